From an optimization exercise on the open Yosys and OpenROAD flow, aimed at small area; shortcuts taken in it are not production practice.
Where RTL was checked, it was by simulation tests only, not by an equivalence proof against the original.
Order is by start time. A run may have started before the one above it ended, and the first run may already hold edits.
Not every run is shown, and edits may drop behaviour that the tests do not exercise.
For run 2, only the layout was checked, not whether the RTL still works.
Power and IR drop assume default switching activity.

<file path="design/flow/config.mk">
export PLATFORM = sky130hd
export DESIGN_NAME = SortingNetwork
export DESIGN_NICKNAME = SortingNetwork
export VERILOG_FILES = /design/flow/design.v
export SDC_FILE = /design/flow/constraint.sdc
export NUM_CORES = 4
export LEC_CHECK = 0
export CAP_MARGIN = 20
export CORE_MARGIN = 10
export CORE_UTILIZATION = 40
export SLEW_MARGIN = 20
</file>
<file path="design/flow/constraint.sdc">
create_clock -name core_clock -period 6.0 [get_ports {clk}]
set_input_delay 1.2000 -clock core_clock [delete_from_list [all_inputs] [get_ports {clk}]]
set_output_delay 1.2000 -clock core_clock [all_outputs]
set_load 0.01 [all_outputs]
</file>
<file path="design/flow/design.v">
module SwitchComparator (
    input wire [31:0] a_in,
    input wire [31:0] b_in,
    output wire [31:0] a_out,
    output wire [31:0] b_out
    );
    assign a_out = (a_in < b_in) ? b_in : a_in;
    assign b_out = (a_in < b_in) ? a_in : b_in;
endmodule
module SortingNetwork (
    input wire [511:0] data_in,      
    input wire clk,                  
    input wire ena,                  
    input wire rst,                  
    output reg [511:0] data_out,    
    output wire valid                
    );
    reg [3:0] cnt;
    assign valid = (cnt >= 4'd11);
    wire [31:0] data_in_1 [0:15];
    wire [31:0] data_out_1 [0:15];
    wire [31:0] data_in_2 [0:15];
    wire [31:0] data_out_2 [0:15];
    wire [31:0] data_in_3 [0:15];
    wire [31:0] data_out_3 [0:15];
    wire [31:0] data_in_4 [0:15];
    wire [31:0] data_out_4 [0:15];
    wire [31:0] data_in_5 [0:15];
    wire [31:0] data_out_5 [0:15];
    wire [31:0] data_in_6 [0:15];
    wire [31:0] data_out_6 [0:15];
    wire [31:0] data_in_7 [0:15];
    wire [31:0] data_out_7 [0:15];
    wire [31:0] data_in_8 [0:15];
    wire [31:0] data_out_8 [0:15];
    wire [31:0] data_in_9 [0:15];
    wire [31:0] data_out_9 [0:15];
    wire [31:0] data_in_10 [0:15];
    wire [31:0] data_out_10 [0:15];
    reg [511:0] reg1, reg2, reg3, reg4, reg5, reg6, reg7, reg8, reg9, reg10;
    assign {data_in_1[0], data_in_1[1], data_in_1[2], data_in_1[3], 
            data_in_1[4], data_in_1[5], data_in_1[6], data_in_1[7], 
            data_in_1[8], data_in_1[9], data_in_1[10], data_in_1[11], 
            data_in_1[12], data_in_1[13], data_in_1[14], data_in_1[15]} = reg1;
    assign {data_in_2[0], data_in_2[1], data_in_2[2], data_in_2[3], 
            data_in_2[4], data_in_2[5], data_in_2[6], data_in_2[7], 
            data_in_2[8], data_in_2[9], data_in_2[10], data_in_2[11], 
            data_in_2[12], data_in_2[13], data_in_2[14], data_in_2[15]} = reg2;
    assign {data_in_3[0], data_in_3[1], data_in_3[2], data_in_3[3], 
            data_in_3[4], data_in_3[5], data_in_3[6], data_in_3[7], 
            data_in_3[8], data_in_3[9], data_in_3[10], data_in_3[11], 
            data_in_3[12], data_in_3[13], data_in_3[14], data_in_3[15]} = reg3;
    assign {data_in_4[0], data_in_4[1], data_in_4[2], data_in_4[3], 
            data_in_4[4], data_in_4[5], data_in_4[6], data_in_4[7], 
            data_in_4[8], data_in_4[9], data_in_4[10], data_in_4[11], 
            data_in_4[12], data_in_4[13], data_in_4[14], data_in_4[15]} = reg4;
    assign {data_in_5[0], data_in_5[1], data_in_5[2], data_in_5[3], 
            data_in_5[4], data_in_5[5], data_in_5[6], data_in_5[7], 
            data_in_5[8], data_in_5[9], data_in_5[10], data_in_5[11], 
            data_in_5[12], data_in_5[13], data_in_5[14], data_in_5[15]} = reg5;
    assign {data_in_6[0], data_in_6[1], data_in_6[2], data_in_6[3], 
            data_in_6[4], data_in_6[5], data_in_6[6], data_in_6[7], 
            data_in_6[8], data_in_6[9], data_in_6[10], data_in_6[11], 
            data_in_6[12], data_in_6[13], data_in_6[14], data_in_6[15]} = reg6;
    assign {data_in_7[0], data_in_7[1], data_in_7[2], data_in_7[3], 
            data_in_7[4], data_in_7[5], data_in_7[6], data_in_7[7], 
            data_in_7[8], data_in_7[9], data_in_7[10], data_in_7[11], 
            data_in_7[12], data_in_7[13], data_in_7[14], data_in_7[15]} = reg7;
    assign {data_in_8[0], data_in_8[1], data_in_8[2], data_in_8[3], 
            data_in_8[4], data_in_8[5], data_in_8[6], data_in_8[7], 
            data_in_8[8], data_in_8[9], data_in_8[10], data_in_8[11], 
            data_in_8[12], data_in_8[13], data_in_8[14], data_in_8[15]} = reg8;
    assign {data_in_9[0], data_in_9[1], data_in_9[2], data_in_9[3], 
            data_in_9[4], data_in_9[5], data_in_9[6], data_in_9[7], 
            data_in_9[8], data_in_9[9], data_in_9[10], data_in_9[11], 
            data_in_9[12], data_in_9[13], data_in_9[14], data_in_9[15]} = reg9;
    assign {data_in_10[0], data_in_10[1], data_in_10[2], data_in_10[3], 
            data_in_10[4], data_in_10[5], data_in_10[6], data_in_10[7], 
            data_in_10[8], data_in_10[9], data_in_10[10], data_in_10[11], 
            data_in_10[12], data_in_10[13], data_in_10[14], data_in_10[15]} = reg10;
    always @(posedge clk or posedge rst) begin
        if(rst) begin
            cnt <= 0;
        end else if (ena) begin
            reg1 <= data_in;
            reg2 <= {data_out_1[0], data_out_1[1], data_out_1[2], data_out_1[3], 
                    data_out_1[4], data_out_1[5], data_out_1[6], data_out_1[7], 
                    data_out_1[8], data_out_1[9], data_out_1[10], data_out_1[11], 
                    data_out_1[12], data_out_1[13], data_out_1[14], data_out_1[15]};
            reg3 <= {data_out_2[0], data_out_2[1], data_out_2[2], data_out_2[3], 
                    data_out_2[4], data_out_2[5], data_out_2[6], data_out_2[7], 
                    data_out_2[8], data_out_2[9], data_out_2[10], data_out_2[11], 
                    data_out_2[12], data_out_2[13], data_out_2[14], data_out_2[15]};
            reg4 <= {data_out_3[0], data_out_3[1], data_out_3[2], data_out_3[3], 
                    data_out_3[4], data_out_3[5], data_out_3[6], data_out_3[7], 
                    data_out_3[8], data_out_3[9], data_out_3[10], data_out_3[11], 
                    data_out_3[12], data_out_3[13], data_out_3[14], data_out_3[15]};
            reg5 <= {data_out_4[0], data_out_4[1], data_out_4[2], data_out_4[3], 
                    data_out_4[4], data_out_4[5], data_out_4[6], data_out_4[7], 
                    data_out_4[8], data_out_4[9], data_out_4[10], data_out_4[11], 
                    data_out_4[12], data_out_4[13], data_out_4[14], data_out_4[15]};
            reg6 <= {data_out_5[0], data_out_5[1], data_out_5[2], data_out_5[3], 
                    data_out_5[4], data_out_5[5], data_out_5[6], data_out_5[7], 
                    data_out_5[8], data_out_5[9], data_out_5[10], data_out_5[11], 
                    data_out_5[12], data_out_5[13], data_out_5[14], data_out_5[15]};
            reg7 <= {data_out_6[0], data_out_6[1], data_out_6[2], data_out_6[3], 
                    data_out_6[4], data_out_6[5], data_out_6[6], data_out_6[7], 
                    data_out_6[8], data_out_6[9], data_out_6[10], data_out_6[11], 
                    data_out_6[12], data_out_6[13], data_out_6[14], data_out_6[15]};
            reg8 <= {data_out_7[0], data_out_7[1], data_out_7[2], data_out_7[3], 
                    data_out_7[4], data_out_7[5], data_out_7[6], data_out_7[7], 
                    data_out_7[8], data_out_7[9], data_out_7[10], data_out_7[11], 
                    data_out_7[12], data_out_7[13], data_out_7[14], data_out_7[15]};
            reg9 <= {data_out_8[0], data_out_8[1], data_out_8[2], data_out_8[3], 
                    data_out_8[4], data_out_8[5], data_out_8[6], data_out_8[7], 
                    data_out_8[8], data_out_8[9], data_out_8[10], data_out_8[11], 
                    data_out_8[12], data_out_8[13], data_out_8[14], data_out_8[15]};
            reg10 <= {data_out_9[0], data_out_9[1], data_out_9[2], data_out_9[3], 
                    data_out_9[4], data_out_9[5], data_out_9[6], data_out_9[7], 
                    data_out_9[8], data_out_9[9], data_out_9[10], data_out_9[11], 
                    data_out_9[12], data_out_9[13], data_out_9[14], data_out_9[15]};
            data_out <= {data_out_10[0], data_out_10[1], data_out_10[2], data_out_10[3], 
                    data_out_10[4], data_out_10[5], data_out_10[6], data_out_10[7], 
                    data_out_10[8], data_out_10[9], data_out_10[10], data_out_10[11], 
                    data_out_10[12], data_out_10[13], data_out_10[14], data_out_10[15]};
            if (cnt >= 4'd15) begin
                cnt <= 4'd12;
            end else begin
                cnt <= cnt + 1;
            end
        end
    end
    SwitchComparator cmp1_1(data_in_1[0], data_in_1[1], data_out_1[0], data_out_1[1]);
    SwitchComparator cmp1_2(data_in_1[2], data_in_1[3], data_out_1[2], data_out_1[3]);
    SwitchComparator cmp1_3(data_in_1[4], data_in_1[5], data_out_1[4], data_out_1[5]);
    SwitchComparator cmp1_4(data_in_1[6], data_in_1[7], data_out_1[6], data_out_1[7]);
    SwitchComparator cmp1_5(data_in_1[8], data_in_1[9], data_out_1[8], data_out_1[9]);
    SwitchComparator cmp1_6(data_in_1[10], data_in_1[11], data_out_1[10], data_out_1[11]);
    SwitchComparator cmp1_7(data_in_1[12], data_in_1[13], data_out_1[12], data_out_1[13]);
    SwitchComparator cmp1_8(data_in_1[14], data_in_1[15], data_out_1[14], data_out_1[15]);
    SwitchComparator cmp2_1(data_in_2[0], data_in_2[2], data_out_2[0], data_out_2[2]);
    SwitchComparator cmp2_2(data_in_2[1], data_in_2[3], data_out_2[1], data_out_2[3]);
    SwitchComparator cmp2_3(data_in_2[4], data_in_2[6], data_out_2[4], data_out_2[6]);
    SwitchComparator cmp2_4(data_in_2[5], data_in_2[7], data_out_2[5], data_out_2[7]);
    SwitchComparator cmp2_5(data_in_2[8], data_in_2[10], data_out_2[8], data_out_2[10]);
    SwitchComparator cmp2_6(data_in_2[9], data_in_2[11], data_out_2[9], data_out_2[11]);
    SwitchComparator cmp2_7(data_in_2[12], data_in_2[14], data_out_2[12], data_out_2[14]);
    SwitchComparator cmp2_8(data_in_2[13], data_in_2[15], data_out_2[13], data_out_2[15]);
    SwitchComparator cmp3_1(data_in_3[1], data_in_3[2], data_out_3[1], data_out_3[2]);
    SwitchComparator cmp3_2(data_in_3[5], data_in_3[6], data_out_3[5], data_out_3[6]);
    SwitchComparator cmp3_3(data_in_3[9], data_in_3[10], data_out_3[9], data_out_3[10]);
    SwitchComparator cmp3_4(data_in_3[13], data_in_3[14], data_out_3[13], data_out_3[14]);
    assign data_out_3[0] = data_in_3[0];
    assign data_out_3[3] = data_in_3[3];
    assign data_out_3[4] = data_in_3[4];
    assign data_out_3[7] = data_in_3[7];
    assign data_out_3[8] = data_in_3[8];
    assign data_out_3[11] = data_in_3[11];
    assign data_out_3[12] = data_in_3[12];
    assign data_out_3[15] = data_in_3[15];
    SwitchComparator cmp4_1(data_in_4[0], data_in_4[4], data_out_4[0], data_out_4[4]);
    SwitchComparator cmp4_2(data_in_4[1], data_in_4[5], data_out_4[1], data_out_4[5]);
    SwitchComparator cmp4_3(data_in_4[2], data_in_4[6], data_out_4[2], data_out_4[6]);
    SwitchComparator cmp4_4(data_in_4[3], data_in_4[7], data_out_4[3], data_out_4[7]);
    SwitchComparator cmp4_5(data_in_4[8], data_in_4[12], data_out_4[8], data_out_4[12]);
    SwitchComparator cmp4_6(data_in_4[9], data_in_4[13], data_out_4[9], data_out_4[13]);
    SwitchComparator cmp4_7(data_in_4[10], data_in_4[14], data_out_4[10], data_out_4[14]);
    SwitchComparator cmp4_8(data_in_4[11], data_in_4[15], data_out_4[11], data_out_4[15]);
    SwitchComparator cmp5_1(data_in_5[2], data_in_5[4], data_out_5[2], data_out_5[4]);
    SwitchComparator cmp5_2(data_in_5[3], data_in_5[5], data_out_5[3], data_out_5[5]);
    SwitchComparator cmp5_3(data_in_5[10], data_in_5[12], data_out_5[10], data_out_5[12]);
    SwitchComparator cmp5_4(data_in_5[11], data_in_5[13], data_out_5[11], data_out_5[13]);
    assign data_out_5[0] = data_in_5[0];
    assign data_out_5[1] = data_in_5[1];
    assign data_out_5[6] = data_in_5[6];
    assign data_out_5[7] = data_in_5[7];
    assign data_out_5[8] = data_in_5[8];
    assign data_out_5[9] = data_in_5[9];
    assign data_out_5[14] = data_in_5[14];
    assign data_out_5[15] = data_in_5[15];
    SwitchComparator cmp6_1(data_in_6[1], data_in_6[2], data_out_6[1], data_out_6[2]);
    SwitchComparator cmp6_2(data_in_6[3], data_in_6[4], data_out_6[3], data_out_6[4]);
    SwitchComparator cmp6_3(data_in_6[5], data_in_6[6], data_out_6[5], data_out_6[6]);
    SwitchComparator cmp6_4(data_in_6[9], data_in_6[10], data_out_6[9], data_out_6[10]);
    SwitchComparator cmp6_5(data_in_6[11], data_in_6[12], data_out_6[11], data_out_6[12]);
    SwitchComparator cmp6_6(data_in_6[13], data_in_6[14], data_out_6[13], data_out_6[14]);
    assign data_out_6[0] = data_in_6[0];
    assign data_out_6[7] = data_in_6[7];
    assign data_out_6[8] = data_in_6[8];
    assign data_out_6[15] = data_in_6[15];
    SwitchComparator cmp7_1(data_in_7[0], data_in_7[8], data_out_7[0], data_out_7[8]);
    SwitchComparator cmp7_2(data_in_7[1], data_in_7[9], data_out_7[1], data_out_7[9]);
    SwitchComparator cmp7_3(data_in_7[2], data_in_7[10], data_out_7[2], data_out_7[10]);
    SwitchComparator cmp7_4(data_in_7[3], data_in_7[11], data_out_7[3], data_out_7[11]);
    SwitchComparator cmp7_5(data_in_7[4], data_in_7[12], data_out_7[4], data_out_7[12]);
    SwitchComparator cmp7_6(data_in_7[5], data_in_7[13], data_out_7[5], data_out_7[13]);
    SwitchComparator cmp7_7(data_in_7[6], data_in_7[14], data_out_7[6], data_out_7[14]);
    SwitchComparator cmp7_8(data_in_7[7], data_in_7[15], data_out_7[7], data_out_7[15]);
    SwitchComparator cmp8_1(data_in_8[4], data_in_8[8], data_out_8[4], data_out_8[8]);
    SwitchComparator cmp8_2(data_in_8[5], data_in_8[9], data_out_8[5], data_out_8[9]);
    SwitchComparator cmp8_3(data_in_8[6], data_in_8[10], data_out_8[6], data_out_8[10]);
    SwitchComparator cmp8_4(data_in_8[7], data_in_8[11], data_out_8[7], data_out_8[11]);
    assign data_out_8[0] = data_in_8[0];
    assign data_out_8[1] = data_in_8[1];
    assign data_out_8[2] = data_in_8[2];
    assign data_out_8[3] = data_in_8[3];
    assign data_out_8[12] = data_in_8[12];
    assign data_out_8[13] = data_in_8[13];
    assign data_out_8[14] = data_in_8[14];
    assign data_out_8[15] = data_in_8[15];
    SwitchComparator cmp9_1(data_in_9[2], data_in_9[4], data_out_9[2], data_out_9[4]);
    SwitchComparator cmp9_2(data_in_9[3], data_in_9[5], data_out_9[3], data_out_9[5]);
    SwitchComparator cmp9_3(data_in_9[6], data_in_9[8], data_out_9[6], data_out_9[8]);
    SwitchComparator cmp9_4(data_in_9[7], data_in_9[9], data_out_9[7], data_out_9[9]);
    SwitchComparator cmp9_5(data_in_9[10], data_in_9[12], data_out_9[10], data_out_9[12]);
    SwitchComparator cmp9_6(data_in_9[11], data_in_9[13], data_out_9[11], data_out_9[13]);
    assign data_out_9[0] = data_in_9[0];
    assign data_out_9[1] = data_in_9[1];
    assign data_out_9[14] = data_in_9[14];
    assign data_out_9[15] = data_in_9[15];
    SwitchComparator cmp10_1(data_in_10[1], data_in_10[2], data_out_10[1], data_out_10[2]);
    SwitchComparator cmp10_2(data_in_10[3], data_in_10[4], data_out_10[3], data_out_10[4]);
    SwitchComparator cmp10_3(data_in_10[5], data_in_10[6], data_out_10[5], data_out_10[6]);
    SwitchComparator cmp10_4(data_in_10[7], data_in_10[8], data_out_10[7], data_out_10[8]);
    SwitchComparator cmp10_5(data_in_10[9], data_in_10[10], data_out_10[9], data_out_10[10]);
    SwitchComparator cmp10_6(data_in_10[11], data_in_10[12], data_out_10[11], data_out_10[12]);
    SwitchComparator cmp10_7(data_in_10[13], data_in_10[14], data_out_10[13], data_out_10[14]);
    assign data_out_10[0] = data_in_10[0];
    assign data_out_10[15] = data_in_10[15];
endmodule
</file>
<file path="design/flow/run.sh">
#!/bin/bash
# synth_recipe.tcl (not shown) runs the flow's synth.tcl, then flattens the netlist and writes it again
# the make line also repeats each setting of config.mk as NAME=value (left out here)
make -C /OpenROAD-flow-scripts/flow DESIGN_CONFIG=/design/flow/config.mk WORK_HOME=/design/flow/orfs CLKGATE_MAP_FILE= SYNTH_SCRIPT=/design/flow/synth_recipe.tcl finish
</file>
==> results of run 1 <==
==> power by group through the flow <==
stage,registers [mW],clock network (mW),logic (mW)
after floorplan,52.3,0,6.84
after global placement,49.5,0,10.8
after detailed placement,49.5,0,11.0
after CTS,48.7,38.9,11.1
after global routing,48.8,40.5,12.0
final,48.7,38.1,11.1
==> layout make-up <==
class                   count  share of cell area [%]
clock buffers             719                    5.12
clock inverters           382                    1.47
diodes                     18                  0.0146
well taps                8879                    3.61
inverters                1961                    2.39
flip-flops and latches   5636                    55.0
repair buffers           1264                    4.21
multi-input cells        8829                    28.2
==> how the worst min path moves through the flow <==
stage	slack, ns	end	cells after the start	from
2_1_floorplan	0.40	data_out[0]	0	reg10[0]
3_3_place_gp	0.40	reg9[451]	0	reg8[451]
3_5_place_dp	0.40	reg4[152]	0	reg3[152]
4_1_cts	0.31	cnt[0]	2	rst
5_1_grt	0.37	cnt[0]	2	rst
6_report	0.39	reg9[475]	0	reg8[475]
==> flip-flops by register name, summed over array words and instances, names as in the netlist <==
signal and cells:
data_out 512, reg10 512, reg1 512, reg2 512
reg3 512, reg4 512, reg5 512, reg6 512
reg7 512, reg8 512, reg9 512, cnt 4
==> cells in the mapped netlist, types with 105 or more instances <==
cell type / number / area [µm²]
a21oi_1: 561 / 2810
a221oi_1: 105 / 920
nand3_1: 256 / 1280
nor2_1: 160 / 601
and4_1: 118 / 1030
edfxtp_1: 5632 / 169000
buf_2: 402 / 2010
inv_1: 1961 / 7360
mux2_2: 3912 / 44100
a21o_1: 145 / 1090
nand4_1: 255 / 1600
nand2_1: 420 / 1580
nor3_1: 113 / 566
ha_1: 1954 / 24400
o21ai_0: 143 / 716
==> critical path, cell delays in order (launching register included) <==
cell	delay [ns]
edfxtp_1	0.38
inv_1	0.06
ha_1	0.32
a211o_1	0.31
a31oi_1	0.18
nor3_1	0.08
nor3_1	0.49
o31a_1	0.39
o311a_2	0.62
buf_4	0.56
mux2_2	0.41
==> cell families (layout without fill, tap and decap cells) <==
logic type / Yosys count / count (layout)
DFF: 5636 / 5636
adders and majority gates: 1954 / 1954
and+or+nand+nor: 1498 / 1498
buffers and inverters: 2383 / 4326
other: 0 / 18
muxes: 4034 / 4034
AOI/OAI and AO/OA: 1343 / 1343
==> through the flow <==
stage                     cell area [µm²]  utilization (%)  total power, mW  worst slack (ns)  instances
after floorplan                    266000                -             59.1            -79.56      16800
after global placement             287000             43.4             60.3              1.27      26600
after detailed placement           288000             43.4             60.5              1.70      26600
after CTS                          308000             46.5             98.6              1.83      27700
after global routing               308000             46.5              101              1.66      27700
final                              308000             46.5             97.9              1.88      27700
==> routing by layer <==
| metal | vias up | global-route usage [%] | wire (µm) |
|---|---|---|---|
| met4 | 70 | 8.49 | 36400 |
| met5 | - | 0 | 475 |
| met3 | 1193 | 3.53 | 56400 |
| li1 | 67100 | - | - |
| met1 | 74900 | 33.2 | 370000 |
| met2 | 5668 | 35.6 | 369000 |
==> cells in the final DEF (no fill, tap or decap), types with 255 or more instances in the layout <==
cell,netlist,layout
a21oi_1,561,561
clkbuf_16,0,614
clkdlybuf4s50_1,0,1027
edfxtp_1,5632,5632
ha_1,1954,1954
inv_1,1961,1961
mux2_2,3912,3912
nand2_1,420,420
nand3_1,256,256
nand4_1,255,255
==> flow_metrics.py, run 1 <==
metrics = {
    "floorplan": {
        "placeableCoreArea_um2": 663000,
        "number_of_top_level_design_ports": 1028,
        "initial_core_util_pct": 40.1,
        "core.rowCount": 299,
        "fp.dieArea_um2": 697000,
        "chipWidth_um": 835,
        "chipHeight_um": 835,
    },
    "synthesis": {
        "post_synth_num_cell_types": 46,
        "dominant_combinational_cell_family_by_area_after_synthesis": "multiplexers",
        "synth_simple_gate_area_share_pct": 2.92,
        "ys_async_sr_fraction_pct": 0.0710,
        "yosysWarnings": 1,
        "ys_seq_elements": 5636,
        "edff_count_synth": 5632,
        "syn_nets": 19300,
        "post_synthesis_xor_xnor_area_fraction_pct": 0,
        "synth_compound_gate_area_share_pct": 3.37,
        "synth.area.mux_share_pct": 17.2,
        "post_synth.cell_area_avg_um2": 15.8,
        "post_synth_inst_count": 16800,
        "ys_dominant_reg_cell": "edfxtp_1",
        "synth_adder_area_share_pct": 9.20,
        "mappedNetlistArea_um2": 266000,
        "ys_seq_area_share_pct": 63.7,
    },
    "timing": {
        "timing.final.max_slew_violations": 0,
        "clock.fmax_mhz": 243,
        "fin_crit_ns": 4.12,
        "final.hold.worst_slack_ns": 0.387,
        "hold_viol": 0,
        "timing.clock.skew_ns": 0.0798,
        "post-route-period-util_pct": 68.7,
        "grt_setup_unrepaired": "no",
        "timing_worst_slew_pin_value_ns": 1.11,
        "maxSlewHeadroom_pct": 25.8,
        "setup_viol": 0,
        "timing.setup.tns_ns": 0,
    },
    "place": {
        "placement.io_buffers": 1027,
        "gpl.final_weighted_congestion": 0.974,
        "estimated_wirelength_of_the_detail_placed_design_um": 671000,
    },
    "cells_and_area": {
        "layout-drive-gt1-share_pct": 27.6,
        "nNetsFinal": 20800,
        "seq_area_um2": 169000,
        "filler_cell_count": 56800,
        "multi_input_comb_area_um2": 86900,
        "syn2layout_area_growth_pct": 15.9,
    },
    "route": {
        "drt_wl_total_um": 833000,
        "drt.antenna.violating_nets": 0,
        "drt_pass1_iterations": 8,
        "vias_per_cell": 5.38,
        "number_of_drc_markers_in_iteration_0": 16900,
        "drcViolationCount": 0,
        "num_vias": 149000,
        "detail_route.wl_per_cell_um": 30.1,
    },
    "critical_path": {
        "worst_ep_arrival_time_ns": 5.00,
        "startpoint_of_the_worst_slack_reg_to_reg_timing_path": "reg1[450]",
        "worstSetupEndpoint": "reg2[456]",
        "timing_worst_setup_path_type": "reg -> reg",
        "timing.critical_path.to_type": "register",
        "worst-path-max-fanout": 42,
        "critical_path.startpoint": "reg1[450]",
        "r2r_depth": 10,
        "timing.critical_path.from_type": "register",
        "critPathRequiredTime_ns": 6.88,
        "r2r_slack_ns": 1.88,
        "worst_r2r_endpoint": "reg2[456]",
    },
    "power_and_ir_drop": {
        "power.clock.fraction_pct": 38.9,
        "p_sw_mw": 24.5,
        "comb_power_share_pct": 11.3,
        "power_per_cell_area_nw_per_um2": 318,
        "cellLeakagePower_nw": 116,
        "p_int_mw": 73.4,
        "pwr-share-seq_pct": 49.8,
        "power_switching_share_pct": 25.0,
        "power.ir.vdd_worst_mv": 0.370,
    },
    "global_route": {
        "groute.usage.overall_pct": 23.1,
        "grt_remaining_overflow": 0,
        "number_of_global_route_vias_before_repair": 143000,
        "grt_first_pass_wirelength_um": 1140000,
        "grt_max_degree": 108,
        "initial_antenna_violation_count": 114,
    },
    "clock_network": {
        "cts_root_buf": "clkbuf_16",
        "cts_max_level": 6,
        "max-clock-path-buffers": 4,
        "cts_tree": "done",
        "clk_transition_reported_paths_ns": 0.06,
        "holdBufCountCts": 0,
        "clock_insertion_delay_worst_skew_ns": 1.14,
        "cts_setup_buffers": 0,
        "number_of_resized_instances_in_the_post_cts_repair_step": 0,
        "cts_inserted_buffers": 610,
        "clkSinkCount": 5636,
    },
    "hold_path": {
        "type_of_the_tightest_min_delay_check": "reg -> reg",
    },
    "run_status": {
        "status": "no timing/DRC/antenna violations",
    },
    "job": {
        "drv.max_cap_violation_count": 0,
    },
}
==> run 2, diff against run 1 <==
==> design/flow/design.v (replaced) <==
module INV   (input a, output y); assign y = ~a; endmodule
module O22AI (input a1, input a2, input b1, input b2, output y); assign y = ~((a1 | a2) & (b1 | b2)); endmodule
module CAS_SAME (input [31:0] x, input [31:0] y, output [31:0] lo_n, output [31:0] hi_n);
    wire s, sn;
    CMP32 cmp(.x(x), .y(y), .s(s), .sn(sn));
    genvar i;
    generate for (i = 0; i < 32; i = i + 1) begin : m
        O22AI ml(.a1(y[i]), .a2(sn), .b1(x[i]), .b2(s), .y(lo_n[i]));   
        O22AI mh(.a1(x[i]), .a2(sn), .b1(y[i]), .b2(s), .y(hi_n[i]));   
    end endgenerate
endmodule
module INV32 (input [31:0] a, output [31:0] y);
    genvar i;
    generate for (i = 0; i < 32; i = i + 1) begin : n
        INV n(.a(a[i]), .y(y[i]));
    end endgenerate
endmodule
module C4 (input [3:0] x, input [3:0] y, output G, output P);
    wire [3:0] g0 = x & ~y;
    wire [3:0] p0 = x | ~y;
    wire g10 = g0[1] | (p0[1] & g0[0]);
    wire g32 = g0[3] | (p0[3] & g0[2]);
    assign G = g32 | (p0[3] & p0[2] & g10);
    assign P = p0[3] & p0[2] & p0[1] & p0[0];
endmodule
module NODE_T (input gh, input gl, input ph, input pl, output gn, output pn);
    assign gn = ~(gh | (ph & gl));
    assign pn = ~(ph & pl);
endmodule
module NODE_I (input gnh, input gnl, input pnh, input pnl, output g, output p);
    assign g = ~(gnh & (pnh | gnl));
    assign p = ~(pnh | pnl);
endmodule
module ROOT_T (input gh, input gl, input ph, output s, output sn);
    assign sn = ~(gh | (ph & gl));
    assign s = ~sn;
endmodule
module CMP32 (input [31:0] x, input [31:0] y, output s, output sn);
    wire [7:0] G, P;
    wire [3:0] g1n, p1n;
    wire [1:0] g2, p2;
    genvar i;
    generate for (i = 0; i < 8; i = i + 1) begin : b
        C4 c(.x(x[4*i+3:4*i]), .y(y[4*i+3:4*i]), .G(G[i]), .P(P[i]));
    end endgenerate
    generate for (i = 0; i < 4; i = i + 1) begin : n1
        NODE_T n(.gh(G[2*i+1]), .gl(G[2*i]), .ph(P[2*i+1]), .pl(P[2*i]), .gn(g1n[i]), .pn(p1n[i]));
    end endgenerate
    generate for (i = 0; i < 2; i = i + 1) begin : n2
        NODE_I n(.gnh(g1n[2*i+1]), .gnl(g1n[2*i]), .pnh(p1n[2*i+1]), .pnl(p1n[2*i]), .g(g2[i]), .p(p2[i]));
    end endgenerate
    ROOT_T r(.gh(g2[1]), .gl(g2[0]), .ph(p2[1]), .s(s), .sn(sn));
endmodule
module SortingNetwork (
    input  wire [511:0] data_in,
    input  wire         clk,
    input  wire         ena,
    input  wire         rst,
    output wire [511:0] data_out,
    output wire         valid
    );
    reg [1:0] vld;
    always @(posedge clk or posedge rst) begin
        if (rst) vld <= 2'd0;
        else if (ena) vld <= {vld[0:0], 1'b1};
    end
    assign valid = vld[1];
    wire [31:0] w0_0, w0_13;
    CAS_SAME c0_0_13(.x(data_in[31:0]), .y(data_in[447:416]), .lo_n(w0_0), .hi_n(w0_13));
    wire [31:0] w0_1, w0_12;
    CAS_SAME c0_1_12(.x(data_in[63:32]), .y(data_in[415:384]), .lo_n(w0_1), .hi_n(w0_12));
    wire [31:0] w0_2, w0_15;
    CAS_SAME c0_2_15(.x(data_in[95:64]), .y(data_in[511:480]), .lo_n(w0_2), .hi_n(w0_15));
    wire [31:0] w0_3, w0_14;
    CAS_SAME c0_3_14(.x(data_in[127:96]), .y(data_in[479:448]), .lo_n(w0_3), .hi_n(w0_14));
    wire [31:0] w0_4, w0_8;
    CAS_SAME c0_4_8(.x(data_in[159:128]), .y(data_in[287:256]), .lo_n(w0_4), .hi_n(w0_8));
    wire [31:0] w0_5, w0_6;
    CAS_SAME c0_5_6(.x(data_in[191:160]), .y(data_in[223:192]), .lo_n(w0_5), .hi_n(w0_6));
    wire [31:0] w0_7, w0_11;
    CAS_SAME c0_7_11(.x(data_in[255:224]), .y(data_in[383:352]), .lo_n(w0_7), .hi_n(w0_11));
    wire [31:0] w0_9, w0_10;
    CAS_SAME c0_9_10(.x(data_in[319:288]), .y(data_in[351:320]), .lo_n(w0_9), .hi_n(w0_10));
    wire [31:0] w1_0, w1_5;
    CAS_SAME c1_0_5(.x(w0_0), .y(w0_5), .lo_n(w1_5), .hi_n(w1_0));
    wire [31:0] w1_1, w1_7;
    CAS_SAME c1_1_7(.x(w0_1), .y(w0_7), .lo_n(w1_7), .hi_n(w1_1));
    wire [31:0] w1_2, w1_9;
    CAS_SAME c1_2_9(.x(w0_2), .y(w0_9), .lo_n(w1_9), .hi_n(w1_2));
    wire [31:0] w1_3, w1_4;
    CAS_SAME c1_3_4(.x(w0_3), .y(w0_4), .lo_n(w1_4), .hi_n(w1_3));
    wire [31:0] w1_6, w1_13;
    CAS_SAME c1_6_13(.x(w0_6), .y(w0_13), .lo_n(w1_13), .hi_n(w1_6));
    wire [31:0] w1_8, w1_14;
    CAS_SAME c1_8_14(.x(w0_8), .y(w0_14), .lo_n(w1_14), .hi_n(w1_8));
    wire [31:0] w1_10, w1_15;
    CAS_SAME c1_10_15(.x(w0_10), .y(w0_15), .lo_n(w1_15), .hi_n(w1_10));
    wire [31:0] w1_11, w1_12;
    CAS_SAME c1_11_12(.x(w0_11), .y(w0_12), .lo_n(w1_12), .hi_n(w1_11));
    wire [31:0] w2_0, w2_1;
    CAS_SAME c2_0_1(.x(w1_0), .y(w1_1), .lo_n(w2_0), .hi_n(w2_1));
    wire [31:0] w2_2, w2_3;
    CAS_SAME c2_2_3(.x(w1_2), .y(w1_3), .lo_n(w2_2), .hi_n(w2_3));
    wire [31:0] w2_4, w2_5;
    CAS_SAME c2_4_5(.x(w1_4), .y(w1_5), .lo_n(w2_4), .hi_n(w2_5));
    wire [31:0] w2_6, w2_8;
    CAS_SAME c2_6_8(.x(w1_6), .y(w1_8), .lo_n(w2_6), .hi_n(w2_8));
    wire [31:0] w2_7, w2_9;
    CAS_SAME c2_7_9(.x(w1_7), .y(w1_9), .lo_n(w2_7), .hi_n(w2_9));
    wire [31:0] w2_10, w2_11;
    CAS_SAME c2_10_11(.x(w1_10), .y(w1_11), .lo_n(w2_10), .hi_n(w2_11));
    wire [31:0] w2_12, w2_13;
    CAS_SAME c2_12_13(.x(w1_12), .y(w1_13), .lo_n(w2_12), .hi_n(w2_13));
    wire [31:0] w2_14, w2_15;
    CAS_SAME c2_14_15(.x(w1_14), .y(w1_15), .lo_n(w2_14), .hi_n(w2_15));
    wire [31:0] w3_0, w3_2;
    CAS_SAME c3_0_2(.x(w2_0), .y(w2_2), .lo_n(w3_2), .hi_n(w3_0));
    wire [31:0] w3_1, w3_3;
    CAS_SAME c3_1_3(.x(w2_1), .y(w2_3), .lo_n(w3_3), .hi_n(w3_1));
    wire [31:0] w3_4, w3_10;
    CAS_SAME c3_4_10(.x(w2_4), .y(w2_10), .lo_n(w3_10), .hi_n(w3_4));
    wire [31:0] w3_5, w3_11;
    CAS_SAME c3_5_11(.x(w2_5), .y(w2_11), .lo_n(w3_11), .hi_n(w3_5));
    wire [31:0] w3_6, w3_7;
    CAS_SAME c3_6_7(.x(w2_6), .y(w2_7), .lo_n(w3_7), .hi_n(w3_6));
    wire [31:0] w3_8, w3_9;
    CAS_SAME c3_8_9(.x(w2_8), .y(w2_9), .lo_n(w3_9), .hi_n(w3_8));
    wire [31:0] w3_12, w3_14;
    CAS_SAME c3_12_14(.x(w2_12), .y(w2_14), .lo_n(w3_14), .hi_n(w3_12));
    wire [31:0] w3_13, w3_15;
    CAS_SAME c3_13_15(.x(w2_13), .y(w2_15), .lo_n(w3_15), .hi_n(w3_13));
    reg [511:0] r0;   
    always @(posedge clk) if (ena) r0 <= {w3_15, w3_14, w3_13, w3_12, w3_11, w3_10, w3_9, w3_8, w3_7, w3_6, w3_5, w3_4, w3_3, w3_2, w3_1, w3_0};
    wire [31:0] w4_1, w4_2;
    CAS_SAME c4_1_2(.x(r0[63:32]), .y(r0[95:64]), .lo_n(w4_1), .hi_n(w4_2));
    wire [31:0] w4_3, w4_12;
    CAS_SAME c4_3_12(.x(r0[127:96]), .y(r0[415:384]), .lo_n(w4_3), .hi_n(w4_12));
    wire [31:0] w4_4, w4_6;
    CAS_SAME c4_4_6(.x(r0[159:128]), .y(r0[223:192]), .lo_n(w4_4), .hi_n(w4_6));
    wire [31:0] w4_5, w4_7;
    CAS_SAME c4_5_7(.x(r0[191:160]), .y(r0[255:224]), .lo_n(w4_5), .hi_n(w4_7));
    wire [31:0] w4_8, w4_10;
    CAS_SAME c4_8_10(.x(r0[287:256]), .y(r0[351:320]), .lo_n(w4_8), .hi_n(w4_10));
    wire [31:0] w4_9, w4_11;
    CAS_SAME c4_9_11(.x(r0[319:288]), .y(r0[383:352]), .lo_n(w4_9), .hi_n(w4_11));
    wire [31:0] w4_13, w4_14;
    CAS_SAME c4_13_14(.x(r0[447:416]), .y(r0[479:448]), .lo_n(w4_13), .hi_n(w4_14));
    wire [31:0] w5_1, w5_4;
    CAS_SAME c5_1_4(.x(w4_1), .y(w4_4), .lo_n(w5_4), .hi_n(w5_1));
    wire [31:0] w5_2, w5_6;
    CAS_SAME c5_2_6(.x(w4_2), .y(w4_6), .lo_n(w5_6), .hi_n(w5_2));
    wire [31:0] w5_5, w5_8;
    CAS_SAME c5_5_8(.x(w4_5), .y(w4_8), .lo_n(w5_8), .hi_n(w5_5));
    wire [31:0] w5_7, w5_10;
    CAS_SAME c5_7_10(.x(w4_7), .y(w4_10), .lo_n(w5_10), .hi_n(w5_7));
    wire [31:0] w5_9, w5_13;
    CAS_SAME c5_9_13(.x(w4_9), .y(w4_13), .lo_n(w5_13), .hi_n(w5_9));
    wire [31:0] w5_11, w5_14;
    CAS_SAME c5_11_14(.x(w4_11), .y(w4_14), .lo_n(w5_14), .hi_n(w5_11));
    wire [31:0] w6_2, w6_4;
    CAS_SAME c6_2_4(.x(w5_2), .y(w5_4), .lo_n(w6_2), .hi_n(w6_4));
    wire [31:0] w6_3, w6_6;
    wire [31:0] t6_3;
    INV32 ti6_3(.a(w4_3), .y(t6_3));
    CAS_SAME c6_3_6(.x(t6_3), .y(w5_6), .lo_n(w6_3), .hi_n(w6_6));
    wire [31:0] w6_9, w6_12;
    wire [31:0] t6_12;
    INV32 ti6_12(.a(w4_12), .y(t6_12));
    CAS_SAME c6_9_12(.x(w5_9), .y(t6_12), .lo_n(w6_9), .hi_n(w6_12));
    wire [31:0] w6_11, w6_13;
    CAS_SAME c6_11_13(.x(w5_11), .y(w5_13), .lo_n(w6_11), .hi_n(w6_13));
    wire [31:0] w7_3, w7_5;
    wire [31:0] t7_3;
    INV32 ti7_3(.a(w6_3), .y(t7_3));
    CAS_SAME c7_3_5(.x(t7_3), .y(w5_5), .lo_n(w7_3), .hi_n(w7_5));
    wire [31:0] w7_6, w7_8;
    wire [31:0] t7_6;
    INV32 ti7_6(.a(w6_6), .y(t7_6));
    CAS_SAME c7_6_8(.x(t7_6), .y(w5_8), .lo_n(w7_6), .hi_n(w7_8));
    wire [31:0] w7_7, w7_9;
    wire [31:0] t7_9;
    INV32 ti7_9(.a(w6_9), .y(t7_9));
    CAS_SAME c7_7_9(.x(w5_7), .y(t7_9), .lo_n(w7_7), .hi_n(w7_9));
    wire [31:0] w7_10, w7_12;
    wire [31:0] t7_12;
    INV32 ti7_12(.a(w6_12), .y(t7_12));
    CAS_SAME c7_10_12(.x(w5_10), .y(t7_12), .lo_n(w7_10), .hi_n(w7_12));
    reg [511:0] r1;   
    always @(posedge clk) if (ena) r1 <= {r0[511:480], w5_14, w6_13, w7_12, w6_11, w7_10, w7_9, w7_8, w7_7, w7_6, w7_5, w6_4, w7_3, w6_2, w5_1, r0[31:0]};
    wire [31:0] w8_3, w8_4;
    CAS_SAME c8_3_4(.x(r1[127:96]), .y(r1[159:128]), .lo_n(w8_4), .hi_n(w8_3));
    wire [31:0] w8_5, w8_6;
    CAS_SAME c8_5_6(.x(r1[191:160]), .y(r1[223:192]), .lo_n(w8_6), .hi_n(w8_5));
    wire [31:0] w8_7, w8_8;
    CAS_SAME c8_7_8(.x(r1[255:224]), .y(r1[287:256]), .lo_n(w8_8), .hi_n(w8_7));
    wire [31:0] w8_9, w8_10;
    CAS_SAME c8_9_10(.x(r1[319:288]), .y(r1[351:320]), .lo_n(w8_10), .hi_n(w8_9));
    wire [31:0] w8_11, w8_12;
    CAS_SAME c8_11_12(.x(r1[383:352]), .y(r1[415:384]), .lo_n(w8_12), .hi_n(w8_11));
    wire [31:0] w9_6, w9_7;
    CAS_SAME c9_6_7(.x(w8_6), .y(w8_7), .lo_n(w9_6), .hi_n(w9_7));
    wire [31:0] w9_8, w9_9;
    CAS_SAME c9_8_9(.x(w8_8), .y(w8_9), .lo_n(w9_8), .hi_n(w9_9));
    wire [31:0] o2;
    INV32 oi2(.a(r1[95:64]), .y(o2));
    wire [31:0] o6;
    INV32 oi6(.a(w9_6), .y(o6));
    wire [31:0] o7;
    INV32 oi7(.a(w9_7), .y(o7));
    wire [31:0] o8;
    INV32 oi8(.a(w9_8), .y(o8));
    wire [31:0] o9;
    INV32 oi9(.a(w9_9), .y(o9));
    wire [31:0] o13;
    INV32 oi13(.a(r1[447:416]), .y(o13));
    assign data_out = {r1[511:480], r1[479:448], o13, w8_12, w8_11, w8_10, o9, o8, o7, o6, w8_5, w8_4, w8_3, o2, r1[63:32], r1[31:0]};
endmodule
==> design/flow/flow/run.sh (new file) <==
#!/bin/bash
# The standard layout (standard.sh, unchanged synthesis and steps), with the
# port buffers made of the smallest buffer cell instead of the one ORFS picks by default.
export BUFFER_PORTS_ARGS="-buffer_cell sky130_fd_sc_hd__buf_1"
bash standard.sh > standard.log 2>&1
==> design/flow/standard.sh (new file) <==
#!/bin/bash
# synth_recipe.tcl (not shown) runs the flow's synth.tcl, then flattens the netlist and writes it again
# the make line also repeats each setting of config.mk as NAME=value (left out here)
make -C /OpenROAD-flow-scripts/flow DESIGN_CONFIG=/design/flow/config.mk WORK_HOME=/design/flow/orfs CLKGATE_MAP_FILE= SYNTH_SCRIPT=/design/flow/synth_recipe.tcl "${@:-finish}"
--- a/design/flow/config.mk
+++ b/design/flow/config.mk
@@ -8,4 +8,5 @@
 export CAP_MARGIN = 20
-export CORE_MARGIN = 10
-export CORE_UTILIZATION = 40
+export CORE_MARGIN = 2
+export CORE_UTILIZATION = 55
 export SLEW_MARGIN = 20
+export SYNTH_HIERARCHICAL = 1
removed: design/flow/run.sh
==> run 2 against run 1 <==
Compared with the run above:
- the flow now stops in global routing (5_1_grt)
- area after synthesis fell by 65%
- synthesized cell count fell by 36%
==> flow_metrics.py, run 2 <==
metrics = {
    "run_status": {
        "status": "did not finish",
        "outcome.stop_stage": "global routing (5_1_grt)",
        "error_message": "[ERROR GRT-0116] Global routing finished with congestion. Check the congestion regions in the DRC Viewer.",
    },
    "floorplan": {
        "initial_core_util_pct": 55.4,
        "chipWidth_um": 417,
        "number_of_top_level_design_ports": 1028,
        "core.rowCount": 151,
        "chipHeight_um": 417,
    },
    "clock_network": {
        "cts_inserted_buffers": 105,
        "max-clock-path-buffers": 3,
        "cts_max_level": 3,
        "clkSinkCount": 1026,
        "cts_root_buf": "clkbuf_16",
    },
    "global_route": {
        "groute.usage.overall_pct": 70.3,
        "grt_remaining_overflow": 7,
        "grt_max_degree": 173,
        "number_of_global_route_vias_before_repair": 137000,
        "grt_first_pass_wirelength_um": 911000,
    },
    "synthesis": {
        "post_synth.cell_area_avg_um2": 8.67,
        "post_synth_inst_count": 10800,
        "syn_nets": 11400,
        "mappedNetlistArea_um2": 94000,
        "yosysWarnings": 7,
    },
    "place": {
        "estimated_wirelength_of_the_detail_placed_design_um": 455000,
        "placement.setup.worst_slack_ns": -2.89,
        "placement.io_buffers": 1027,
        "place.detailed.instances": 18300,
        "gpl.final_weighted_congestion": 1.40,
    },
}
==> run 2: worst max-delay path by stage <==
stage | end | slack [ns]
detailed placement | r0[506] | -2.89
CTS | r0[372] | -1.29
floorplan | r0[0] | -2.27
global placement | r0[499] | -2.64
==> run 2: repair_timing <==
item,CTS
endpoints found under the hold margin,0
pin swaps,59
gates resized for setup,504
hold buffers,0
setup buffers,43
endpoints found under the setup margin,899
gates cloned,26
==> run 2: stage by stage <==
stage	setup TNS, ns	hold WS (ns)	area [µm²]
2_1_floorplan	-2217.54	0.400	94700
3_3_place_gp	-1525.23	0.403	135000
3_5_place_dp	-1706.95	0.412	135000
4_1_cts	-931.50	0.206	142000
==> run 2: metal layers <==
| metal | GRT overflow | track usage (%) |
|---|---|---|
| met1 | 0 | 71.3 |
| met2 | 4 | 89.7 |
| met3 | 1 | 49.9 |
| met4 | 2 | 69.5 |
| met5 | 0 | 23.9 |
==> run 3, diff against run 2 <==
==> design/flow/design.v (replaced) <==
module INV (input a, output y);
    assign y = ~a;
endmodule
module O22AI (input a1, input a2, input b1, input b2, output y);
    assign y = ~((a1 | a2) & (b1 | b2));
endmodule
module C4 (input [3:0] x, input [3:0] y, output G, output P);
    wire [3:0] g0 = x & ~y;
    wire [3:0] p0 = x | ~y;
    wire g10 = g0[1] | (p0[1] & g0[0]);
    wire g32 = g0[3] | (p0[3] & g0[2]);
    assign G = g32 | (p0[3] & p0[2] & g10);
    assign P = p0[3] & p0[2] & p0[1] & p0[0];
endmodule
module NODE_T (input gh, input gl, input ph, input pl, output gn, output pn);
    assign gn = ~(gh | (ph & gl));
    assign pn = ~(ph & pl);
endmodule
module NODE_I (input gnh, input gnl, input pnh, input pnl, output g, output p);
    assign g = ~(gnh & (pnh | gnl));
    assign p = ~(pnh | pnl);
endmodule
module ROOT_T (input gh, input gl, input ph, output s);
    assign s = gh | (ph & gl);
endmodule
module CMP32 (input [31:0] x, input [31:0] y, output s);
    wire [7:0] G, P;
    wire [3:0] g1n, p1n;
    wire [1:0] g2, p2;
    genvar i;
    generate for (i = 0; i < 8; i = i + 1) begin : b
        C4 c(.x(x[4*i+3:4*i]), .y(y[4*i+3:4*i]), .G(G[i]), .P(P[i]));
    end endgenerate
    generate for (i = 0; i < 4; i = i + 1) begin : n1
        NODE_T n(.gh(G[2*i+1]), .gl(G[2*i]), .ph(P[2*i+1]), .pl(P[2*i]), .gn(g1n[i]), .pn(p1n[i]));
    end endgenerate
    generate for (i = 0; i < 2; i = i + 1) begin : n2
        NODE_I n(.gnh(g1n[2*i+1]), .gnl(g1n[2*i]), .pnh(p1n[2*i+1]), .pnl(p1n[2*i]), .g(g2[i]), .p(p2[i]));
    end endgenerate
    ROOT_T r(.gh(g2[1]), .gl(g2[0]), .ph(p2[1]), .s(s));
endmodule
module MUX64 (input [31:0] x, input [31:0] y, input s, output [31:0] lo_n, output [31:0] hi_n);
    wire sn;
    INV is(.a(s), .y(sn));
    genvar i;
    generate for (i = 0; i < 32; i = i + 1) begin : m
        O22AI ml(.a1(y[i]), .a2(sn), .b1(x[i]), .b2(s), .y(lo_n[i]));
        O22AI mh(.a1(x[i]), .a2(sn), .b1(y[i]), .b2(s), .y(hi_n[i]));
    end endgenerate
endmodule
module CAS_SAME (input [31:0] x, input [31:0] y, output [31:0] lo_n, output [31:0] hi_n);
    wire s;
    CMP32 cmp(.x(x), .y(y), .s(s));
    MUX64 mux(.x(x), .y(y), .s(s), .lo_n(lo_n), .hi_n(hi_n));
endmodule
module INV32 (input [31:0] a, output [31:0] y);
    genvar i;
    generate for (i = 0; i < 32; i = i + 1) begin : n
        INV n(.a(a[i]), .y(y[i]));
    end endgenerate
endmodule
module SortingNetwork (
    input  wire [511:0] data_in,
    input  wire         clk,
    input  wire         ena,
    input  wire         rst,
    output wire [511:0] data_out,
    output wire         valid
    );
    reg [2:0] vld;
    always @(posedge clk or posedge rst) begin
        if (rst) vld <= 3'd0;
        else if (ena) vld <= {vld[1:0], 1'b1};
    end
    assign valid = vld[2];
    wire [31:0] w0_0, w0_13;
    CAS_SAME c0_0_13(.x(data_in[31:0]), .y(data_in[447:416]), .lo_n(w0_0), .hi_n(w0_13));
    wire [31:0] w0_1, w0_12;
    CAS_SAME c0_1_12(.x(data_in[63:32]), .y(data_in[415:384]), .lo_n(w0_1), .hi_n(w0_12));
    wire [31:0] w0_2, w0_15;
    CAS_SAME c0_2_15(.x(data_in[95:64]), .y(data_in[511:480]), .lo_n(w0_2), .hi_n(w0_15));
    wire [31:0] w0_3, w0_14;
    CAS_SAME c0_3_14(.x(data_in[127:96]), .y(data_in[479:448]), .lo_n(w0_3), .hi_n(w0_14));
    wire [31:0] w0_4, w0_8;
    CAS_SAME c0_4_8(.x(data_in[159:128]), .y(data_in[287:256]), .lo_n(w0_4), .hi_n(w0_8));
    wire [31:0] w0_5, w0_6;
    CAS_SAME c0_5_6(.x(data_in[191:160]), .y(data_in[223:192]), .lo_n(w0_5), .hi_n(w0_6));
    wire [31:0] w0_7, w0_11;
    CAS_SAME c0_7_11(.x(data_in[255:224]), .y(data_in[383:352]), .lo_n(w0_7), .hi_n(w0_11));
    wire [31:0] w0_9, w0_10;
    CAS_SAME c0_9_10(.x(data_in[319:288]), .y(data_in[351:320]), .lo_n(w0_9), .hi_n(w0_10));
    wire [31:0] w1_0, w1_5;
    CAS_SAME c1_0_5(.x(w0_0), .y(w0_5), .lo_n(w1_5), .hi_n(w1_0));
    wire [31:0] w1_1, w1_7;
    CAS_SAME c1_1_7(.x(w0_1), .y(w0_7), .lo_n(w1_7), .hi_n(w1_1));
    wire [31:0] w1_2, w1_9;
    CAS_SAME c1_2_9(.x(w0_2), .y(w0_9), .lo_n(w1_9), .hi_n(w1_2));
    wire [31:0] w1_3, w1_4;
    CAS_SAME c1_3_4(.x(w0_3), .y(w0_4), .lo_n(w1_4), .hi_n(w1_3));
    wire [31:0] w1_6, w1_13;
    CAS_SAME c1_6_13(.x(w0_6), .y(w0_13), .lo_n(w1_13), .hi_n(w1_6));
    wire [31:0] w1_8, w1_14;
    CAS_SAME c1_8_14(.x(w0_8), .y(w0_14), .lo_n(w1_14), .hi_n(w1_8));
    wire [31:0] w1_10, w1_15;
    CAS_SAME c1_10_15(.x(w0_10), .y(w0_15), .lo_n(w1_15), .hi_n(w1_10));
    wire [31:0] w1_11, w1_12;
    CAS_SAME c1_11_12(.x(w0_11), .y(w0_12), .lo_n(w1_12), .hi_n(w1_11));
    wire [31:0] w2_0, w2_1;
    CAS_SAME c2_0_1(.x(w1_0), .y(w1_1), .lo_n(w2_0), .hi_n(w2_1));
    wire [31:0] w2_2, w2_3;
    CAS_SAME c2_2_3(.x(w1_2), .y(w1_3), .lo_n(w2_2), .hi_n(w2_3));
    wire [31:0] w2_4, w2_5;
    CAS_SAME c2_4_5(.x(w1_4), .y(w1_5), .lo_n(w2_4), .hi_n(w2_5));
    wire [31:0] w2_6, w2_8;
    CAS_SAME c2_6_8(.x(w1_6), .y(w1_8), .lo_n(w2_6), .hi_n(w2_8));
    wire [31:0] w2_7, w2_9;
    CAS_SAME c2_7_9(.x(w1_7), .y(w1_9), .lo_n(w2_7), .hi_n(w2_9));
    wire [31:0] w2_10, w2_11;
    CAS_SAME c2_10_11(.x(w1_10), .y(w1_11), .lo_n(w2_10), .hi_n(w2_11));
    wire [31:0] w2_12, w2_13;
    CAS_SAME c2_12_13(.x(w1_12), .y(w1_13), .lo_n(w2_12), .hi_n(w2_13));
    wire [31:0] w2_14, w2_15;
    CAS_SAME c2_14_15(.x(w1_14), .y(w1_15), .lo_n(w2_14), .hi_n(w2_15));
    reg [511:0] r0;   
    always @(posedge clk) if (ena) r0 <= {w2_15, w2_14, w2_13, w2_12, w2_11, w2_10, w2_9, w2_8, w2_7, w2_6, w2_5, w2_4, w2_3, w2_2, w2_1, w2_0};
    wire [31:0] w3_0, w3_2;
    CAS_SAME c3_0_2(.x(r0[31:0]), .y(r0[95:64]), .lo_n(w3_2), .hi_n(w3_0));
    wire [31:0] w3_1, w3_3;
    CAS_SAME c3_1_3(.x(r0[63:32]), .y(r0[127:96]), .lo_n(w3_3), .hi_n(w3_1));
    wire [31:0] w3_4, w3_10;
    CAS_SAME c3_4_10(.x(r0[159:128]), .y(r0[351:320]), .lo_n(w3_10), .hi_n(w3_4));
    wire [31:0] w3_5, w3_11;
    CAS_SAME c3_5_11(.x(r0[191:160]), .y(r0[383:352]), .lo_n(w3_11), .hi_n(w3_5));
    wire [31:0] w3_6, w3_7;
    CAS_SAME c3_6_7(.x(r0[223:192]), .y(r0[255:224]), .lo_n(w3_7), .hi_n(w3_6));
    wire [31:0] w3_8, w3_9;
    CAS_SAME c3_8_9(.x(r0[287:256]), .y(r0[319:288]), .lo_n(w3_9), .hi_n(w3_8));
    wire [31:0] w3_12, w3_14;
    CAS_SAME c3_12_14(.x(r0[415:384]), .y(r0[479:448]), .lo_n(w3_14), .hi_n(w3_12));
    wire [31:0] w3_13, w3_15;
    CAS_SAME c3_13_15(.x(r0[447:416]), .y(r0[511:480]), .lo_n(w3_15), .hi_n(w3_13));
    wire [31:0] w4_1, w4_2;
    CAS_SAME c4_1_2(.x(w3_1), .y(w3_2), .lo_n(w4_1), .hi_n(w4_2));
    wire [31:0] w4_3, w4_12;
    CAS_SAME c4_3_12(.x(w3_3), .y(w3_12), .lo_n(w4_3), .hi_n(w4_12));
    wire [31:0] w4_4, w4_6;
    CAS_SAME c4_4_6(.x(w3_4), .y(w3_6), .lo_n(w4_4), .hi_n(w4_6));
    wire [31:0] w4_5, w4_7;
    CAS_SAME c4_5_7(.x(w3_5), .y(w3_7), .lo_n(w4_5), .hi_n(w4_7));
    wire [31:0] w4_8, w4_10;
    CAS_SAME c4_8_10(.x(w3_8), .y(w3_10), .lo_n(w4_8), .hi_n(w4_10));
    wire [31:0] w4_9, w4_11;
    CAS_SAME c4_9_11(.x(w3_9), .y(w3_11), .lo_n(w4_9), .hi_n(w4_11));
    wire [31:0] w4_13, w4_14;
    CAS_SAME c4_13_14(.x(w3_13), .y(w3_14), .lo_n(w4_13), .hi_n(w4_14));
    wire s5_1_4;
    CMP32 k5_1_4(.x(w4_1), .y(w4_4), .s(s5_1_4));
    wire s5_2_6;
    CMP32 k5_2_6(.x(w4_2), .y(w4_6), .s(s5_2_6));
    wire s5_5_8;
    CMP32 k5_5_8(.x(w4_5), .y(w4_8), .s(s5_5_8));
    wire s5_7_10;
    CMP32 k5_7_10(.x(w4_7), .y(w4_10), .s(s5_7_10));
    wire s5_9_13;
    CMP32 k5_9_13(.x(w4_9), .y(w4_13), .s(s5_9_13));
    wire s5_11_14;
    CMP32 k5_11_14(.x(w4_11), .y(w4_14), .s(s5_11_14));
    reg [511:0] r1;   
    always @(posedge clk) if (ena) r1 <= {w3_15, w4_14, w4_13, w4_12, w4_11, w4_10, w4_9, w4_8, w4_7, w4_6, w4_5, w4_4, w4_3, w4_2, w4_1, w3_0};
    reg [5:0] rs1;   
    always @(posedge clk) if (ena) rs1 <= {s5_11_14, s5_9_13, s5_7_10, s5_5_8, s5_2_6, s5_1_4};
    wire [31:0] w5_1, w5_4;
    MUX64 m5_1_4(.x(r1[63:32]), .y(r1[159:128]), .s(rs1[0]), .lo_n(w5_4), .hi_n(w5_1));
    wire [31:0] w5_2, w5_6;
    MUX64 m5_2_6(.x(r1[95:64]), .y(r1[223:192]), .s(rs1[1]), .lo_n(w5_6), .hi_n(w5_2));
    wire [31:0] w5_5, w5_8;
    MUX64 m5_5_8(.x(r1[191:160]), .y(r1[287:256]), .s(rs1[2]), .lo_n(w5_8), .hi_n(w5_5));
    wire [31:0] w5_7, w5_10;
    MUX64 m5_7_10(.x(r1[255:224]), .y(r1[351:320]), .s(rs1[3]), .lo_n(w5_10), .hi_n(w5_7));
    wire [31:0] w5_9, w5_13;
    MUX64 m5_9_13(.x(r1[319:288]), .y(r1[447:416]), .s(rs1[4]), .lo_n(w5_13), .hi_n(w5_9));
    wire [31:0] w5_11, w5_14;
    MUX64 m5_11_14(.x(r1[383:352]), .y(r1[479:448]), .s(rs1[5]), .lo_n(w5_14), .hi_n(w5_11));
    wire [31:0] t6_3;
    INV32 it6_3(.a(r1[127:96]), .y(t6_3));
    wire [31:0] t6_12;
    INV32 it6_12(.a(r1[415:384]), .y(t6_12));
    wire [31:0] w6_2, w6_4;
    CAS_SAME c6_2_4(.x(w5_2), .y(w5_4), .lo_n(w6_2), .hi_n(w6_4));
    wire [31:0] w6_3, w6_6;
    CAS_SAME c6_3_6(.x(t6_3), .y(w5_6), .lo_n(w6_3), .hi_n(w6_6));
    wire [31:0] w6_9, w6_12;
    CAS_SAME c6_9_12(.x(w5_9), .y(t6_12), .lo_n(w6_9), .hi_n(w6_12));
    wire [31:0] w6_11, w6_13;
    CAS_SAME c6_11_13(.x(w5_11), .y(w5_13), .lo_n(w6_11), .hi_n(w6_13));
    wire [31:0] t7_3;
    INV32 it7_3(.a(w6_3), .y(t7_3));
    wire [31:0] t7_6;
    INV32 it7_6(.a(w6_6), .y(t7_6));
    wire [31:0] t7_9;
    INV32 it7_9(.a(w6_9), .y(t7_9));
    wire [31:0] t7_12;
    INV32 it7_12(.a(w6_12), .y(t7_12));
    wire [31:0] w7_3, w7_5;
    CAS_SAME c7_3_5(.x(t7_3), .y(w5_5), .lo_n(w7_3), .hi_n(w7_5));
    wire [31:0] w7_6, w7_8;
    CAS_SAME c7_6_8(.x(t7_6), .y(w5_8), .lo_n(w7_6), .hi_n(w7_8));
    wire [31:0] w7_7, w7_9;
    CAS_SAME c7_7_9(.x(w5_7), .y(t7_9), .lo_n(w7_7), .hi_n(w7_9));
    wire [31:0] w7_10, w7_12;
    CAS_SAME c7_10_12(.x(w5_10), .y(t7_12), .lo_n(w7_10), .hi_n(w7_12));
    wire s8_3_4;
    CMP32 k8_3_4(.x(w7_3), .y(w6_4), .s(s8_3_4));
    wire s8_5_6;
    CMP32 k8_5_6(.x(w7_5), .y(w7_6), .s(s8_5_6));
    wire s8_7_8;
    CMP32 k8_7_8(.x(w7_7), .y(w7_8), .s(s8_7_8));
    wire s8_9_10;
    CMP32 k8_9_10(.x(w7_9), .y(w7_10), .s(s8_9_10));
    wire s8_11_12;
    CMP32 k8_11_12(.x(w6_11), .y(w7_12), .s(s8_11_12));
    reg [511:0] r2;   
    always @(posedge clk) if (ena) r2 <= {r1[511:480], w5_14, w6_13, w7_12, w6_11, w7_10, w7_9, w7_8, w7_7, w7_6, w7_5, w6_4, w7_3, w6_2, w5_1, r1[31:0]};
    reg [4:0] rs2;   
    always @(posedge clk) if (ena) rs2 <= {s8_11_12, s8_9_10, s8_7_8, s8_5_6, s8_3_4};
    wire [31:0] w8_3, w8_4;
    MUX64 m8_3_4(.x(r2[127:96]), .y(r2[159:128]), .s(rs2[0]), .lo_n(w8_4), .hi_n(w8_3));
    wire [31:0] w8_5, w8_6;
    MUX64 m8_5_6(.x(r2[191:160]), .y(r2[223:192]), .s(rs2[1]), .lo_n(w8_6), .hi_n(w8_5));
    wire [31:0] w8_7, w8_8;
    MUX64 m8_7_8(.x(r2[255:224]), .y(r2[287:256]), .s(rs2[2]), .lo_n(w8_8), .hi_n(w8_7));
    wire [31:0] w8_9, w8_10;
    MUX64 m8_9_10(.x(r2[319:288]), .y(r2[351:320]), .s(rs2[3]), .lo_n(w8_10), .hi_n(w8_9));
    wire [31:0] w8_11, w8_12;
    MUX64 m8_11_12(.x(r2[383:352]), .y(r2[415:384]), .s(rs2[4]), .lo_n(w8_12), .hi_n(w8_11));
    wire [31:0] w9_6, w9_7;
    CAS_SAME c9_6_7(.x(w8_6), .y(w8_7), .lo_n(w9_6), .hi_n(w9_7));
    wire [31:0] w9_8, w9_9;
    CAS_SAME c9_8_9(.x(w8_8), .y(w8_9), .lo_n(w9_8), .hi_n(w9_9));
    wire [31:0] o2;
    INV32 oi2(.a(r2[95:64]), .y(o2));
    wire [31:0] o6;
    INV32 oi6(.a(w9_6), .y(o6));
    wire [31:0] o7;
    INV32 oi7(.a(w9_7), .y(o7));
    wire [31:0] o8;
    INV32 oi8(.a(w9_8), .y(o8));
    wire [31:0] o9;
    INV32 oi9(.a(w9_9), .y(o9));
    wire [31:0] o13;
    INV32 oi13(.a(r2[447:416]), .y(o13));
    assign data_out = {r2[511:480], r2[479:448], o13, w8_12, w8_11, w8_10, o9, o8, o7, o6, w8_5, w8_4, w8_3, o2, r2[63:32], r2[31:0]};
endmodule
==> design/flow/flow/run.sh (replaced) <==
#!/bin/bash
# The standard layout (standard.sh, unchanged synthesis and steps), with the
# port buffers made of the smallest buffer cell instead of the one ORFS picks by default,
# and ORFS's power recovery (downsizing gates off the critical paths) after global routing.
export BUFFER_PORTS_ARGS="-buffer_cell sky130_fd_sc_hd__buf_1"
export RECOVER_POWER=100
bash standard.sh > standard.log 2>&1
--- a/design/flow/config.mk
+++ b/design/flow/config.mk
@@ -7,6 +7,7 @@
 export LEC_CHECK = 0
-export CAP_MARGIN = 20
+export CAP_MARGIN = 0
 export CORE_MARGIN = 2
-export CORE_UTILIZATION = 55
-export SLEW_MARGIN = 20
+export CORE_UTILIZATION = 70
+export PLACE_DENSITY = 0.8
+export SLEW_MARGIN = 0
 export SYNTH_HIERARCHICAL = 1
==> run 3 against run 2 <==
Compared with the run above:
- synthesized cell count increased by 4.8%
- the flow again stops in global routing (5_1_grt)
- area after synthesis increased by 17%
==> flow_metrics.py, run 3 <==
metrics = {
    "run_status": {
        "outcome.stop_stage": "global routing (5_1_grt)",
        "status": "did not finish",
        "error_message": "[ERROR GRT-0116] Global routing finished with congestion. Check the congestion regions in the DRC Viewer.",
    },
    "clock_network": {
        "cts_root_buf": "clkbuf_16",
        "max-clock-path-buffers": 3,
        "cts_inserted_buffers": 154,
        "clkSinkCount": 1550,
        "cts_max_level": 4,
    },
    "place": {
        "placement.io_buffers": 1027,
        "estimated_wirelength_of_the_detail_placed_design_um": 448000,
        "place.detailed.instances": 16700,
        "dpl-instance-area_um2": 135000,
        "gpl.final_weighted_congestion": 1.47,
    },
    "floorplan": {
        "number_of_top_level_design_ports": 1028,
        "chipWidth_um": 400,
        "core.rowCount": 145,
        "initial_core_util_pct": 70.4,
        "chipHeight_um": 400,
    },
    "synthesis": {
        "post_synth_inst_count": 11400,
        "mappedNetlistArea_um2": 110000,
        "yosysWarnings": 7,
        "syn_nets": 11900,
        "post_synth.cell_area_avg_um2": 9.65,
    },
    "global_route": {
        "grt_remaining_overflow": 2168,
        "grt_first_pass_wirelength_um": 1070000,
        "grt_max_degree": 161,
        "groute.usage.overall_pct": 89.0,
        "number_of_global_route_vias_before_repair": 150000,
    },
}
## run 3: how the worst max path moves through the flow
stage                       from  endpoint  slack (ns)  cells after the start
global placement    data_in[386]   r0[317]       -1.24                     28
detailed placement  data_in[386]   r0[316]       -1.53                     27
CTS                       rs1[4]    rs2[4]       -0.03                     29
floorplan                 rs1[4]    rs2[4]       -2.58                     25
## run 3: layer usage
metal / overflow / GRT usage, %
met1: 114 / 85.9
met2: 1202 / 100
met3: 107 / 80.8
met4: 734 / 91.6
met5: 11 / 60.7
## run 3: stage by stage
step	TNS, ns	hold WS, ns	worst slack [ns]	utilization, %
2_1_floorplan	-2294.94	0.400	-2.58	-
3_3_place_gp	-324.01	0.402	-1.24	86.5
3_5_place_dp	-469.91	0.405	-1.53	86.5
4_1_cts	-0.0650	0.177	-0.0345	90.7
## run 3: timing repair
item,CTS
resized for setup,210
endpoints found under the setup margin,412
cloned,0
pin swaps,4
setup buffers,4
hold buffers,0
==> run 4, diff against run 3 <==
--- a/design/flow/design.v
+++ b/design/flow/design.v
@@ -22,6 +22,9 @@
 endmodule
-module ROOT_T (input gh, input gl, input ph, output s);
+module ROOT_P (input gh, input gl, input ph, output s);
     assign s = gh | (ph & gl);
 endmodule
-module CMP32 (input [31:0] x, input [31:0] y, output s);
+module ROOT_N (input gh, input gl, input ph, output sn);
+    assign sn = ~(gh | (ph & gl));
+endmodule
+module CMP32 (input [31:0] x, input [31:0] y, output s, output sn);
     wire [7:0] G, P;
@@ -39,7 +42,6 @@
     end endgenerate
-    ROOT_T r(.gh(g2[1]), .gl(g2[0]), .ph(p2[1]), .s(s));
-endmodule
-module MUX64 (input [31:0] x, input [31:0] y, input s, output [31:0] lo_n, output [31:0] hi_n);
-    wire sn;
-    INV is(.a(s), .y(sn));
+    ROOT_P rp(.gh(g2[1]), .gl(g2[0]), .ph(p2[1]), .s(s));
+    ROOT_N rn(.gh(g2[1]), .gl(g2[0]), .ph(p2[1]), .sn(sn));
+endmodule
+module MUX64 (input [31:0] x, input [31:0] y, input s, input sn, output [31:0] lo_n, output [31:0] hi_n);
     genvar i;
@@ -51,5 +53,5 @@
 module CAS_SAME (input [31:0] x, input [31:0] y, output [31:0] lo_n, output [31:0] hi_n);
-    wire s;
-    CMP32 cmp(.x(x), .y(y), .s(s));
-    MUX64 mux(.x(x), .y(y), .s(s), .lo_n(lo_n), .hi_n(hi_n));
+    wire s, sn;
+    CMP32 cmp(.x(x), .y(y), .s(s), .sn(sn));
+    MUX64 mux(.x(x), .y(y), .s(s), .sn(sn), .lo_n(lo_n), .hi_n(hi_n));
 endmodule
@@ -155,30 +157,30 @@
     CAS_SAME c4_13_14(.x(w3_13), .y(w3_14), .lo_n(w4_13), .hi_n(w4_14));
-    wire s5_1_4;
-    CMP32 k5_1_4(.x(w4_1), .y(w4_4), .s(s5_1_4));
-    wire s5_2_6;
-    CMP32 k5_2_6(.x(w4_2), .y(w4_6), .s(s5_2_6));
-    wire s5_5_8;
-    CMP32 k5_5_8(.x(w4_5), .y(w4_8), .s(s5_5_8));
-    wire s5_7_10;
-    CMP32 k5_7_10(.x(w4_7), .y(w4_10), .s(s5_7_10));
-    wire s5_9_13;
-    CMP32 k5_9_13(.x(w4_9), .y(w4_13), .s(s5_9_13));
-    wire s5_11_14;
-    CMP32 k5_11_14(.x(w4_11), .y(w4_14), .s(s5_11_14));
+    wire s5_1_4, s5_1_4n;
+    CMP32 k5_1_4(.x(w4_1), .y(w4_4), .s(s5_1_4), .sn(s5_1_4n));
+    wire s5_2_6, s5_2_6n;
+    CMP32 k5_2_6(.x(w4_2), .y(w4_6), .s(s5_2_6), .sn(s5_2_6n));
+    wire s5_5_8, s5_5_8n;
+    CMP32 k5_5_8(.x(w4_5), .y(w4_8), .s(s5_5_8), .sn(s5_5_8n));
+    wire s5_7_10, s5_7_10n;
+    CMP32 k5_7_10(.x(w4_7), .y(w4_10), .s(s5_7_10), .sn(s5_7_10n));
+    wire s5_9_13, s5_9_13n;
+    CMP32 k5_9_13(.x(w4_9), .y(w4_13), .s(s5_9_13), .sn(s5_9_13n));
+    wire s5_11_14, s5_11_14n;
+    CMP32 k5_11_14(.x(w4_11), .y(w4_14), .s(s5_11_14), .sn(s5_11_14n));
     reg [511:0] r1;   
     always @(posedge clk) if (ena) r1 <= {w3_15, w4_14, w4_13, w4_12, w4_11, w4_10, w4_9, w4_8, w4_7, w4_6, w4_5, w4_4, w4_3, w4_2, w4_1, w3_0};
-    reg [5:0] rs1;   
-    always @(posedge clk) if (ena) rs1 <= {s5_11_14, s5_9_13, s5_7_10, s5_5_8, s5_2_6, s5_1_4};
+    reg [11:0] rs1;   
+    always @(posedge clk) if (ena) rs1 <= {s5_11_14n, s5_11_14, s5_9_13n, s5_9_13, s5_7_10n, s5_7_10, s5_5_8n, s5_5_8, s5_2_6n, s5_2_6, s5_1_4n, s5_1_4};
     wire [31:0] w5_1, w5_4;
-    MUX64 m5_1_4(.x(r1[63:32]), .y(r1[159:128]), .s(rs1[0]), .lo_n(w5_4), .hi_n(w5_1));
+    MUX64 m5_1_4(.x(r1[63:32]), .y(r1[159:128]), .s(rs1[0]), .sn(rs1[1]), .lo_n(w5_4), .hi_n(w5_1));
     wire [31:0] w5_2, w5_6;
-    MUX64 m5_2_6(.x(r1[95:64]), .y(r1[223:192]), .s(rs1[1]), .lo_n(w5_6), .hi_n(w5_2));
+    MUX64 m5_2_6(.x(r1[95:64]), .y(r1[223:192]), .s(rs1[2]), .sn(rs1[3]), .lo_n(w5_6), .hi_n(w5_2));
     wire [31:0] w5_5, w5_8;
-    MUX64 m5_5_8(.x(r1[191:160]), .y(r1[287:256]), .s(rs1[2]), .lo_n(w5_8), .hi_n(w5_5));
+    MUX64 m5_5_8(.x(r1[191:160]), .y(r1[287:256]), .s(rs1[4]), .sn(rs1[5]), .lo_n(w5_8), .hi_n(w5_5));
     wire [31:0] w5_7, w5_10;
-    MUX64 m5_7_10(.x(r1[255:224]), .y(r1[351:320]), .s(rs1[3]), .lo_n(w5_10), .hi_n(w5_7));
+    MUX64 m5_7_10(.x(r1[255:224]), .y(r1[351:320]), .s(rs1[6]), .sn(rs1[7]), .lo_n(w5_10), .hi_n(w5_7));
     wire [31:0] w5_9, w5_13;
-    MUX64 m5_9_13(.x(r1[319:288]), .y(r1[447:416]), .s(rs1[4]), .lo_n(w5_13), .hi_n(w5_9));
+    MUX64 m5_9_13(.x(r1[319:288]), .y(r1[447:416]), .s(rs1[8]), .sn(rs1[9]), .lo_n(w5_13), .hi_n(w5_9));
     wire [31:0] w5_11, w5_14;
-    MUX64 m5_11_14(.x(r1[383:352]), .y(r1[479:448]), .s(rs1[5]), .lo_n(w5_14), .hi_n(w5_11));
+    MUX64 m5_11_14(.x(r1[383:352]), .y(r1[479:448]), .s(rs1[10]), .sn(rs1[11]), .lo_n(w5_14), .hi_n(w5_11));
     wire [31:0] t6_3;
@@ -211,26 +213,26 @@
     CAS_SAME c7_10_12(.x(w5_10), .y(t7_12), .lo_n(w7_10), .hi_n(w7_12));
-    wire s8_3_4;
-    CMP32 k8_3_4(.x(w7_3), .y(w6_4), .s(s8_3_4));
-    wire s8_5_6;
-    CMP32 k8_5_6(.x(w7_5), .y(w7_6), .s(s8_5_6));
-    wire s8_7_8;
-    CMP32 k8_7_8(.x(w7_7), .y(w7_8), .s(s8_7_8));
-    wire s8_9_10;
-    CMP32 k8_9_10(.x(w7_9), .y(w7_10), .s(s8_9_10));
-    wire s8_11_12;
-    CMP32 k8_11_12(.x(w6_11), .y(w7_12), .s(s8_11_12));
+    wire s8_3_4, s8_3_4n;
+    CMP32 k8_3_4(.x(w7_3), .y(w6_4), .s(s8_3_4), .sn(s8_3_4n));
+    wire s8_5_6, s8_5_6n;
+    CMP32 k8_5_6(.x(w7_5), .y(w7_6), .s(s8_5_6), .sn(s8_5_6n));
+    wire s8_7_8, s8_7_8n;
+    CMP32 k8_7_8(.x(w7_7), .y(w7_8), .s(s8_7_8), .sn(s8_7_8n));
+    wire s8_9_10, s8_9_10n;
+    CMP32 k8_9_10(.x(w7_9), .y(w7_10), .s(s8_9_10), .sn(s8_9_10n));
+    wire s8_11_12, s8_11_12n;
+    CMP32 k8_11_12(.x(w6_11), .y(w7_12), .s(s8_11_12), .sn(s8_11_12n));
     reg [511:0] r2;   
     always @(posedge clk) if (ena) r2 <= {r1[511:480], w5_14, w6_13, w7_12, w6_11, w7_10, w7_9, w7_8, w7_7, w7_6, w7_5, w6_4, w7_3, w6_2, w5_1, r1[31:0]};
-    reg [4:0] rs2;   
-    always @(posedge clk) if (ena) rs2 <= {s8_11_12, s8_9_10, s8_7_8, s8_5_6, s8_3_4};
+    reg [9:0] rs2;   
+    always @(posedge clk) if (ena) rs2 <= {s8_11_12n, s8_11_12, s8_9_10n, s8_9_10, s8_7_8n, s8_7_8, s8_5_6n, s8_5_6, s8_3_4n, s8_3_4};
     wire [31:0] w8_3, w8_4;
-    MUX64 m8_3_4(.x(r2[127:96]), .y(r2[159:128]), .s(rs2[0]), .lo_n(w8_4), .hi_n(w8_3));
+    MUX64 m8_3_4(.x(r2[127:96]), .y(r2[159:128]), .s(rs2[0]), .sn(rs2[1]), .lo_n(w8_4), .hi_n(w8_3));
     wire [31:0] w8_5, w8_6;
-    MUX64 m8_5_6(.x(r2[191:160]), .y(r2[223:192]), .s(rs2[1]), .lo_n(w8_6), .hi_n(w8_5));
+    MUX64 m8_5_6(.x(r2[191:160]), .y(r2[223:192]), .s(rs2[2]), .sn(rs2[3]), .lo_n(w8_6), .hi_n(w8_5));
     wire [31:0] w8_7, w8_8;
-    MUX64 m8_7_8(.x(r2[255:224]), .y(r2[287:256]), .s(rs2[2]), .lo_n(w8_8), .hi_n(w8_7));
+    MUX64 m8_7_8(.x(r2[255:224]), .y(r2[287:256]), .s(rs2[4]), .sn(rs2[5]), .lo_n(w8_8), .hi_n(w8_7));
     wire [31:0] w8_9, w8_10;
-    MUX64 m8_9_10(.x(r2[319:288]), .y(r2[351:320]), .s(rs2[3]), .lo_n(w8_10), .hi_n(w8_9));
+    MUX64 m8_9_10(.x(r2[319:288]), .y(r2[351:320]), .s(rs2[6]), .sn(rs2[7]), .lo_n(w8_10), .hi_n(w8_9));
     wire [31:0] w8_11, w8_12;
-    MUX64 m8_11_12(.x(r2[383:352]), .y(r2[415:384]), .s(rs2[4]), .lo_n(w8_12), .hi_n(w8_11));
+    MUX64 m8_11_12(.x(r2[383:352]), .y(r2[415:384]), .s(rs2[8]), .sn(rs2[9]), .lo_n(w8_12), .hi_n(w8_11));
     wire [31:0] w9_6, w9_7;
==> design/flow/flow/run.sh (replaced) <==
#!/bin/bash
# The standard layout (standard.sh, unchanged synthesis and steps), with the
# port buffers made of the smallest buffer cell instead of the one ORFS picks by default.
export BUFFER_PORTS_ARGS="-buffer_cell sky130_fd_sc_hd__buf_1"
bash standard.sh > standard.log 2>&1
--- a/design/flow/config.mk
+++ b/design/flow/config.mk
@@ -9,4 +9,4 @@
 export CORE_MARGIN = 2
-export CORE_UTILIZATION = 70
-export PLACE_DENSITY = 0.8
+export CORE_UTILIZATION = 60
+export CTS_BUF_LIST = sky130_fd_sc_hd__clkbuf_4 sky130_fd_sc_hd__clkbuf_8
 export SLEW_MARGIN = 0
==> run 4 against run 3 <==
Compared with the run above:
- the run again fails in global routing (5_1_grt)
- synthesized cell count barely moved
- area after synthesis rose by 0.57%
==> flow_metrics.py, run 4 <==
metrics = {
    "synthesis": {
        "post_synth_inst_count": 11400,
        "yosysWarnings": 7,
        "mappedNetlistArea_um2": 110000,
        "syn_nets": 11900,
        "post_synth.cell_area_avg_um2": 9.70,
    },
    "place": {
        "estimated_wirelength_of_the_detail_placed_design_um": 456000,
        "gpl.final_weighted_congestion": 1.41,
        "placement.io_buffers": 1027,
        "dpl-instance-area_um2": 139000,
    },
    "floorplan": {
        "chipHeight_um": 433,
        "chipWidth_um": 433,
        "initial_core_util_pct": 60.3,
        "core.rowCount": 157,
        "number_of_top_level_design_ports": 1028,
    },
    "run_status": {
        "error_message": "[ERROR GRT-0116] Global routing finished with congestion. Check the congestion regions in the DRC Viewer.",
        "outcome.stop_stage": "global routing (5_1_grt)",
        "status": "did not finish",
    },
    "global_route": {
        "groute.usage.overall_pct": 62.5,
        "grt_first_pass_wirelength_um": 846000,
        "grt_max_degree": 156,
        "number_of_global_route_vias_before_repair": 129000,
        "grt_remaining_overflow": 12,
    },
    "clock_network": {
        "cts_max_level": 5,
        "max-clock-path-buffers": 4,
        "clkSinkCount": 1561,
        "cts_root_buf": "clkbuf_8",
        "cts_inserted_buffers": 280,
    },
}
run 4: how the worst max path moves through the flow:
stage          slack [ns]  depth (start not counted)  endpoint          from
3_3_place_gp        -0.90                         25     r0[6]    data_in[3]
4_1_cts              0.05                         21   rs1[11]       r0[287]
2_1_floorplan       -0.53                         21     r0[0]  data_in[418]
3_5_place_dp        -1.07                         28   r0[277]    data_in[3]
run 4: repair_timing:
item | in CTS
endpoints found under the setup margin | 40
gates resized for setup | 2
buffers inserted | 3
hold buffers | 1
endpoints found under the hold margin | 3
run 4: stage by stage:
stage          hold WS (ns)  std cells  worst slack, ns  utilization (%)
4_1_cts               0.418      17900           0.0517             78.6
3_5_place_dp          0.405      17400            -1.07             75.7
2_1_floorplan         0.400      11400           -0.535                -
3_3_place_gp          0.402      17400           -0.895             75.7
run 4: metal layers:
layer	overflow	GRT usage [%]
met5	0	13.8
met4	7	61.7
met3	0	38.9
met2	5	83.5
met1	0	64.4
==> run 5, diff against run 4 <==
==> design/flow/design.v (replaced) <==
module INV (input a, output y);
    assign y = ~a;
endmodule
module O22AI (input a1, input a2, input b1, input b2, output y);
    assign y = ~((a1 | a2) & (b1 | b2));
endmodule
module C4 (input [3:0] x, input [3:0] y, output G, output P);
    wire [3:0] g0 = x & ~y;
    wire [3:0] p0 = x | ~y;
    wire g10 = g0[1] | (p0[1] & g0[0]);
    wire g32 = g0[3] | (p0[3] & g0[2]);
    assign G = g32 | (p0[3] & p0[2] & g10);
    assign P = p0[3] & p0[2] & p0[1] & p0[0];
endmodule
module NODE_T (input gh, input gl, input ph, input pl, output gn, output pn);
    assign gn = ~(gh | (ph & gl));
    assign pn = ~(ph & pl);
endmodule
module NODE_I (input gnh, input gnl, input pnh, input pnl, output g, output p);
    assign g = ~(gnh & (pnh | gnl));
    assign p = ~(pnh | pnl);
endmodule
module ROOT_P (input gh, input gl, input ph, output s);
    assign s = gh | (ph & gl);
endmodule
module ROOT_N (input gh, input gl, input ph, output sn);
    assign sn = ~(gh | (ph & gl));
endmodule
module CMP32 (input [31:0] x, input [31:0] y, output s, output sn);
    wire [7:0] G, P;
    wire [3:0] g1n, p1n;
    wire [1:0] g2, p2;
    genvar i;
    generate for (i = 0; i < 8; i = i + 1) begin : b
        C4 c(.x(x[4*i+3:4*i]), .y(y[4*i+3:4*i]), .G(G[i]), .P(P[i]));
    end endgenerate
    generate for (i = 0; i < 4; i = i + 1) begin : n1
        NODE_T n(.gh(G[2*i+1]), .gl(G[2*i]), .ph(P[2*i+1]), .pl(P[2*i]), .gn(g1n[i]), .pn(p1n[i]));
    end endgenerate
    generate for (i = 0; i < 2; i = i + 1) begin : n2
        NODE_I n(.gnh(g1n[2*i+1]), .gnl(g1n[2*i]), .pnh(p1n[2*i+1]), .pnl(p1n[2*i]), .g(g2[i]), .p(p2[i]));
    end endgenerate
    ROOT_P rp(.gh(g2[1]), .gl(g2[0]), .ph(p2[1]), .s(s));
    ROOT_N rn(.gh(g2[1]), .gl(g2[0]), .ph(p2[1]), .sn(sn));
endmodule
module CMP32S (input [31:0] x, input [31:0] y, output s);
    wire [7:0] G, P;
    wire [3:0] g1n, p1n;
    wire [1:0] g2, p2;
    genvar i;
    generate for (i = 0; i < 8; i = i + 1) begin : b
        C4 c(.x(x[4*i+3:4*i]), .y(y[4*i+3:4*i]), .G(G[i]), .P(P[i]));
    end endgenerate
    generate for (i = 0; i < 4; i = i + 1) begin : n1
        NODE_T n(.gh(G[2*i+1]), .gl(G[2*i]), .ph(P[2*i+1]), .pl(P[2*i]), .gn(g1n[i]), .pn(p1n[i]));
    end endgenerate
    generate for (i = 0; i < 2; i = i + 1) begin : n2
        NODE_I n(.gnh(g1n[2*i+1]), .gnl(g1n[2*i]), .pnh(p1n[2*i+1]), .pnl(p1n[2*i]), .g(g2[i]), .p(p2[i]));
    end endgenerate
    ROOT_P rp(.gh(g2[1]), .gl(g2[0]), .ph(p2[1]), .s(s));
endmodule
module MUX64 (input [31:0] x, input [31:0] y, input s, input sn, output [31:0] lo_n, output [31:0] hi_n);
    genvar i;
    generate for (i = 0; i < 32; i = i + 1) begin : m
        O22AI ml(.a1(y[i]), .a2(sn), .b1(x[i]), .b2(s), .y(lo_n[i]));
        O22AI mh(.a1(x[i]), .a2(sn), .b1(y[i]), .b2(s), .y(hi_n[i]));
    end endgenerate
endmodule
module CAS_SAME (input [31:0] x, input [31:0] y, output [31:0] lo_n, output [31:0] hi_n);
    wire s, sn;
    CMP32 cmp(.x(x), .y(y), .s(s), .sn(sn));
    MUX64 mux(.x(x), .y(y), .s(s), .sn(sn), .lo_n(lo_n), .hi_n(hi_n));
endmodule
module INV32 (input [31:0] a, output [31:0] y);
    genvar i;
    generate for (i = 0; i < 32; i = i + 1) begin : n
        INV n(.a(a[i]), .y(y[i]));
    end endgenerate
endmodule
module SortingNetwork (
    input  wire [511:0] data_in,
    input  wire         clk,
    input  wire         ena,
    input  wire         rst,
    output wire [511:0] data_out,
    output wire         valid
    );
    reg [2:0] vld;
    always @(posedge clk or posedge rst) begin
        if (rst) vld <= 3'd0;
        else if (ena) vld <= {vld[1:0], 1'b1};
    end
    assign valid = vld[2];
    wire s0_0_13, s0_0_13n;
    CMP32 k0_0_13(.x(data_in[31:0]), .y(data_in[447:416]), .s(s0_0_13), .sn(s0_0_13n));
    wire s0_1_12, s0_1_12n;
    CMP32 k0_1_12(.x(data_in[63:32]), .y(data_in[415:384]), .s(s0_1_12), .sn(s0_1_12n));
    wire s0_2_15, s0_2_15n;
    CMP32 k0_2_15(.x(data_in[95:64]), .y(data_in[511:480]), .s(s0_2_15), .sn(s0_2_15n));
    wire s0_3_14, s0_3_14n;
    CMP32 k0_3_14(.x(data_in[127:96]), .y(data_in[479:448]), .s(s0_3_14), .sn(s0_3_14n));
    wire s0_4_8, s0_4_8n;
    CMP32 k0_4_8(.x(data_in[159:128]), .y(data_in[287:256]), .s(s0_4_8), .sn(s0_4_8n));
    wire s0_5_6, s0_5_6n;
    CMP32 k0_5_6(.x(data_in[191:160]), .y(data_in[223:192]), .s(s0_5_6), .sn(s0_5_6n));
    wire s0_7_11, s0_7_11n;
    CMP32 k0_7_11(.x(data_in[255:224]), .y(data_in[383:352]), .s(s0_7_11), .sn(s0_7_11n));
    wire s0_9_10, s0_9_10n;
    CMP32 k0_9_10(.x(data_in[319:288]), .y(data_in[351:320]), .s(s0_9_10), .sn(s0_9_10n));
    wire [31:0] w0_0, w0_13;
    MUX64 m0_0_13(.x(data_in[31:0]), .y(data_in[447:416]), .s(s0_0_13), .sn(s0_0_13n), .lo_n(w0_0), .hi_n(w0_13));
    wire [31:0] w0_1, w0_12;
    MUX64 m0_1_12(.x(data_in[63:32]), .y(data_in[415:384]), .s(s0_1_12), .sn(s0_1_12n), .lo_n(w0_1), .hi_n(w0_12));
    wire [31:0] w0_2, w0_15;
    MUX64 m0_2_15(.x(data_in[95:64]), .y(data_in[511:480]), .s(s0_2_15), .sn(s0_2_15n), .lo_n(w0_2), .hi_n(w0_15));
    wire [31:0] w0_3, w0_14;
    MUX64 m0_3_14(.x(data_in[127:96]), .y(data_in[479:448]), .s(s0_3_14), .sn(s0_3_14n), .lo_n(w0_3), .hi_n(w0_14));
    wire [31:0] w0_4, w0_8;
    MUX64 m0_4_8(.x(data_in[159:128]), .y(data_in[287:256]), .s(s0_4_8), .sn(s0_4_8n), .lo_n(w0_4), .hi_n(w0_8));
    wire [31:0] w0_5, w0_6;
    MUX64 m0_5_6(.x(data_in[191:160]), .y(data_in[223:192]), .s(s0_5_6), .sn(s0_5_6n), .lo_n(w0_5), .hi_n(w0_6));
    wire [31:0] w0_7, w0_11;
    MUX64 m0_7_11(.x(data_in[255:224]), .y(data_in[383:352]), .s(s0_7_11), .sn(s0_7_11n), .lo_n(w0_7), .hi_n(w0_11));
    wire [31:0] w0_9, w0_10;
    MUX64 m0_9_10(.x(data_in[319:288]), .y(data_in[351:320]), .s(s0_9_10), .sn(s0_9_10n), .lo_n(w0_9), .hi_n(w0_10));
    wire s1_0_5, s1_0_5n;
    CMP32 k1_0_5(.x(w0_5), .y(w0_0), .s(s1_0_5), .sn(s1_0_5n));
    wire s1_1_7, s1_1_7n;
    CMP32 k1_1_7(.x(w0_7), .y(w0_1), .s(s1_1_7), .sn(s1_1_7n));
    wire s1_2_9, s1_2_9n;
    CMP32 k1_2_9(.x(w0_9), .y(w0_2), .s(s1_2_9), .sn(s1_2_9n));
    wire s1_3_4, s1_3_4n;
    CMP32 k1_3_4(.x(w0_4), .y(w0_3), .s(s1_3_4), .sn(s1_3_4n));
    wire s1_6_13, s1_6_13n;
    CMP32 k1_6_13(.x(w0_13), .y(w0_6), .s(s1_6_13), .sn(s1_6_13n));
    wire s1_8_14, s1_8_14n;
    CMP32 k1_8_14(.x(w0_14), .y(w0_8), .s(s1_8_14), .sn(s1_8_14n));
    wire s1_10_15, s1_10_15n;
    CMP32 k1_10_15(.x(w0_15), .y(w0_10), .s(s1_10_15), .sn(s1_10_15n));
    wire s1_11_12, s1_11_12n;
    CMP32 k1_11_12(.x(w0_12), .y(w0_11), .s(s1_11_12), .sn(s1_11_12n));
    wire [31:0] w1_0, w1_5;
    MUX64 m1_0_5(.x(w0_0), .y(w0_5), .s(s1_0_5), .sn(s1_0_5n), .lo_n(w1_0), .hi_n(w1_5));
    wire [31:0] w1_1, w1_7;
    MUX64 m1_1_7(.x(w0_1), .y(w0_7), .s(s1_1_7), .sn(s1_1_7n), .lo_n(w1_1), .hi_n(w1_7));
    wire [31:0] w1_2, w1_9;
    MUX64 m1_2_9(.x(w0_2), .y(w0_9), .s(s1_2_9), .sn(s1_2_9n), .lo_n(w1_2), .hi_n(w1_9));
    wire [31:0] w1_3, w1_4;
    MUX64 m1_3_4(.x(w0_3), .y(w0_4), .s(s1_3_4), .sn(s1_3_4n), .lo_n(w1_3), .hi_n(w1_4));
    wire [31:0] w1_6, w1_13;
    MUX64 m1_6_13(.x(w0_6), .y(w0_13), .s(s1_6_13), .sn(s1_6_13n), .lo_n(w1_6), .hi_n(w1_13));
    wire [31:0] w1_8, w1_14;
    MUX64 m1_8_14(.x(w0_8), .y(w0_14), .s(s1_8_14), .sn(s1_8_14n), .lo_n(w1_8), .hi_n(w1_14));
    wire [31:0] w1_10, w1_15;
    MUX64 m1_10_15(.x(w0_10), .y(w0_15), .s(s1_10_15), .sn(s1_10_15n), .lo_n(w1_10), .hi_n(w1_15));
    wire [31:0] w1_11, w1_12;
    MUX64 m1_11_12(.x(w0_11), .y(w0_12), .s(s1_11_12), .sn(s1_11_12n), .lo_n(w1_11), .hi_n(w1_12));
    wire s2_0_1, s2_0_1n;
    CMP32 k2_0_1(.x(w1_0), .y(w1_1), .s(s2_0_1), .sn(s2_0_1n));
    wire s2_2_3, s2_2_3n;
    CMP32 k2_2_3(.x(w1_2), .y(w1_3), .s(s2_2_3), .sn(s2_2_3n));
    wire s2_4_5, s2_4_5n;
    CMP32 k2_4_5(.x(w1_4), .y(w1_5), .s(s2_4_5), .sn(s2_4_5n));
    wire s2_6_8, s2_6_8n;
    CMP32 k2_6_8(.x(w1_6), .y(w1_8), .s(s2_6_8), .sn(s2_6_8n));
    wire s2_7_9, s2_7_9n;
    CMP32 k2_7_9(.x(w1_7), .y(w1_9), .s(s2_7_9), .sn(s2_7_9n));
    wire s2_10_11, s2_10_11n;
    CMP32 k2_10_11(.x(w1_10), .y(w1_11), .s(s2_10_11), .sn(s2_10_11n));
    wire s2_12_13, s2_12_13n;
    CMP32 k2_12_13(.x(w1_12), .y(w1_13), .s(s2_12_13), .sn(s2_12_13n));
    wire s2_14_15, s2_14_15n;
    CMP32 k2_14_15(.x(w1_14), .y(w1_15), .s(s2_14_15), .sn(s2_14_15n));
    reg [511:0] r0;   
    always @(posedge clk) if (ena) r0 <= {w1_15, w1_14, w1_13, w1_12, w1_11, w1_10, w1_9, w1_8, w1_7, w1_6, w1_5, w1_4, w1_3, w1_2, w1_1, w1_0};
    reg [15:0] rs0;   
    always @(posedge clk) if (ena) rs0 <= {s2_14_15n, s2_14_15, s2_12_13n, s2_12_13, s2_10_11n, s2_10_11, s2_7_9n, s2_7_9, s2_6_8n, s2_6_8, s2_4_5n, s2_4_5, s2_2_3n, s2_2_3, s2_0_1n, s2_0_1};
    wire [31:0] w2_0, w2_1;
    MUX64 m2_0_1(.x(r0[31:0]), .y(r0[63:32]), .s(rs0[0]), .sn(rs0[1]), .lo_n(w2_0), .hi_n(w2_1));
    wire [31:0] w2_2, w2_3;
    MUX64 m2_2_3(.x(r0[95:64]), .y(r0[127:96]), .s(rs0[2]), .sn(rs0[3]), .lo_n(w2_2), .hi_n(w2_3));
    wire [31:0] w2_4, w2_5;
    MUX64 m2_4_5(.x(r0[159:128]), .y(r0[191:160]), .s(rs0[4]), .sn(rs0[5]), .lo_n(w2_4), .hi_n(w2_5));
    wire [31:0] w2_6, w2_8;
    MUX64 m2_6_8(.x(r0[223:192]), .y(r0[287:256]), .s(rs0[6]), .sn(rs0[7]), .lo_n(w2_6), .hi_n(w2_8));
    wire [31:0] w2_7, w2_9;
    MUX64 m2_7_9(.x(r0[255:224]), .y(r0[319:288]), .s(rs0[8]), .sn(rs0[9]), .lo_n(w2_7), .hi_n(w2_9));
    wire [31:0] w2_10, w2_11;
    MUX64 m2_10_11(.x(r0[351:320]), .y(r0[383:352]), .s(rs0[10]), .sn(rs0[11]), .lo_n(w2_10), .hi_n(w2_11));
    wire [31:0] w2_12, w2_13;
    MUX64 m2_12_13(.x(r0[415:384]), .y(r0[447:416]), .s(rs0[12]), .sn(rs0[13]), .lo_n(w2_12), .hi_n(w2_13));
    wire [31:0] w2_14, w2_15;
    MUX64 m2_14_15(.x(r0[479:448]), .y(r0[511:480]), .s(rs0[14]), .sn(rs0[15]), .lo_n(w2_14), .hi_n(w2_15));
    wire s3_0_2, s3_0_2n;
    CMP32 k3_0_2(.x(w2_2), .y(w2_0), .s(s3_0_2), .sn(s3_0_2n));
    wire s3_1_3, s3_1_3n;
    CMP32 k3_1_3(.x(w2_3), .y(w2_1), .s(s3_1_3), .sn(s3_1_3n));
    wire s3_4_10, s3_4_10n;
    CMP32 k3_4_10(.x(w2_10), .y(w2_4), .s(s3_4_10), .sn(s3_4_10n));
    wire s3_5_11, s3_5_11n;
    CMP32 k3_5_11(.x(w2_11), .y(w2_5), .s(s3_5_11), .sn(s3_5_11n));
    wire s3_6_7, s3_6_7n;
    CMP32 k3_6_7(.x(w2_7), .y(w2_6), .s(s3_6_7), .sn(s3_6_7n));
    wire s3_8_9, s3_8_9n;
    CMP32 k3_8_9(.x(w2_9), .y(w2_8), .s(s3_8_9), .sn(s3_8_9n));
    wire s3_12_14, s3_12_14n;
    CMP32 k3_12_14(.x(w2_14), .y(w2_12), .s(s3_12_14), .sn(s3_12_14n));
    wire s3_13_15, s3_13_15n;
    CMP32 k3_13_15(.x(w2_15), .y(w2_13), .s(s3_13_15), .sn(s3_13_15n));
    wire [31:0] w3_0, w3_2;
    MUX64 m3_0_2(.x(w2_0), .y(w2_2), .s(s3_0_2), .sn(s3_0_2n), .lo_n(w3_0), .hi_n(w3_2));
    wire [31:0] w3_1, w3_3;
    MUX64 m3_1_3(.x(w2_1), .y(w2_3), .s(s3_1_3), .sn(s3_1_3n), .lo_n(w3_1), .hi_n(w3_3));
    wire [31:0] w3_4, w3_10;
    MUX64 m3_4_10(.x(w2_4), .y(w2_10), .s(s3_4_10), .sn(s3_4_10n), .lo_n(w3_4), .hi_n(w3_10));
    wire [31:0] w3_5, w3_11;
    MUX64 m3_5_11(.x(w2_5), .y(w2_11), .s(s3_5_11), .sn(s3_5_11n), .lo_n(w3_5), .hi_n(w3_11));
    wire [31:0] w3_6, w3_7;
    MUX64 m3_6_7(.x(w2_6), .y(w2_7), .s(s3_6_7), .sn(s3_6_7n), .lo_n(w3_6), .hi_n(w3_7));
    wire [31:0] w3_8, w3_9;
    MUX64 m3_8_9(.x(w2_8), .y(w2_9), .s(s3_8_9), .sn(s3_8_9n), .lo_n(w3_8), .hi_n(w3_9));
    wire [31:0] w3_12, w3_14;
    MUX64 m3_12_14(.x(w2_12), .y(w2_14), .s(s3_12_14), .sn(s3_12_14n), .lo_n(w3_12), .hi_n(w3_14));
    wire [31:0] w3_13, w3_15;
    MUX64 m3_13_15(.x(w2_13), .y(w2_15), .s(s3_13_15), .sn(s3_13_15n), .lo_n(w3_13), .hi_n(w3_15));
    wire s4_1_2, s4_1_2n;
    CMP32 k4_1_2(.x(w3_1), .y(w3_2), .s(s4_1_2), .sn(s4_1_2n));
    wire s4_3_12, s4_3_12n;
    CMP32 k4_3_12(.x(w3_3), .y(w3_12), .s(s4_3_12), .sn(s4_3_12n));
    wire s4_4_6, s4_4_6n;
    CMP32 k4_4_6(.x(w3_4), .y(w3_6), .s(s4_4_6), .sn(s4_4_6n));
    wire s4_5_7, s4_5_7n;
    CMP32 k4_5_7(.x(w3_5), .y(w3_7), .s(s4_5_7), .sn(s4_5_7n));
    wire s4_8_10, s4_8_10n;
    CMP32 k4_8_10(.x(w3_8), .y(w3_10), .s(s4_8_10), .sn(s4_8_10n));
    wire s4_9_11, s4_9_11n;
    CMP32 k4_9_11(.x(w3_9), .y(w3_11), .s(s4_9_11), .sn(s4_9_11n));
    wire s4_13_14, s4_13_14n;
    CMP32 k4_13_14(.x(w3_13), .y(w3_14), .s(s4_13_14), .sn(s4_13_14n));
    wire [31:0] w4_1, w4_2;
    MUX64 m4_1_2(.x(w3_1), .y(w3_2), .s(s4_1_2), .sn(s4_1_2n), .lo_n(w4_1), .hi_n(w4_2));
    wire [31:0] w4_3, w4_12;
    MUX64 m4_3_12(.x(w3_3), .y(w3_12), .s(s4_3_12), .sn(s4_3_12n), .lo_n(w4_3), .hi_n(w4_12));
    wire [31:0] w4_4, w4_6;
    MUX64 m4_4_6(.x(w3_4), .y(w3_6), .s(s4_4_6), .sn(s4_4_6n), .lo_n(w4_4), .hi_n(w4_6));
    wire [31:0] w4_5, w4_7;
    MUX64 m4_5_7(.x(w3_5), .y(w3_7), .s(s4_5_7), .sn(s4_5_7n), .lo_n(w4_5), .hi_n(w4_7));
    wire [31:0] w4_8, w4_10;
    MUX64 m4_8_10(.x(w3_8), .y(w3_10), .s(s4_8_10), .sn(s4_8_10n), .lo_n(w4_8), .hi_n(w4_10));
    wire [31:0] w4_9, w4_11;
    MUX64 m4_9_11(.x(w3_9), .y(w3_11), .s(s4_9_11), .sn(s4_9_11n), .lo_n(w4_9), .hi_n(w4_11));
    wire [31:0] w4_13, w4_14;
    MUX64 m4_13_14(.x(w3_13), .y(w3_14), .s(s4_13_14), .sn(s4_13_14n), .lo_n(w4_13), .hi_n(w4_14));
    reg [511:0] r1;   
    always @(posedge clk) if (ena) r1 <= {w3_15, w4_14, w4_13, w4_12, w4_11, w4_10, w4_9, w4_8, w4_7, w4_6, w4_5, w4_4, w4_3, w4_2, w4_1, w3_0};
    wire s5_1_4, s5_1_4n;
    CMP32 k5_1_4(.x(r1[159:128]), .y(r1[63:32]), .s(s5_1_4), .sn(s5_1_4n));
    wire s5_2_6, s5_2_6n;
    CMP32 k5_2_6(.x(r1[223:192]), .y(r1[95:64]), .s(s5_2_6), .sn(s5_2_6n));
    wire s5_5_8, s5_5_8n;
    CMP32 k5_5_8(.x(r1[287:256]), .y(r1[191:160]), .s(s5_5_8), .sn(s5_5_8n));
    wire s5_7_10, s5_7_10n;
    CMP32 k5_7_10(.x(r1[351:320]), .y(r1[255:224]), .s(s5_7_10), .sn(s5_7_10n));
    wire s5_9_13, s5_9_13n;
    CMP32 k5_9_13(.x(r1[447:416]), .y(r1[319:288]), .s(s5_9_13), .sn(s5_9_13n));
    wire s5_11_14, s5_11_14n;
    CMP32 k5_11_14(.x(r1[479:448]), .y(r1[383:352]), .s(s5_11_14), .sn(s5_11_14n));
    wire [31:0] w5_1, w5_4;
    MUX64 m5_1_4(.x(r1[63:32]), .y(r1[159:128]), .s(s5_1_4), .sn(s5_1_4n), .lo_n(w5_1), .hi_n(w5_4));
    wire [31:0] w5_2, w5_6;
    MUX64 m5_2_6(.x(r1[95:64]), .y(r1[223:192]), .s(s5_2_6), .sn(s5_2_6n), .lo_n(w5_2), .hi_n(w5_6));
    wire [31:0] w5_5, w5_8;
    MUX64 m5_5_8(.x(r1[191:160]), .y(r1[287:256]), .s(s5_5_8), .sn(s5_5_8n), .lo_n(w5_5), .hi_n(w5_8));
    wire [31:0] w5_7, w5_10;
    MUX64 m5_7_10(.x(r1[255:224]), .y(r1[351:320]), .s(s5_7_10), .sn(s5_7_10n), .lo_n(w5_7), .hi_n(w5_10));
    wire [31:0] w5_9, w5_13;
    MUX64 m5_9_13(.x(r1[319:288]), .y(r1[447:416]), .s(s5_9_13), .sn(s5_9_13n), .lo_n(w5_9), .hi_n(w5_13));
    wire [31:0] w5_11, w5_14;
    MUX64 m5_11_14(.x(r1[383:352]), .y(r1[479:448]), .s(s5_11_14), .sn(s5_11_14n), .lo_n(w5_11), .hi_n(w5_14));
    wire [31:0] f_6_3_5a;
    INV32 if_6_3_5a(.a(r1[127:96]), .y(f_6_3_5a));
    wire g_6_3_5;
    CMP32S k_6_3_5(.x(f_6_3_5a), .y(w5_5), .s(g_6_3_5));
    wire g_6_6_5;
    CMP32S k_6_6_5(.x(w5_6), .y(w5_5), .s(g_6_6_5));
    wire la7_3_5 = (g_6_3_5 & g_6_6_5);
    wire la7_3_5n = ~la7_3_5;
    wire g_6_3_8;
    CMP32S k_6_3_8(.x(f_6_3_5a), .y(w5_8), .s(g_6_3_8));
    wire g_6_6_8;
    CMP32S k_6_6_8(.x(w5_6), .y(w5_8), .s(g_6_6_8));
    wire la7_6_8 = (g_6_3_8 | g_6_6_8);
    wire la7_6_8n = ~la7_6_8;
    wire g_6_7_9;
    CMP32S k_6_7_9(.x(w5_7), .y(w5_9), .s(g_6_7_9));
    wire [31:0] f_6_7_12b;
    INV32 if_6_7_12b(.a(r1[415:384]), .y(f_6_7_12b));
    wire g_6_7_12;
    CMP32S k_6_7_12(.x(w5_7), .y(f_6_7_12b), .s(g_6_7_12));
    wire la7_7_9 = (g_6_7_9 | g_6_7_12);
    wire la7_7_9n = ~la7_7_9;
    wire g_6_10_9;
    CMP32S k_6_10_9(.x(w5_10), .y(w5_9), .s(g_6_10_9));
    wire g_6_10_12;
    CMP32S k_6_10_12(.x(w5_10), .y(f_6_7_12b), .s(g_6_10_12));
    wire la7_10_12 = (g_6_10_9 & g_6_10_12);
    wire la7_10_12n = ~la7_10_12;
    wire s6_2_4, s6_2_4n;
    CMP32 k6_2_4(.x(w5_2), .y(w5_4), .s(s6_2_4), .sn(s6_2_4n));
    wire s6_3_6, s6_3_6n;
    CMP32 k6_3_6(.x(f_6_3_5a), .y(w5_6), .s(s6_3_6), .sn(s6_3_6n));
    wire s6_9_12, s6_9_12n;
    CMP32 k6_9_12(.x(w5_9), .y(f_6_7_12b), .s(s6_9_12), .sn(s6_9_12n));
    wire s6_11_13, s6_11_13n;
    CMP32 k6_11_13(.x(w5_11), .y(w5_13), .s(s6_11_13), .sn(s6_11_13n));
    wire [31:0] w6_2, w6_4;
    MUX64 m6_2_4(.x(w5_2), .y(w5_4), .s(s6_2_4), .sn(s6_2_4n), .lo_n(w6_2), .hi_n(w6_4));
    wire [31:0] w6_3, w6_6;
    MUX64 m6_3_6(.x(f_6_3_5a), .y(w5_6), .s(s6_3_6), .sn(s6_3_6n), .lo_n(w6_3), .hi_n(w6_6));
    wire [31:0] w6_9, w6_12;
    MUX64 m6_9_12(.x(w5_9), .y(f_6_7_12b), .s(s6_9_12), .sn(s6_9_12n), .lo_n(w6_9), .hi_n(w6_12));
    wire [31:0] w6_11, w6_13;
    MUX64 m6_11_13(.x(w5_11), .y(w5_13), .s(s6_11_13), .sn(s6_11_13n), .lo_n(w6_11), .hi_n(w6_13));
    wire [31:0] f_7_3;
    INV32 if_7_3(.a(w6_3), .y(f_7_3));
    wire [31:0] f_7_6;
    INV32 if_7_6(.a(w6_6), .y(f_7_6));
    wire [31:0] f_7_9;
    INV32 if_7_9(.a(w6_9), .y(f_7_9));
    wire [31:0] f_7_12;
    INV32 if_7_12(.a(w6_12), .y(f_7_12));
    wire [31:0] w7_3, w7_5;
    MUX64 m7_3_5(.x(f_7_3), .y(w5_5), .s(la7_3_5), .sn(la7_3_5n), .lo_n(w7_3), .hi_n(w7_5));
    wire [31:0] w7_6, w7_8;
    MUX64 m7_6_8(.x(f_7_6), .y(w5_8), .s(la7_6_8), .sn(la7_6_8n), .lo_n(w7_6), .hi_n(w7_8));
    wire [31:0] w7_7, w7_9;
    MUX64 m7_7_9(.x(w5_7), .y(f_7_9), .s(la7_7_9), .sn(la7_7_9n), .lo_n(w7_7), .hi_n(w7_9));
    wire [31:0] w7_10, w7_12;
    MUX64 m7_10_12(.x(w5_10), .y(f_7_12), .s(la7_10_12), .sn(la7_10_12n), .lo_n(w7_10), .hi_n(w7_12));
    reg [511:0] r2;   
    always @(posedge clk) if (ena) r2 <= {r1[511:480], w5_14, w6_13, w7_12, w6_11, w7_10, w7_9, w7_8, w7_7, w7_6, w7_5, w6_4, w7_3, w6_2, w5_1, r1[31:0]};
    wire g_8_5_7;
    CMP32S k_8_5_7(.x(r2[255:224]), .y(r2[191:160]), .s(g_8_5_7));
    wire g_8_6_7;
    CMP32S k_8_6_7(.x(r2[255:224]), .y(r2[223:192]), .s(g_8_6_7));
    wire la9_6_7 = ((g_8_5_7 | 1'b0) | (g_8_6_7 | 1'b0));
    wire la9_6_7n = ~la9_6_7;
    wire g_8_8_9;
    CMP32S k_8_8_9(.x(r2[319:288]), .y(r2[287:256]), .s(g_8_8_9));
    wire g_8_8_10;
    CMP32S k_8_8_10(.x(r2[351:320]), .y(r2[287:256]), .s(g_8_8_10));
    wire la9_8_9 = ((1'b0 | 1'b0) | (g_8_8_9 | g_8_8_10));
    wire la9_8_9n = ~la9_8_9;
    wire s8_3_4, s8_3_4n;
    CMP32 k8_3_4(.x(r2[159:128]), .y(r2[127:96]), .s(s8_3_4), .sn(s8_3_4n));
    wire s8_5_6, s8_5_6n;
    CMP32 k8_5_6(.x(r2[223:192]), .y(r2[191:160]), .s(s8_5_6), .sn(s8_5_6n));
    wire s8_7_8, s8_7_8n;
    CMP32 k8_7_8(.x(r2[287:256]), .y(r2[255:224]), .s(s8_7_8), .sn(s8_7_8n));
    wire s8_9_10, s8_9_10n;
    CMP32 k8_9_10(.x(r2[351:320]), .y(r2[319:288]), .s(s8_9_10), .sn(s8_9_10n));
    wire s8_11_12, s8_11_12n;
    CMP32 k8_11_12(.x(r2[415:384]), .y(r2[383:352]), .s(s8_11_12), .sn(s8_11_12n));
    wire [31:0] w8_3, w8_4;
    MUX64 m8_3_4(.x(r2[127:96]), .y(r2[159:128]), .s(s8_3_4), .sn(s8_3_4n), .lo_n(w8_3), .hi_n(w8_4));
    wire [31:0] w8_5, w8_6;
    MUX64 m8_5_6(.x(r2[191:160]), .y(r2[223:192]), .s(s8_5_6), .sn(s8_5_6n), .lo_n(w8_5), .hi_n(w8_6));
    wire [31:0] w8_7, w8_8;
    MUX64 m8_7_8(.x(r2[255:224]), .y(r2[287:256]), .s(s8_7_8), .sn(s8_7_8n), .lo_n(w8_7), .hi_n(w8_8));
    wire [31:0] w8_9, w8_10;
    MUX64 m8_9_10(.x(r2[319:288]), .y(r2[351:320]), .s(s8_9_10), .sn(s8_9_10n), .lo_n(w8_9), .hi_n(w8_10));
    wire [31:0] w8_11, w8_12;
    MUX64 m8_11_12(.x(r2[383:352]), .y(r2[415:384]), .s(s8_11_12), .sn(s8_11_12n), .lo_n(w8_11), .hi_n(w8_12));
    wire [31:0] w9_6, w9_7;
    MUX64 m9_6_7(.x(w8_6), .y(w8_7), .s(la9_6_7), .sn(la9_6_7n), .lo_n(w9_6), .hi_n(w9_7));
    wire [31:0] w9_8, w9_9;
    MUX64 m9_8_9(.x(w8_8), .y(w8_9), .s(la9_8_9), .sn(la9_8_9n), .lo_n(w9_8), .hi_n(w9_9));
    wire [31:0] o2;
    INV32 oi2(.a(r2[95:64]), .y(o2));
    wire [31:0] o6;
    INV32 oi6(.a(w9_6), .y(o6));
    wire [31:0] o7;
    INV32 oi7(.a(w9_7), .y(o7));
    wire [31:0] o8;
    INV32 oi8(.a(w9_8), .y(o8));
    wire [31:0] o9;
    INV32 oi9(.a(w9_9), .y(o9));
    wire [31:0] o13;
    INV32 oi13(.a(r2[447:416]), .y(o13));
    assign data_out = {r2[511:480], r2[479:448], o13, w8_12, w8_11, w8_10, o9, o8, o7, o6, w8_5, w8_4, w8_3, o2, r2[63:32], r2[31:0]};
endmodule
--- a/design/flow/config.mk
+++ b/design/flow/config.mk
@@ -9,3 +9,3 @@
 export CORE_MARGIN = 2
-export CORE_UTILIZATION = 60
+export CORE_UTILIZATION = 55
 export CTS_BUF_LIST = sky130_fd_sc_hd__clkbuf_4 sky130_fd_sc_hd__clkbuf_8
==> run 5 against run 4 <==
Compared with the run above:
- now fails the layout checks on capacitance limit, slew limit, setup timing
- synthesized cell count grew 4.7%
- area after synthesis grew 3.2%
==> flow_metrics.py, run 5 <==
metrics = {
    "clock_network": {
        "clkSinkCount": 1555,
        "clock_insertion_delay_worst_skew_ns": 1.13,
        "cts_tree": "done",
        "max-clock-path-buffers": 4,
        "cts_inserted_buffers": 279,
        "cts_root_buf": "clkbuf_8",
        "clk_transition_reported_paths_ns": 0.06,
        "cts_max_level": 5,
    },
    "global_route": {
        "grt_max_degree": 181,
        "global_route.usage.met1_pct": 62.0,
        "initial_antenna_violation_count": 93,
        "busiest_layer": "met2",
        "number_of_global_route_vias_before_repair": 120000,
        "global_route_track_usage_on_met3_pct": 22.4,
        "global_route.usage.met2_pct": 78.2,
        "grt_first_pass_wirelength_um": 840000,
        "grt_remaining_overflow": 0,
        "groute.usage.overall_pct": 55.4,
    },
    "critical_path": {
        "worst-path-max-fanout": 38,
        "crit_cells": 17,
        "timing.critical_path.from_type": "register",
        "timing_worst_setup_path_type": "reg -> reg",
        "worst_ep_arrival_time_ns": 6.82,
        "critPathRequiredTime_ns": 6.77,
        "critical-path-top-cell-by-count": "o22ai_1",
        "r2r_depth": 17,
        "critical-path-slowest-cell": "o22ai_1",
        "timing.critical_path.to_type": "register",
        "worstSetupEndpoint": "r1[104]",
        "critical_path.top_delay_family": "compound AO/OA/AOI/OAI gates",
        "critPathMaxStageDelay_ns": 0.79,
        "startpoint_of_the_worst_slack_reg_to_reg_timing_path": "rs0[14]",
        "path_buf_inv": 4,
        "worst_r2r_endpoint": "r1[104]",
        "ordered_list_of_cells_on_the_worst_path": "buf_12, o22ai_1, nor2b_1, a211oi_1, nand2_1, nor2_1, a21oi_4, buf_12, o22ai_1, o2bb2ai_1, a211oi_1, a21oi_2, o21ai_2, a21oi_4, buf_4, o22ai_1, buf_4",
        "r2r_slack_ns": -0.05,
        "critical_path.startpoint": "rs0[14]",
    },
    "timing": {
        "worst_slack_ns": -0.0484,
        "timing.final.max_slew_violations": 4,
        "setup_viol": 4,
        "hold_viol": 0,
        "timing_worst_slew_pin_value_ns": 1.63,
        "final.hold.worst_slack_ns": 0.366,
        "fin_crit_ns": 6.05,
        "maxSlewHeadroom_pct": -8.92,
        "post-route-period-util_pct": 101,
        "timing.clock.skew_ns": 0.107,
        "clock.fmax_mhz": 165,
    },
    "floorplan": {
        "initial_core_util_pct": 55.5,
        "placeableCoreArea_um2": 205000,
        "core.rowCount": 166,
        "fp.dieArea_um2": 211000,
        "chipWidth_um": 459,
        "chipHeight_um": 459,
        "number_of_top_level_design_ports": 1028,
    },
    "synthesis": {
        "mappedNetlistArea_um2": 114000,
        "post_synth_inst_count": 11900,
        "post_synth.cell_area_avg_um2": 9.55,
        "syn_nets": 12400,
        "yosysWarnings": 7,
    },
    "run_status": {
        "violatedChecks": "capacitance limit, slew limit, setup timing",
        "status": "finished with violations",
    },
    "place": {
        "estimated_wirelength_of_the_detail_placed_design_um": 494000,
        "dpl-instance-area_um2": 134000,
        "placement.io_buffers": 1027,
        "place.detailed.instances": 17100,
        "gpl.final_weighted_congestion": 1.24,
    },
    "route": {
        "drcViolationCount": 0,
        "drt.antenna.violating_nets": 0,
        "vias_per_cell": 7.53,
        "num_vias": 133000,
        "number_of_drc_markers_in_iteration_0": 27700,
        "detail_route.wl_per_cell_um": 34.6,
        "drt_wl_total_um": 612000,
        "drt_pass1_iterations": 13,
    },
    "cells_and_area": {
        "final_std_cells_w_o_fill": 17700,
        "finalCoreUtilization_pct": 68.2,
        "layout.cells.most_common_list": "3809 x o22ai_1, 1969 x inv_1, 1552 x edfxtp_1",
        "final_area_um2": 140000,
        "seq_area_um2": 46700,
        "reg_top3": "r0 (512), r1 (512), r2 (512)",
        "syn2layout_area_growth_pct": 23.0,
        "layout-drive-gt1-share_pct": 20.8,
        "multi_input_comb_area_um2": 59400,
        "nNetsFinal": 15300,
        "filler_cell_count": 15800,
        "layout_commonest_cell": "o22ai_1",
    },
    "hold_path": {
        "min_delay_path_depth": 0,
        "type_of_the_tightest_min_delay_check": "reg -> reg",
        "origin_of_the_worst_min_delay_path": "r1[2]",
    },
    "job": {
        "drv.max_cap_violation_count": 1,
    },
}
[run 5: routing by layer]
metal | up-vias | routed length [µm]
met5 | - | 412
met4 | 42 | 80300
met3 | 3878 | 97300
met2 | 13100 | 242000
met1 | 61600 | 191000
li1 | 54500 | -
[run 5: stage by stage]
| stage | setup WS [ns] | setup TNS [ns] |
|---|---|---|
| after floorplan | 0.107 | 0 |
| after global placement | -0.375 | -4.32 |
| final | -0.0484 | -0.110 |
| after detailed placement | -0.476 | -6.05 |
| after CTS | 0.0475 | 0 |
| after global routing | -0.0526 | -0.179 |
[run 5: cell type report]
cell class	count	area share [%]
Tap cell	2688	2.40
Clock buffer	338	3.07
Antenna cell	81	0.145
Sequential cell	1555	33.3
Timing Repair Buffer	2671	12.5
Inverter	1969	5.28
Clock inverter	133	0.852
Multi-Input combinational cell	8266	42.4
[run 5: worst min-delay path by stage]
stage | to | slack [ns]
6_report | r2[2] | 0.37
3_3_place_gp | r2[22] | 0.40
5_1_grt | r2[2] | 0.38
4_1_cts | r2[2] | 0.38
2_1_floorplan | r2[0] | 0.40
3_5_place_dp | r2[497] | 0.41
[run 5: what timing repair did]
item,CTS,global route
setup buffers,0,8
hold buffers,1,0
endpoints found under the hold margin,3,0
endpoints found under the setup margin,0,194
gates resized for setup,0,31
Power of run 5 is left out: the tool's default activity adds up to more than one toggle a clock period on the data nets, which glitch-free logic cannot reach.
==> run 6, diff against run 5 <==
--- a/design/flow/config.mk
+++ b/design/flow/config.mk
@@ -9,3 +9,3 @@
 export CORE_MARGIN = 2
-export CORE_UTILIZATION = 55
+export CORE_UTILIZATION = 50
 export CTS_BUF_LIST = sky130_fd_sc_hd__clkbuf_4 sky130_fd_sc_hd__clkbuf_8
==> run 6 against run 5 <==
Compared with the run above:
- now clean on timing, DRC and antenna
- critical path depth up 1
- fmax grew 3.2%
- clock skew down 0.020 ns
- global-route usage is 3.4 points lower
- flip-flop and latch count unchanged
- sequential share of layout area is 1.0 points lower
- largest cell class unchanged
- via count is 0.21% higher
- cell count is 4.6% higher
- final area is 3.1% higher
- die area grew 9.9%
==> flow_metrics.py, run 6 <==
metrics = {
    "cells_and_area": {
        "layout-drive-gt1-share_pct": 23.5,
        "filler_cell_count": 18400,
        "layout.cells.most_common_list": "3824 x o22ai_1, 2054 x buf_4, 1969 x inv_1",
        "final_area_um2": 144000,
        "syn2layout_area_growth_pct": 26.9,
        "final_std_cells_w_o_fill": 18500,
        "layout_commonest_cell": "o22ai_1",
        "reg_top3": "r0 (512), r1 (512), r2 (512)",
        "nNetsFinal": 15800,
    },
    "critical_path": {
        "timing_worst_setup_path_type": "reg -> reg",
        "r2r_slack_ns": 0.14,
        "critPathMaxStageDelay_ns": 0.98,
        "worst_ep_arrival_time_ns": 6.64,
        "timing.critical_path.to_type": "register",
        "worst_r2r_endpoint": "r1[327]",
        "r2r_depth": 18,
        "critical-path-slowest-cell": "o22ai_1",
        "worst-path-max-fanout": 30,
        "timing.critical_path.from_type": "register",
        "path_buf_inv": 5,
        "critical_path.top_delay_family": "compound AO/OA/AOI/OAI gates",
        "critPathRequiredTime_ns": 6.78,
        "ordered_list_of_cells_on_the_worst_path": "buf_4, o22ai_1, inv_1, a2bb2oi_1, o31ai_1, a21oi_2, o21ai_2, a21oi_4, buf_4, o22ai_1, o2bb2ai_1, a211oi_1, buf_4, a21oi_2, o21ai_2, a21o_2, buf_12, o22ai_1",
        "startpoint_of_the_worst_slack_reg_to_reg_timing_path": "rs0[10]",
    },
    "global_route": {
        "grt_first_pass_wirelength_um": 859000,
        "initial_antenna_violation_count": 82,
        "grt_max_degree": 199,
        "number_of_global_route_vias_before_repair": 120000,
        "groute.usage.overall_pct": 51.9,
        "grt_remaining_overflow": 0,
    },
    "clock_network": {
        "cts_max_level": 5,
        "clkSinkCount": 1555,
        "cts_tree": "done",
        "cts_inserted_buffers": 276,
        "clk_transition_reported_paths_ns": 0.06,
        "max-clock-path-buffers": 4,
        "cts_root_buf": "clkbuf_8",
        "clock_insertion_delay_worst_skew_ns": 1.13,
    },
    "synthesis": {
        "yosysWarnings": 7,
        "syn_nets": 12400,
        "mappedNetlistArea_um2": 114000,
        "post_synth_inst_count": 11900,
        "post_synth.cell_area_avg_um2": 9.55,
    },
    "timing": {
        "timing.setup.tns_ns": 0,
        "post-route-period-util_pct": 97.7,
        "timing.clock.skew_ns": 0.0876,
        "setup_viol": 0,
        "maxSlewHeadroom_pct": 4.04,
        "grt_setup_unrepaired": "no",
        "hold_viol": 0,
        "final.hold.worst_slack_ns": 0.411,
        "timing_worst_slew_pin_value_ns": 1.44,
        "clock.fmax_mhz": 171,
        "fin_crit_ns": 5.86,
        "timing.final.max_slew_violations": 0,
    },
    "floorplan": {
        "chipHeight_um": 481,
        "fp.dieArea_um2": 231000,
        "number_of_top_level_design_ports": 1028,
        "placeableCoreArea_um2": 227000,
        "chipWidth_um": 481,
        "initial_core_util_pct": 50.2,
        "core.rowCount": 175,
    },
    "route": {
        "drt.antenna.violating_nets": 0,
        "drcViolationCount": 0,
        "number_of_drc_markers_in_iteration_0": 24400,
        "vias_per_cell": 7.21,
        "num_vias": 134000,
        "drt_pass1_iterations": 13,
        "detail_route.wl_per_cell_um": 34.1,
        "drt_wl_total_um": 631000,
    },
    "place": {
        "estimated_wirelength_of_the_detail_placed_design_um": 517000,
        "gpl.final_weighted_congestion": 1.18,
        "placement.io_buffers": 1027,
        "dpl-instance-area_um2": 139000,
        "place.detailed.instances": 18000,
    },
    "hold_path": {
        "origin_of_the_worst_min_delay_path": "r1[30]",
        "type_of_the_tightest_min_delay_check": "reg -> reg",
        "min_delay_path_depth": 0,
        "timing.hold.worst_endpoint": "r2[30]",
    },
    "job": {
        "drv.max_cap_violation_count": 0,
    },
    "run_status": {
        "status": "no timing/DRC/antenna violations",
    },
}
[run 6: cell types whose count changed in the layout (fill, tap and decap cells not counted), sizes merged]
| cell | before | now |
|---|---|---|
| clkbuf | 340 | 346 |
| diode | 81 | 52 |
| buf | 2668 | 3198 |
| clkinvlp | 17 | 13 |
| clkinv | 93 | 88 |
| inv | 1970 | 1974 |
| a21oi | 319 | 320 |
| bufinv | 22 | 19 |
[run 6: repair_timing]
action	in CTS	in global routing
resized for setup	0	10
endpoints found under the setup margin	0	130
setup buffers	0	5
hold endpoints to repair	3	0
hold buffers	1	0
[run 6: how the worst max path moves through the flow]
stage                    to  depth (start not counted)  slack [ns]       start
finish              r1[327]                         18        0.14     rs0[10]
global placement     rs0[1]                         27       -0.47  data_in[0]
detailed placement   rs0[1]                         24       -0.51  data_in[0]
CTS                 r1[348]                         19        0.16     rs0[10]
global route         r2[97]                         14        0.02     r1[191]
floorplan           r1[100]                         15        0.11      rs0[2]
[run 6: through the flow]
step                      setup slack, ns  util (%)
after global routing               0.0209      63.6
after detailed placement           -0.508      61.1
after floorplan                     0.107         -
final                               0.139      63.6
after global placement             -0.468      61.1
after CTS                           0.159      63.5
[run 6: worst reg2reg max path, stage by stage (launching register included)]
cell and delay (ns):
edfxtp_1 0.68, buf_4 0.29, o22ai_1 0.98, inv_1 0.16, a2bb2oi_1 0.18, o31ai_1 0.29
a21oi_2 0.10, o21ai_2 0.10, a21oi_4 0.23, buf_4 0.24, o22ai_1 0.41, o2bb2ai_1 0.21
a211oi_1 0.08, buf_4 0.18, a21oi_2 0.19, o21ai_2 0.12, a21o_2 0.24, buf_12 0.17
o22ai_1 0.72
[run 6: layer usage]
metal / track usage [%] / wire (µm) / vias to the layer above
li1: - / - / 55600
met1: 61.2 / 210000 / 62500
met2: 74.0 / 254000 / 12200
met3: 17.0 / 90900 / 3166
met4: 49.5 / 76100 / 50
met5: 0.249 / 407 / -
[run 6: cell type report]
type	count	area, µm²	share of cell area (%)
clock inverter	125	1110	0.769
tap	3009	3760	2.61
timing repair buffer	3201	21600	15.0
inverter	1969	7390	5.12
sequential	1555	46700	32.3
clock buffer	344	4330	3.00
multi-input combinational	8267	59300	41.1
antenna	52	130	0.0901
Power of run 6 is left out for the same reason.
==> run 7, diff against run 6 <==
==> design/flow/config.mk (replaced) <==
export PLATFORM = sky130hd
export DESIGN_NAME = SortingNetwork
export DESIGN_NICKNAME = SortingNetwork
export VERILOG_FILES = /design/flow/design.v
export SDC_FILE = /design/flow/constraint.sdc
export NUM_CORES = 4
export LEC_CHECK = 0
export CAP_MARGIN = 20
export CORE_MARGIN = 2
export CORE_UTILIZATION = 55
export SETUP_SLACK_MARGIN = 0.2
export SLEW_MARGIN = 20
export SYNTH_HIERARCHICAL = 1
==> run 7 against run 6 <==
Compared with the run above:
- still clean on timing, DRC and antenna
- core utilization increased by 4.4 points
- die area decreased by 9.0%
- area after synthesis unchanged
- final area decreased by 3.3%
- fmax increased by 0.89%
- flip-flop and latch count unchanged
- critical path depth increased by 6
==> flow_metrics.py, run 7 <==
metrics = {
    "run_status": {
        "status": "no timing/DRC/antenna violations",
    },
    "timing": {
        "fin_crit_ns": 5.81,
        "timing_worst_slew_pin_value_ns": 1.29,
        "maxSlewHeadroom_pct": 13.9,
        "worst_slack_ns": 0.191,
        "post-route-period-util_pct": 96.8,
        "setup_viol": 0,
        "timing.setup.tns_ns": 0,
        "hold_viol": 0,
        "timing.final.max_slew_violations": 0,
        "grt_setup_unrepaired": "no",
        "timing.clock.skew_ns": 0.0803,
        "clock.fmax_mhz": 172,
    },
    "clock_network": {
        "cts_inserted_buffers": 163,
        "clock_insertion_delay_worst_skew_ns": 0.91,
        "cts_tree": "done",
        "clkSinkCount": 1555,
        "cts_max_level": 4,
        "cts_root_buf": "clkbuf_16",
        "holdBufCountCts": 0,
        "clk_transition_reported_paths_ns": 0.06,
        "max-clock-path-buffers": 3,
    },
    "cells_and_area": {
        "nNetsFinal": 15100,
        "layout_commonest_cell": "o22ai_1",
        "syn2layout_area_growth_pct": 22.7,
        "layout-drive-gt1-share_pct": 19.7,
        "layout.cells.most_common_list": "3806 x o22ai_1, 1969 x inv_1, 1552 x edfxtp_1",
        "final_std_cells_w_o_fill": 17500,
        "filler_cell_count": 15700,
        "reg_top3": "r0 (512), r1 (512), r2 (512)",
    },
    "route": {
        "number_of_drc_markers_in_iteration_0": 26100,
        "drt_wl_total_um": 600000,
        "drcViolationCount": 0,
        "drt_pass1_iterations": 13,
        "drt.antenna.violating_nets": 0,
        "detail_route.wl_per_cell_um": 34.4,
        "num_vias": 131000,
        "vias_per_cell": 7.51,
    },
    "global_route": {
        "grt_max_degree": 197,
        "initial_antenna_violation_count": 102,
        "grt_remaining_overflow": 0,
        "number_of_global_route_vias_before_repair": 117000,
        "groute.usage.overall_pct": 54.1,
        "grt_first_pass_wirelength_um": 821000,
    },
    "place": {
        "placement.io_buffers": 1027,
        "gpl.final_weighted_congestion": 1.19,
        "estimated_wirelength_of_the_detail_placed_design_um": 486000,
        "placement.setup.worst_slack_ns": -0.354,
        "place.detailed.instances": 17100,
    },
    "floorplan": {
        "fp.dieArea_um2": 211000,
        "core.rowCount": 166,
        "number_of_top_level_design_ports": 1028,
        "placeableCoreArea_um2": 205000,
        "chipWidth_um": 459,
        "chipHeight_um": 459,
        "initial_core_util_pct": 55.5,
    },
    "synthesis": {
        "syn_nets": 12400,
        "post_synth_inst_count": 11900,
        "yosysWarnings": 7,
        "mappedNetlistArea_um2": 114000,
        "post_synth.cell_area_avg_um2": 9.55,
    },
    "critical_path": {
        "timing.critical_path.from_type": "input pin",
        "critPathRequiredTime_ns": 6.63,
        "worst-path-max-fanout": 18,
        "timing.critical_path.to_type": "register",
        "worst_ep_arrival_time_ns": 6.44,
        "timing_worst_setup_path_type": "in -> reg",
    },
    "hold_path": {
        "type_of_the_tightest_min_delay_check": "in -> async",
    },
    "job": {
        "drv.max_cap_violation_count": 0,
    },
}
==> run 7: final cells by class <==
class	count	area, µm²	share of cell area [%]
multi-input cells	8266	59500	42.6
flip-flops and latches	1555	46700	33.4
repair buffers	2592	16900	12.1
inverters	1969	7390	5.29
clock buffers	188	4240	3.03
well taps	2688	3360	2.41
clock inverters	111	1340	0.962
diodes	81	203	0.145
==> run 7: layer usage <==
metal	GRT usage [%]	up-vias	part of all wire (%)
met5	0.666	-	0.069
met4	54.1	44	13
met3	19.9	3586	15
met2	76.7	12500	40
met1	61.9	60800	32
li1	-	54200	-
==> run 7: path summary, 6_finish.rpt <==
kind	start	end	slack, ns	depth (start not counted)
max	data_in[127]	rs0[15]	0.19	24
min	rst	vld[1]	0.15	2
max reg2reg	rs0[4]	r1[161]	0.24	18
min reg2reg	r1[492]	r2[492]	0.41	0
max in group asynchronous	rst	vld[0]	5.72	2
min in group core_clock	r1[492]	r2[492]	0.41	0
==> run 7: stage by stage <==
stage               util, %  hold slack, ns  instance area, µm²
CTS                    67.8           0.132              139000
floorplan                 -           0.400              114000
detailed placement     65.0           0.405              133000
global route           68.0           0.174              140000
global placement       65.0           0.404              133000
finish                 68.0           0.152              140000
==> run 7: worst max-delay path, cell delays in order <==
cell and delay [ns]:
buf_1 0.25, inv_1 0.11, o2bb2ai_1 0.17, a211oi_1 0.40
nand2_1 0.16, nor2_1 0.16, buf_4 0.15, a21oi_4 0.13
buf_4 0.20, o22ai_1 0.44, inv_1 0.14, o2bb2ai_1 0.17
o31ai_1 0.34, a21oi_2 0.11, o21ai_2 0.26, a21oi_4 0.20
o22ai_2 0.32, buf_4 0.34, inv_1 0.12, o2bb2ai_1 0.17
a211oi_1 0.35, nand2_1 0.22, nor2_1 0.23, a21oi_2 0.08
==> run 7: timing repair <==
action	4_1_cts	5_1_grt
buffers inserted	0	4
setup endpoints to repair	0	283
hold endpoints to repair	0	0
gates resized for setup	0	28
Power of run 7 is left out for the same reason.

==> afterwards: timing with drivers on the ports <==
The results above use ideal ports. As a check the final layouts listed here were re-extracted and re-timed, cells and wires unchanged.
Step 1: set_driving_cell puts a clkbuf_16 on clk and a buf_2 on each other input, an assumption about the parent block.
Step 2 moves the port delays by t, midway between the first and last clock arrival at a register: inputs arrive t later, outputs are due t later. That takes back most of the time a late clock gives input paths.
a / b / c = ideal ports / drivers / drivers and shift; a / b = the first two.
run | t, ns | setup WS [ns] | worst setup path at the end | pins driven straight from the clock port
run 1 | 1.231 | 1.880 / 1.880 / 1.717 | input to register | 1
run 5 | 1.185 | -0.048 / -0.048 / -1.167 | input to register | 1
run 6 | 1.191 | 0.139 / 0.139 / -0.834 | input to register | 1
run 7 | 0.990 | 0.191 / 0.198 / -0.784 | input to register | 1
Met with ideal ports but missed after step 2: setup timing in run 6 and run 7. For run 5, which loses most, drivers alone change the setup slack by 0.000 ns; drivers and shift together by -1.119 ns.
